Background: an optimization exercise with open tools, aiming at a short achievable clock period and few clock cycles. Do not read the settings as production practice. Where RTL was checked, it was by simulation tests only, not by an equivalence proof against the original. Runs are listed by start time; runs that overlapped did not see each other's results, and the first one shown may already differ from the original design. The series may have gaps, and a smaller design here may also do less where the tests do not look. Only the layout flow was run in runs 2 to 4; the RTL was not checked for function there. Power figures rest on the tool's default switching activity, not on a simulated workload.

===== flow/design.v =====
module CPU (
    input  wire        clk,
    input  wire        rst,
    output wire [31:0] imem_addr,
    input  wire [31:0] imem_rdata,
    output wire [31:0] dmem_addr,
    output wire        dmem_we,
    output wire [ 3:0] dmem_wmask,
    output wire [31:0] dmem_wdata,
    input  wire [31:0] dmem_rdata,
    output wire        diffen,
    output wire [31:0] diffPC,
    output wire [31:0] diffInstr,
    output wire [31:0] nextPC
);
localparam [31:0] RESET_PC = 32'h80000000;
reg  [31:0] pc_f;
reg         valid_d;
reg  [31:0] pc_d, ins_d;
reg         pred_d;
reg         valid_x;
reg  [31:0] pc_x, ins_x;
reg  [31:0] a_x, b_x;           
reg         fa_x, fb_x;         
reg  [9:0]  aluop_x;            
reg         sel_alu_x, sel_ld_x, sel_dv_x;
reg  [31:0] dval_x;             
reg         br_x, jmp_x, predx_x, p8_x;
reg  [2:0]  f3_x;
reg  [31:0] tgt_x, pc4_x, alt_x;
reg         we_x;               
reg  [4:0]  rd_x;
reg         st_x;               
reg  [3:0]  wmask_x;
reg  [31:0] addr_x;
reg         csrw_x, csrs_x, ecall_x, ebreak_x;
reg  [3:0]  csrsel_x;           
reg         valid_w;
reg  [31:0] pc_w, ins_w, npc_w, res_w;
reg         halted;
reg  [31:0] rf [1:31];
reg  [31:0] mstatus, mtvec, mepc, mcause;
wire [31:0] ins_f = imem_rdata;
wire        f_jal = ins_f[6:0] == 7'b1101111;
wire        f_bb  = (ins_f[6:0] == 7'b1100011) & ins_f[31];
wire        pred_f = f_jal | f_bb;
wire [31:0] immJ_f = {{12{ins_f[31]}}, ins_f[19:12], ins_f[20], ins_f[30:21], 1'b0};
wire [31:0] immB_f = {{20{ins_f[31]}}, ins_f[7], ins_f[30:25], ins_f[11:8], 1'b0};
wire [31:0] tgtJ_f = pc_f + immJ_f;
wire [31:0] tgtB_f = pc_f + immB_f;
wire [31:0] tgt_f  = ins_f[3] ? tgtJ_f : tgtB_f;
assign imem_addr = pc_f;
wire [6:0] op  = ins_d[6:0];
wire [2:0] f3  = ins_d[14:12];
wire [4:0] rs1 = ins_d[19:15];
wire [4:0] rs2 = ins_d[24:20];
wire [4:0] rd  = ins_d[11:7];
wire d_lui   = op == 7'b0110111;
wire d_auipc = op == 7'b0010111;
wire d_jal   = op == 7'b1101111;
wire d_jalr  = op == 7'b1100111;
wire d_br    = op == 7'b1100011;
wire d_ld    = op == 7'b0000011;
wire d_st    = op == 7'b0100011;
wire d_opi   = op == 7'b0010011;
wire d_op    = op == 7'b0110011;
wire d_sys   = op == 7'b1110011;
wire d_csrrw = d_sys & (f3 == 3'b001);
wire d_csrrs = d_sys & (f3 == 3'b010);
wire d_csr   = d_csrrw | d_csrrs;
wire d_ecall = ins_d == 32'h00000073;
wire d_mret  = ins_d == 32'h30200073;
wire d_ebrk  = ins_d == 32'h00100073;
wire [31:0] immI = {{20{ins_d[31]}}, ins_d[31:20]};
wire [31:0] immS = {{20{ins_d[31]}}, ins_d[31:25], ins_d[11:7]};
wire [31:0] immB = {{20{ins_d[31]}}, ins_d[7], ins_d[30:25], ins_d[11:8], 1'b0};
wire [31:0] immU = {ins_d[31:12], 12'b0};
wire [31:0] immJ = {{12{ins_d[31]}}, ins_d[19:12], ins_d[20], ins_d[30:21], 1'b0};
wire [31:0] rv1 = (rs1 == 5'd0) ? 32'd0 : rf[rs1];
wire [31:0] rv2 = (rs2 == 5'd0) ? 32'd0 : rf[rs2];
wire [31:0] agu   = rv1 + (d_st ? immS : immI);
wire [31:0] pcimm = pc_d + (d_jal ? immJ : d_br ? immB : immU);
wire [31:0] pc4_d = pc_d + 32'd4;
wire [11:0] csra = ins_d[31:20];
wire [31:0] csr_old = (csra == 12'h341 | d_mret) ? mepc :
                      (csra == 12'h342)          ? mcause :
                      (csra == 12'h300)          ? mstatus :
                      (csra == 12'h305 | d_ecall) ? mtvec : 32'd0;
wire d_we = (d_lui | d_auipc | d_jal | d_jalr | d_ld | d_opi | d_op | d_csr) & (rd != 5'd0);
wire d_agi = (d_ld | d_st | d_jalr) & valid_x & we_x & (rd_x == rs1);
wire x_taken;
wire x_mispred;
wire x_p8kill;
wire kill_fd = valid_x & (x_mispred | ebreak_x);    
wire dkill   = kill_fd | x_p8kill;                   
wire stall   = valid_d & d_agi & ~dkill;
wire d_jump  = d_jalr | d_ecall | d_mret;           
wire redir_d = valid_d & d_jump & ~stall & ~dkill;
wire [31:0] tgt_d = d_jalr ? agu : (d_ecall | d_mret) ? csr_old : pcimm;
wire        predx_d = pred_d | d_jump;
wire [31:0] alt_d = predx_d ? pc4_d : tgt_d;
wire        vx_next = valid_d & ~stall & ~dkill;
wire rr  = d_op;
wire ri  = d_opi;
wire alu_add  = (ri & f3 == 3'b000) | (rr & f3 == 3'b000 & ~ins_d[30]);
wire alu_sub  = rr & f3 == 3'b000 & ins_d[30];
wire alu_sll  = (ri | rr) & f3 == 3'b001;
wire alu_slt  = (ri | rr) & f3 == 3'b010;
wire alu_sltu = (ri | rr) & f3 == 3'b011;
wire alu_xor  = (ri | rr) & f3 == 3'b100;
wire alu_srl  = (ri | rr) & f3 == 3'b101 & ~ins_d[30];
wire alu_sra  = (ri | rr) & f3 == 3'b101 & ins_d[30];
wire alu_or   = (ri | rr) & f3 == 3'b110;
wire alu_and  = (ri | rr) & f3 == 3'b111;
wire [31:0] dval_d = d_lui ? immU : d_auipc ? pcimm : d_csr ? csr_old : pc4_d;
wire fa_d = valid_x & we_x & (rd_x == rs1);
wire fb_d = valid_x & we_x & (rd_x == rs2) & ~d_opi;
wire [31:0] A = fa_x ? res_w : a_x;
wire [31:0] B = fb_x ? res_w : b_x;
wire [31:0] x_add = A + B;
wire [31:0] x_sub = A - B;
wire        x_eq  = A == B;
wire        x_lt  = $signed(A) < $signed(B);
wire        x_ltu = A < B;
wire [31:0] x_sll = A << B[4:0];
wire [31:0] x_srl = A >> B[4:0];
wire [31:0] x_sra = $signed(A) >>> B[4:0];
wire [31:0] alu =
      ({32{aluop_x[0]}} & x_add)
    | ({32{aluop_x[1]}} & x_sub)
    | ({32{aluop_x[2]}} & x_sll)
    | ({32{aluop_x[3]}} & {31'd0, x_lt})
    | ({32{aluop_x[4]}} & {31'd0, x_ltu})
    | ({32{aluop_x[5]}} & (A ^ B))
    | ({32{aluop_x[6]}} & x_srl)
    | ({32{aluop_x[7]}} & x_sra)
    | ({32{aluop_x[8]}} & (A | B))
    | ({32{aluop_x[9]}} & (A & B));
reg x_cond;
always @(*) begin
    case (f3_x)
        3'b000:  x_cond = x_eq;
        3'b001:  x_cond = ~x_eq;
        3'b100:  x_cond = x_lt;
        3'b101:  x_cond = ~x_lt;
        3'b110:  x_cond = x_ltu;
        3'b111:  x_cond = ~x_ltu;
        default: x_cond = 1'b0;
    endcase
end
assign x_taken   = br_x ? x_cond : jmp_x;
assign x_mispred = (x_taken ^ predx_x) & ~x_p8kill;
assign x_p8kill  = valid_x & br_x & x_cond & ~predx_x & p8_x & valid_d & ~pred_d;
reg [31:0] ld;
always @(*) begin
    case (f3_x)
        3'b000:  ld = {{24{dmem_rdata[7]}}, dmem_rdata[7:0]};
        3'b001:  ld = {{16{dmem_rdata[15]}}, dmem_rdata[15:0]};
        3'b100:  ld = {24'd0, dmem_rdata[7:0]};
        3'b101:  ld = {16'd0, dmem_rdata[15:0]};
        default: ld = dmem_rdata;
    endcase
end
wire [31:0] res_x = ({32{sel_alu_x}} & alu) | ({32{sel_ld_x}} & ld) | ({32{sel_dv_x}} & dval_x);
assign dmem_addr  = addr_x;
assign dmem_we    = st_x & ~rst;
assign dmem_wmask = wmask_x;
assign dmem_wdata = B;
wire [31:0] csr_new = csrs_x ? (dval_x | A) : A;
assign diffen    = valid_w;
assign diffPC    = pc_w;
assign diffInstr = ins_w;
assign nextPC    = npc_w;
always @(posedge clk) begin
    if (rst)
        pc_f <= RESET_PC;
    else if (kill_fd)
        pc_f <= alt_x;
    else if (redir_d)
        pc_f <= tgt_d;
    else if (!stall)
        pc_f <= pred_f ? tgt_f : pc_f + 32'd4;
end
always @(posedge clk) begin
    if (rst)
        valid_d <= 1'b0;
    else if (!stall)
        valid_d <= ~kill_fd & ~redir_d & ~halted;
    if (!stall) begin
        pc_d   <= pc_f;
        ins_d  <= ins_f;
        pred_d <= pred_f;
    end
end
always @(posedge clk) begin
    if (rst) begin
        valid_x <= 1'b0;
        we_x    <= 1'b0;
        st_x    <= 1'b0;
        csrw_x  <= 1'b0;
        ecall_x <= 1'b0;
        ebreak_x <= 1'b0;
        br_x    <= 1'b0;
        jmp_x   <= 1'b0;
        predx_x <= 1'b0;
    end else begin
        valid_x <= vx_next;
        we_x    <= vx_next & d_we;
        st_x    <= vx_next & d_st;
        csrw_x  <= vx_next & d_csr;
        ecall_x <= vx_next & d_ecall;
        ebreak_x <= vx_next & d_ebrk;
        br_x    <= vx_next & d_br;
        jmp_x   <= vx_next & (d_jal | d_jump);
        predx_x <= vx_next & predx_d;
    end
    pc_x    <= pc_d;
    ins_x   <= ins_d;
    a_x     <= rv1;
    b_x     <= d_opi ? immI : rv2;
    fa_x    <= fa_d;
    fb_x    <= fb_d;
    aluop_x <= {alu_and, alu_or, alu_sra, alu_srl, alu_xor, alu_sltu, alu_slt, alu_sll, alu_sub, alu_add};
    sel_alu_x <= d_op | d_opi;
    sel_ld_x  <= d_ld;
    sel_dv_x  <= ~(d_op | d_opi | d_ld);
    dval_x  <= dval_d;
    p8_x    <= immB == 32'd8;
    f3_x    <= f3;
    tgt_x   <= tgt_d;
    pc4_x   <= pc4_d;
    alt_x   <= alt_d;
    rd_x    <= rd;
    wmask_x <= (f3[1:0] == 2'b00) ? 4'b0001 : (f3[1:0] == 2'b01) ? 4'b0011 : 4'b1111;
    addr_x  <= agu;
    csrs_x  <= d_csrrs;
    csrsel_x <= {csra == 12'h342, csra == 12'h341, csra == 12'h305, csra == 12'h300};
end
always @(posedge clk) begin
    if (valid_x & we_x)
        rf[rd_x] <= res_x;
end
always @(posedge clk) begin
    if (rst) begin
        mstatus <= 32'h1800;
        mtvec   <= 32'd0;
        mepc    <= 32'd0;
        mcause  <= 32'd0;
    end else if (csrw_x) begin
        if (csrsel_x[0]) mstatus <= csr_new;
        if (csrsel_x[1]) mtvec   <= csr_new;
        if (csrsel_x[2]) mepc    <= csr_new;
        if (csrsel_x[3]) mcause  <= csr_new;
    end else if (ecall_x) begin
        mepc   <= pc_x;
        mcause <= 32'd11;
    end
end
always @(posedge clk) begin
    if (rst)
        halted <= 1'b0;
    else if (ebreak_x)
        halted <= 1'b1;
end
always @(posedge clk) begin
    if (rst)
        valid_w <= 1'b0;
    else
        valid_w <= valid_x;
    pc_w  <= pc_x;
    ins_w <= ins_x;
    npc_w <= x_taken ? tgt_x : pc4_x;
    res_w <= res_x;
end
endmodule

===== flow/run.sh =====
#!/bin/bash
# synth_recipe.tcl (not shown) runs the flow's synth.tcl, then flattens the netlist and writes it again
# the make line also repeats each setting of config.mk as NAME=value (left out here)
make -C /OpenROAD-flow-scripts/flow DESIGN_CONFIG=/design/flow/config.mk WORK_HOME=/design/flow/orfs CLKGATE_MAP_FILE= SYNTH_SCRIPT=/design/flow/synth_recipe.tcl finish

===== flow/config.mk =====
export PLATFORM = sky130hd
export DESIGN_NAME = CPU
export DESIGN_NICKNAME = CPU
export VERILOG_FILES = /design/flow/design.v
export SDC_FILE = /design/flow/constraint.sdc
export NUM_CORES = 4
export LEC_CHECK = 0
export CAP_MARGIN = 20
export CORE_MARGIN = 2
export CORE_UTILIZATION = 40
export PLACE_DENSITY = 0.6
export SETUP_SLACK_MARGIN = 5
export SLEW_MARGIN = 20

===== flow/constraint.sdc =====
create_clock -name core_clock -period 11.0 [get_ports {clk}]
set_input_delay 2.2000 -clock core_clock [delete_from_list [all_inputs] [get_ports {clk}]]
set_output_delay 2.2000 -clock core_clock [all_outputs]
set_load 0.01 [all_outputs]

==> impl_metrics.yaml, run 1 <==
cells_and_area:
  layout.area.seq_sq_um: 44200
  stdcell_area_sq_um: 95200
  nFillCells: 18100
  multiInputGateArea_sq_um: 36700
  most-common-layout-cells: "1,057 x sky130_fd_sc_hd__edfxtp_1, 606 x sky130_fd_sc_hd__dfxtp_1, 605 x sky130_fd_sc_hd__nor2_1"
  most_frequent_standard_cell_in_the_layout_excluding_fill_and_tap_cells: "sky130_fd_sc_hd__edfxtp_1"
  flow.area_growth_from_synthesis_pct: 15.3
  largest_register_ff_count: 992
  regMostFlops: "rf"
  number_of_nets_in_the_final_layout: 6855
  post_route_cells_drive_above_1_share_pct: 19.0
yosys:
  synthesis.yosys.warnings: 1
  syn_avg_cell_area_sq_um: 12.9
  synth-edff-count: 1057
  mappedNetlistNets: 6666
  async_s_r_ff_share_synth_pct: 0
  ys_types: 107
  synth_seq_area_share_pct: 53.5
  synth_seq_cells: 1676
  syn-cell-area_sq_um: 82500
  proportion_of_netlist_area_held_by_the_largest_area_contributor_pct: 38.5
  post_synth_inst_count: 6405
  synth_top_area_cell: "sky130_fd_sc_hd__edfxtp_1"
  synth_area_leaders: "sky130_fd_sc_hd__edfxtp_1 38%, sky130_fd_sc_hd__mux4_2 16%, sky130_fd_sc_hd__dfxtp_1 15%"
  ys.flop_type: "sky130_fd_sc_hd__edfxtp_1"
setup_path:
  timing.critical_path.from_type: "flip-flop"
  worstSetupStartpoint: "ins_d[4]"
  criticalPathCategory: "reg -> reg"
  ff2ff_setup_slack_ps: 5010
  type_of_destination_of_the_critical_path: "flip-flop"
  cpPeakStageDelay_ps: 590
  required_ps: 11770
  critical_path.reg2reg.startpoint: "ins_d[4]"
  path_max_fanout: 18
  cp.arrival_ps: 6760
  path_cells: "nand2b_1, nor2_1, nand3_1, nor2_1, nor2_2, buf_4, nor2b_1, buf_4, a21o_1, ha_1, a21oi_1, nand4b_1, o21ai_0, xor2_1, a22oi_1, o21a_1, a21oi_1, a2111oi_0, a31o_1"
  cpMaxStageDelayCell: "sky130_fd_sc_hd__edfxtp_1"
sta:
  grt_setup_unrepaired: "true"
  setup_viol: 0
  maxSlewViolCount: 0
  final.period_utilization_pct: 54.4
  final_period_minus_worst_setup_slack_ps: 5990
  hold_violations: 0
  maxSlewHeadroom_pct: 8.11
  timing_worst_slew_pin_value_ps: 1380
  timing.clock.skew_ps: 98.8
  fmaxAchievable_mhz: 167
  setup-tns-final_ps: 0
floorplan:
  core_footprint_sq_um: 205000
  floorplan.initialDensity_pct: 40.3
  die-area_sq_um: 210000
  die_ht_um: 458
  io_pins: 264
  core.rowCount: 166
  die_x_um: 458
power:
  power_per_cell_area_nw_per_um2: 161
  leakage_nw: 33.5
  ir_worst_vdd_mv: 0.166
  fin_total_pwr_mw: 15.3
global_route:
  global_route_wire_length_before_repair_um: 465000
  grt_antenna_before_repair: 26
  grt.total_usage_pct: 31.6
  first_global_vias: 58400
  grt.overflow.total: 0
  grt_max_degree: 150
clock_network:
  insertion_delay_ps: 870
  clock_sinks: 1676
  cts_buffer_count: 176
  clock_tree.buffer_depth: 3
  cts_hold_bufs: 0
  root_buffer_cell: "sky130_fd_sc_hd__clkbuf_16"
  htree_num_levels: 4
  tritoncts: "yes"
  clock_transition_at_the_register_clock_pins_on_the_worst_setup_and_hold_paths_after_cts_ps: 60
run_status:
  outcome: "complete, no violations"
routing:
  detailedRoute.firstIterationViolations: 8726
  post_detailed_routing_wire_length_um: 339000
  drt_drc_violations_left: 0
  dr_total_vias: 60700
  wl_per_cell_um: 35.9
  drtPass1Iterations: 9
  post_drt_via_cell_ratio: 6.44
  detail-route-antenna-nets: 0
worst_hold_path:
  hp-class: "reg -> reg"
  hold_path.startpoint: "ins_x[22]"
placement:
  detailedPlacementHpwl_um: 230000
  gp_congestion: 1.03
  placement_cell_area_sq_um: 88600
  placement.io_buffers: 262
flow_run:
  drv.max_cap_violation_count: 0
[worst max-delay path, delay by kind of cell, from the launching register on]
family	cells	cell delay [ps]
compound gates	8	2450
simple gates	7	1800
flops	1	590
buf+inv	2	470
fa+ha+maj	1	310
xor+xnor	1	260
[through the flow]
stage | hold slack [ps] | cells | util, % | setup slack, ps
global placement | 313 | 9076 | 43.3 | 4120
CTS | 325 | 9410 | 46.3 | 4960
finish | 324 | 9433 | 46.5 | 5010
detailed placement | 312 | 9081 | 43.3 | 4060
floorplan | 310 | 6405 | - | 5000
global route | 330 | 9423 | 46.5 | 4850
[metal layers]
layer  wire, um  up-vias  track usage [%]  share of wire, %
met1     134000    31100             43.1                40
li1           -    25200                -                 -
met5        174        -            0.482             0.051
met2     149000     3763             46.9                44
met3      34100      712             6.76                10
met4      21700       11             17.6               6.4
[cells by family after synthesis]
kind of cell / share of synthesized area [%]
compound gates: 11.5
xor+xnor: 1.76
fa+ha+maj: 3.00
buf+inv: 2.98
flops: 53.5
mux: 19.7
other cells: 0.00454
simple gates: 7.58
[Yosys cell counts (all sizes together), types with 14 or more instances]
cell        n
a211oi    172
a21boi     21
a21o       84
a21oi     436
a221o      20
a221oi     44
a222oi     26
a22o       25
a22oi      28
a31oi      30
and2       17
and3       37
buf       116
clkbuf    330
dfxtp     619
edfxtp   1057
ha        190
inv       180
mux2       72
mux2i     253
mux4      575
nand2     350
nand2b     36
nand3      81
nand4      21
nor2      643
nor2b      30
nor3       75
nor4       19
o2111ai    14
o211ai     38
o21a       20
o21ai     283
o21bai     28
o221ai     22
o22ai      20
o31ai      33
or3        30
xnor2     109
xor2       57
[power breakdown]
part / switching (mW) / leakage [nW] / internal, mW
clock network: 2.64 / 2.82 / 3.40
registers: 0.161 / 15.0 / 6.78
logic: 1.52 / 15.7 / 0.834
[area by class of cell]
type	count	area share, %
sequential	1676	46.4
antenna	15	0.0394
multi-input combinational	4102	38.5
timing repair buffer	456	4.64
clock inverter	81	0.948
inverter	182	0.718
tap	2688	3.53
clock buffer	233	5.17
[final timing paths]
check | endpoint | cells after the start
worst max register to register | pc_f[22] | 19
worst min register to register | ins_w[22] | 0
worst max-delay path | pc_f[22] | 19
worst min-delay path | ins_w[22] | 0
[repair_timing]
item | 4_1_cts | 5_1_grt
endpoints found under the setup margin | 426 | 337
gates resized for setup | 43 | 36
buffers inserted | 11 | 6
pin swaps | 3 | 1
cloned | 4 | 1
Testbench counts, summed over its fixed seeds: cycles 47,886.
==> inputs of run 2 (changes only) <==
--- a/flow/design.v
+++ b/flow/design.v
@@ -18,10 +18,10 @@
 reg         valid_d;
 reg  [31:0] pc_d, ins_d;
 reg         pred_d;
+reg  [31:0] rv1_d, rv2_d;       
 reg         valid_x;
 reg  [31:0] pc_x, ins_x;
 reg  [31:0] a_x, b_x;           
-reg         fa_x, fb_x;         
 reg  [9:0]  aluop_x;            
 reg         sel_alu_x, sel_ld_x, sel_dv_x;
 reg  [31:0] dval_x;             
@@ -37,6 +37,8 @@
 reg  [3:0]  csrsel_x;           
 reg         valid_w;
 reg  [31:0] pc_w, ins_w, npc_w, res_w;
+reg         we_w;
+reg  [4:0]  rd_w;
 reg         halted;
 reg  [31:0] rf [1:31];
 reg  [31:0] mstatus, mtvec, mepc, mcause;
@@ -50,6 +52,10 @@
 wire [31:0] tgtB_f = pc_f + immB_f;
 wire [31:0] tgt_f  = ins_f[3] ? tgtJ_f : tgtB_f;
 assign imem_addr = pc_f;
+wire [4:0]  rs1_f = ins_f[19:15];
+wire [4:0]  rs2_f = ins_f[24:20];
+wire [31:0] rf1_f = (rs1_f == 5'd0) ? 32'd0 : (we_w & (rd_w == rs1_f)) ? res_w : rf[rs1_f];
+wire [31:0] rf2_f = (rs2_f == 5'd0) ? 32'd0 : (we_w & (rd_w == rs2_f)) ? res_w : rf[rs2_f];
 wire [6:0] op  = ins_d[6:0];
 wire [2:0] f3  = ins_d[14:12];
 wire [4:0] rs1 = ins_d[19:15];
@@ -76,8 +82,8 @@
 wire [31:0] immB = {{20{ins_d[31]}}, ins_d[7], ins_d[30:25], ins_d[11:8], 1'b0};
 wire [31:0] immU = {ins_d[31:12], 12'b0};
 wire [31:0] immJ = {{12{ins_d[31]}}, ins_d[19:12], ins_d[20], ins_d[30:21], 1'b0};
-wire [31:0] rv1 = (rs1 == 5'd0) ? 32'd0 : rf[rs1];
-wire [31:0] rv2 = (rs2 == 5'd0) ? 32'd0 : rf[rs2];
+wire [31:0] rv1 = (we_w & (rd_w == rs1)) ? res_w : rv1_d;
+wire [31:0] rv2 = (we_w & (rd_w == rs2)) ? res_w : rv2_d;
 wire [31:0] agu   = rv1 + (d_st ? immS : immI);
 wire [31:0] pcimm = pc_d + (d_jal ? immJ : d_br ? immB : immU);
 wire [31:0] pc4_d = pc_d + 32'd4;
@@ -87,7 +93,7 @@
                       (csra == 12'h300)          ? mstatus :
                       (csra == 12'h305 | d_ecall) ? mtvec : 32'd0;
 wire d_we = (d_lui | d_auipc | d_jal | d_jalr | d_ld | d_opi | d_op | d_csr) & (rd != 5'd0);
-wire d_agi = (d_ld | d_st | d_jalr) & valid_x & we_x & (rd_x == rs1);
+wire d_agi = (d_ld | d_st | d_jalr) & we_x & (rd_x == rs1);
 wire x_taken;
 wire x_mispred;
 wire x_p8kill;
@@ -113,10 +119,10 @@
 wire alu_or   = (ri | rr) & f3 == 3'b110;
 wire alu_and  = (ri | rr) & f3 == 3'b111;
 wire [31:0] dval_d = d_lui ? immU : d_auipc ? pcimm : d_csr ? csr_old : pc4_d;
-wire fa_d = valid_x & we_x & (rd_x == rs1);
-wire fb_d = valid_x & we_x & (rd_x == rs2) & ~d_opi;
-wire [31:0] A = fa_x ? res_w : a_x;
-wire [31:0] B = fb_x ? res_w : b_x;
+wire fa_d = we_x & (rd_x == rs1);
+wire fb_d = we_x & (rd_x == rs2);
+wire [31:0] A = a_x;
+wire [31:0] B = b_x;
 wire [31:0] x_add = A + B;
 wire [31:0] x_sub = A - B;
 wire        x_eq  = A == B;
@@ -190,6 +196,11 @@
         pc_d   <= pc_f;
         ins_d  <= ins_f;
         pred_d <= pred_f;
+        rv1_d  <= rf1_f;
+        rv2_d  <= rf2_f;
+    end else begin
+        rv1_d  <= rv1;
+        rv2_d  <= rv2;
     end
 end
 always @(posedge clk) begin
@@ -216,10 +227,8 @@
     end
     pc_x    <= pc_d;
     ins_x   <= ins_d;
-    a_x     <= rv1;
-    b_x     <= d_opi ? immI : rv2;
-    fa_x    <= fa_d;
-    fb_x    <= fb_d;
+    a_x     <= fa_d ? res_x : rv1;
+    b_x     <= d_opi ? immI : fb_d ? res_x : rv2;
     aluop_x <= {alu_and, alu_or, alu_sra, alu_srl, alu_xor, alu_sltu, alu_slt, alu_sll, alu_sub, alu_add};
     sel_alu_x <= d_op | d_opi;
     sel_ld_x  <= d_ld;
@@ -237,8 +246,8 @@
     csrsel_x <= {csra == 12'h342, csra == 12'h341, csra == 12'h305, csra == 12'h300};
 end
 always @(posedge clk) begin
-    if (valid_x & we_x)
-        rf[rd_x] <= res_x;
+    if (we_w)
+        rf[rd_w] <= res_w;
 end
 always @(posedge clk) begin
     if (rst) begin
@@ -263,10 +272,14 @@
         halted <= 1'b1;
 end
 always @(posedge clk) begin
-    if (rst)
+    if (rst) begin
         valid_w <= 1'b0;
-    else
+        we_w    <= 1'b0;
+    end else begin
         valid_w <= valid_x;
+        we_w    <= we_x;
+    end
+    rd_w  <= rd_x;
     pc_w  <= pc_x;
     ins_w <= ins_x;
     npc_w <= x_taken ? tgt_x : pc4_x;
==> run 2 against run 1 <==
First-iteration DRC count rose by 6.2%. Clock skew fell by 22 ps. Critical endpoint is now pc_f[28]. Clock power rose by 4.6%. Final area rose by 4.4%. Via count rose by 8.6%. Highest routed layer unchanged. Largest power group unchanged. Combinational power fell by 3%.
==> impl_metrics.yaml, run 2 <==
run_status:
  outcome: "complete, no violations"
global_route:
  grt_max_degree: 127
  grt_antenna_before_repair: 30
  first_global_vias: 62900
  grt.total_usage_pct: 29.9
  grt.overflow.total: 0
  global_route_wire_length_before_repair_um: 476000
setup_path:
  cp.arrival_ps: 6650
  timing.critical_path.from_type: "flip-flop"
  critical_path.reg2reg.startpoint: "ins_d[19]"
  criticalPathCategory: "reg -> reg"
  r2r.worst_path.cells: 18
  path_max_fanout: 15
  r2r_end: "pc_f[28]"
  cp-endpoint: "pc_f[28]"
  ff2ff_setup_slack_ps: 5120
  worstSetupStartpoint: "ins_d[19]"
  required_ps: 11770
  type_of_destination_of_the_critical_path: "flip-flop"
power:
  ir_worst_vdd_mv: 0.153
  power_per_cell_area_nw_per_um2: 159
  fin_total_pwr_mw: 15.8
  leakage_nw: 34.9
floorplan:
  core.rowCount: 170
  die-area_sq_um: 220000
  die_x_um: 469
  floorplan.initialDensity_pct: 40.3
  core_footprint_sq_um: 215000
  io_pins: 264
  die_ht_um: 469
routing:
  drtPass1Iterations: 9
  post_drt_via_cell_ratio: 6.44
  drt_drc_violations_left: 0
  detail-route-antenna-nets: 0
  dr_total_vias: 65900
  detailedRoute.firstIterationViolations: 9269
  post_detailed_routing_wire_length_um: 341000
  wl_per_cell_um: 33.3
worst_hold_path:
  hp-class: "reg -> reg"
cells_and_area:
  largest_register_ff_count: 992
  number_of_nets_in_the_final_layout: 7503
  nFillCells: 19100
  most-common-layout-cells: "1,057 x sky130_fd_sc_hd__edfxtp_1, 656 x sky130_fd_sc_hd__nor2_1, 652 x sky130_fd_sc_hd__dfxtp_1"
  most_frequent_standard_cell_in_the_layout_excluding_fill_and_tap_cells: "sky130_fd_sc_hd__edfxtp_1"
  regMostFlops: "rf"
  post_route_cells_drive_above_1_share_pct: 17.2
  flow.area_growth_from_synthesis_pct: 14.6
yosys:
  syn_avg_cell_area_sq_um: 12.3
  post_synth_inst_count: 7068
  ys_types: 99
  async_s_r_ff_share_synth_pct: 0
  syn-cell-area_sq_um: 86600
  mappedNetlistNets: 7329
  synth_top_area_cell: "sky130_fd_sc_hd__edfxtp_1"
  ys.flop_type: "sky130_fd_sc_hd__edfxtp_1"
  synth.cells.most_frequent: "1,057 x sky130_fd_sc_hd__edfxtp_1, 694 x sky130_fd_sc_hd__nor2_1, 672 x sky130_fd_sc_hd__dfxtp_1"
  synth_seq_cells: 1729
  synth_seq_area_share_pct: 52.2
  proportion_of_netlist_area_held_by_the_largest_area_contributor_pct: 36.6
  synth_area_leaders: "sky130_fd_sc_hd__edfxtp_1 37%, sky130_fd_sc_hd__dfxtp_1 16%, sky130_fd_sc_hd__mux4_2 14%"
  synth-edff-count: 1057
  most_common_cell_in_the_synthesized_netlist: "sky130_fd_sc_hd__edfxtp_1"
  synthesis.yosys.warnings: 1
clock_network:
  clock_tree.buffer_depth: 3
  htree_num_levels: 4
  root_buffer_cell: "sky130_fd_sc_hd__clkbuf_16"
  tritoncts: "yes"
  clock_transition_at_the_register_clock_pins_on_the_worst_setup_and_hold_paths_after_cts_ps: 70
  cts_hold_bufs: 0
  cts_buffer_count: 182
  insertion_delay_ps: 870
  clock_sinks: 1729
placement:
  gp_congestion: 0.994
  placement.io_buffers: 262
  detailedPlacementHpwl_um: 228000
sta:
  setup-tns-final_ps: 0
  timing.clock.skew_ps: 76.9
  grt_setup_unrepaired: "false"
  setup_viol: 0
  timing_worst_slew_pin_value_ps: 1330
  final.period_utilization_pct: 53.5
  maxSlewViolCount: 0
  hold_violations: 0
  fmaxAchievable_mhz: 170
  maxSlewHeadroom_pct: 10.5
  final_period_minus_worst_setup_slack_ps: 5880
flow_run:
  drv.max_cap_violation_count: 0
[run 2: cell count changes after synthesis, moves of 23 or more]
cell                       delta
sky130_fd_sc_hd__o21ai_0     +77
sky130_fd_sc_hd__o221ai_1    +23
sky130_fd_sc_hd__o22ai_1     +47
sky130_fd_sc_hd__nor2_1      +53
sky130_fd_sc_hd__dfxtp_1     +53
sky130_fd_sc_hd__a211oi_1    +39
sky130_fd_sc_hd__inv_1       +45
sky130_fd_sc_hd__mux2i_1    +104
sky130_fd_sc_hd__a221oi_1    +23
sky130_fd_sc_hd__a21oi_1     +84
sky130_fd_sc_hd__clkbuf_1    +48
sky130_fd_sc_hd__mux4_2      -32
sky130_fd_sc_hd__o21ai_1     +49
[run 2: stage by stage]
stage	cells	hold slack [ps]	worst slack, ps	area, sq um	util [%]
5_1_grt	10200	267	4990	99300	46.2
3_3_place_gp	9880	313	3960	92900	43.2
4_1_cts	10200	261	4970	99100	46.1
3_5_place_dp	9882	312	4000	92900	43.2
6_report	10200	271	5120	99300	46.2
2_1_floorplan	7068	310	5000	86600	-
[run 2: what timing repair did]
item | CTS | global route
gates resized for setup | 13 | 27
cloned | 0 | 1
endpoints found under the setup margin | 159 | 151
buffers inserted | 0 | 12
pin swaps | 0 | 2
[run 2: worst min path at each step]
stage / start / end / slack (ps) / cells past startpoint
after global routing: ins_x[20] / ins_w[20] / 270 / 0
after floorplan: ins_x[0] / ins_w[0] / 310 / 0
final: ins_x[20] / ins_w[20] / 270 / 0
after global placement: ins_x[6] / ins_w[6] / 310 / 0
after detailed placement: ins_x[31] / ins_w[31] / 310 / 0
after CTS: ins_x[20] / ins_w[20] / 260 / 0
[run 2: final cells by class]
type	count	area, sq um	area share [%]
timing repair inverter	1	5.00	0.00504
inverter	231	875	0.881
timing repair buffer	494	4440	4.48
multi-input combinational	4603	39100	39.3
clock inverter	96	1140	1.14
sequential	1729	45200	45.5
clock buffer	244	4990	5.03
tap	2838	3550	3.58
antenna	8	20.0	0.0202
[run 2: cells by family after synthesis]
family | after synthesis | synth area share, %
compound gates | 1762 | 13.1
flops | 1729 | 52.2
simple gates | 1501 | 7.67
mux | 969 | 19.1
buf+inv | 736 | 3.28
fa+ha+maj | 195 | 2.86
xor+xnor | 175 | 1.77
other cells | 1 | 0.00433
[run 2: worst max-delay path: stages, from the launching register on]
cell	delay, ps
sky130_fd_sc_hd__edfxtp_1	420
sky130_fd_sc_hd__xor2_1	190
sky130_fd_sc_hd__nor4_1	300
sky130_fd_sc_hd__and3_2	250
sky130_fd_sc_hd__buf_6	270
sky130_fd_sc_hd__mux2i_1	660
sky130_fd_sc_hd__inv_1	250
sky130_fd_sc_hd__ha_1	460
sky130_fd_sc_hd__nand2_1	100
sky130_fd_sc_hd__a211oi_1	220
sky130_fd_sc_hd__a21oi_2	140
sky130_fd_sc_hd__o21a_1	250
sky130_fd_sc_hd__o31ai_1	750
sky130_fd_sc_hd__o311a_1	360
sky130_fd_sc_hd__nor4_1	90
sky130_fd_sc_hd__o21a_1	230
sky130_fd_sc_hd__a211oi_2	470
sky130_fd_sc_hd__a21oi_1	130
sky130_fd_sc_hd__a32oi_1	230
[run 2: power breakdown]
| part | leakage, nW | internal (mW) | switching (mW) |
|---|---|---|---|
| logic | 16.9 | 0.825 | 1.46 |
| clock network | 2.97 | 3.58 | 2.74 |
| registers | 14.9 | 6.99 | 0.155 |
| total | 34.9 | 11.4 | 4.36 |
[run 2: per-layer routing]
metal,vias to the layer above,share of wire (%),track usage (%)
li1,27700,-,-
met1,33300,39,40.4
met2,4155,45,46.8
met3,777,10,5.79
met4,8,5.3,13.6
met5,-,0.015,0
==> inputs of run 3 (changes only) <==
--- a/flow/design.v
+++ b/flow/design.v
@@ -18,7 +18,8 @@
 reg         valid_d;
 reg  [31:0] pc_d, ins_d;
 reg         pred_d;
-reg  [31:0] rv1_d, rv2_d;       
+reg  [31:0] oh1_d, oh2_d;       
+reg         byp1_d, byp2_d;     
 reg         valid_x;
 reg  [31:0] pc_x, ins_x;
 reg  [31:0] a_x, b_x;           
@@ -54,8 +55,8 @@
 assign imem_addr = pc_f;
 wire [4:0]  rs1_f = ins_f[19:15];
 wire [4:0]  rs2_f = ins_f[24:20];
-wire [31:0] rf1_f = (rs1_f == 5'd0) ? 32'd0 : (we_w & (rd_w == rs1_f)) ? res_w : rf[rs1_f];
-wire [31:0] rf2_f = (rs2_f == 5'd0) ? 32'd0 : (we_w & (rd_w == rs2_f)) ? res_w : rf[rs2_f];
+wire [31:0] oh1_f = (32'd1 << rs1_f) & ~32'd1;
+wire [31:0] oh2_f = (32'd1 << rs2_f) & ~32'd1;
 wire [6:0] op  = ins_d[6:0];
 wire [2:0] f3  = ins_d[14:12];
 wire [4:0] rs1 = ins_d[19:15];
@@ -82,8 +83,18 @@
 wire [31:0] immB = {{20{ins_d[31]}}, ins_d[7], ins_d[30:25], ins_d[11:8], 1'b0};
 wire [31:0] immU = {ins_d[31:12], 12'b0};
 wire [31:0] immJ = {{12{ins_d[31]}}, ins_d[19:12], ins_d[20], ins_d[30:21], 1'b0};
-wire [31:0] rv1 = (we_w & (rd_w == rs1)) ? res_w : rv1_d;
-wire [31:0] rv2 = (we_w & (rd_w == rs2)) ? res_w : rv2_d;
+reg  [31:0] rfr1, rfr2;
+integer k;
+always @(*) begin
+    rfr1 = 32'd0;
+    rfr2 = 32'd0;
+    for (k = 1; k < 32; k = k + 1) begin
+        rfr1 = rfr1 | ({32{oh1_d[k]}} & rf[k]);
+        rfr2 = rfr2 | ({32{oh2_d[k]}} & rf[k]);
+    end
+end
+wire [31:0] rv1 = byp1_d ? res_w : rfr1;
+wire [31:0] rv2 = byp2_d ? res_w : rfr2;
 wire [31:0] agu   = rv1 + (d_st ? immS : immI);
 wire [31:0] pcimm = pc_d + (d_jal ? immJ : d_br ? immB : immU);
 wire [31:0] pc4_d = pc_d + 32'd4;
@@ -99,7 +110,7 @@
 wire x_p8kill;
 wire kill_fd = valid_x & (x_mispred | ebreak_x);    
 wire dkill   = kill_fd | x_p8kill;                   
-wire stall   = valid_d & d_agi & ~dkill;
+wire stall   = valid_d & d_agi;
 wire d_jump  = d_jalr | d_ecall | d_mret;           
 wire redir_d = valid_d & d_jump & ~stall & ~dkill;
 wire [31:0] tgt_d = d_jalr ? agu : (d_ecall | d_mret) ? csr_old : pcimm;
@@ -188,7 +199,7 @@
         pc_f <= pred_f ? tgt_f : pc_f + 32'd4;
 end
 always @(posedge clk) begin
-    if (rst)
+    if (rst | kill_fd)
         valid_d <= 1'b0;
     else if (!stall)
         valid_d <= ~kill_fd & ~redir_d & ~halted;
@@ -196,11 +207,13 @@
         pc_d   <= pc_f;
         ins_d  <= ins_f;
         pred_d <= pred_f;
-        rv1_d  <= rf1_f;
-        rv2_d  <= rf2_f;
+        oh1_d  <= oh1_f;
+        oh2_d  <= oh2_f;
+        byp1_d <= we_x & (rd_x == rs1_f);
+        byp2_d <= we_x & (rd_x == rs2_f);
     end else begin
-        rv1_d  <= rv1;
-        rv2_d  <= rv2;
+        byp1_d <= we_x & (rd_x == rs1);
+        byp2_d <= we_x & (rd_x == rs2);
     end
 end
 always @(posedge clk) begin
==> flow/flow/run.sh (new file) <==
#!/bin/bash
set -euo pipefail
bash standard.sh finish SETUP_SLACK_MARGIN=6 > standard.log 2>&1
==> flow/standard.sh (new file) <==
#!/bin/bash
# synth_recipe.tcl (not shown) runs the flow's synth.tcl, then flattens the netlist and writes it again
# the make line also repeats each setting of config.mk as NAME=value (left out here)
make -C /OpenROAD-flow-scripts/flow DESIGN_CONFIG=/design/flow/config.mk WORK_HOME=/design/flow/orfs CLKGATE_MAP_FILE= SYNTH_SCRIPT=/design/flow/synth_recipe.tcl "${@:-finish}"
--- a/flow/config.mk
+++ b/flow/config.mk
@@ -9,5 +9,4 @@
 export CORE_MARGIN = 2
 export CORE_UTILIZATION = 40
 export PLACE_DENSITY = 0.6
-export SETUP_SLACK_MARGIN = 5
 export SLEW_MARGIN = 20
removed: flow/run.sh
==> run 3 against run 2 <==
Maximum frequency increased by 15%. Cell count decreased by 1.3%. Clock skew grew 23 ps. Register-to-register slack improved by 760 ps. Clock-buffer cell count shrank 12. Synthesized cell count down 0.27%. Worst hold slack better by 55 ps. Sequential power rose by 1%. Critical path depth unchanged. Sequential share of layout area increased by 3.1 points. Total power grew 1.8%. Final area decreased by 5.1%.
==> impl_metrics.yaml, run 3 <==
run_status:
  outcome: "complete, no violations"
power:
  ir_worst_vdd_mv: 0.174
  sw_frac_of_total_pct: 28.6
  share_comb_of_total_power_pct: 15.6
  clock_power_share_pct: 39.3
  switchingPower_mw: 4.58
  seqPwrFrac_pct: 45.1
  leakage_nw: 33.3
  power.internal_mw: 11.5
  power_per_cell_area_nw_per_um2: 170
clock_network:
  tritoncts: "yes"
  root_buffer_cell: "sky130_fd_sc_hd__clkbuf_16"
  insertion_delay_ps: 890
  htree_num_levels: 4
  cts_hold_bufs: 0
  clock_tree.buffer_depth: 3
  clock_transition_at_the_register_clock_pins_on_the_worst_setup_and_hold_paths_after_cts_ps: 60
  cts_buffer_count: 178
  clock_sinks: 1729
setup_path:
  cpPeakStageDelay_ps: 610
  timing.critical_path.from_type: "flip-flop"
  cp.arrival_ps: 5830
  critical_path.n_buffers_inverters: 5
  ff2ff_setup_slack_ps: 5880
  type_of_destination_of_the_critical_path: "flip-flop"
  cpMaxStageDelayCell: "sky130_fd_sc_hd__o221ai_1"
  cp_top_family: "compound AO/OA/AOI/OAI gates"
  path_cells: "buf_6, inv_1, buf_12, o32a_1, ha_1, inv_1, fa_1, nor2b_2, o31ai_4, a211o_1, and2_2, o21ai_0, a21oi_1, xnor2_2, o221ai_1, inv_1, a21oi_1, o21ai_1"
  criticalPathCategory: "reg -> reg"
  most_common_cell_type_on_the_critical_path: "sky130_fd_sc_hd__inv_1"
  path_max_fanout: 26
  required_ps: 11710
global_route:
  grt.total_usage_pct: 38.2
  first_global_vias: 67200
  global_route_wire_length_before_repair_um: 547000
  grt_max_degree: 90
  grt_antenna_before_repair: 20
  grt.overflow.total: 0
cells_and_area:
  largest_register_ff_count: 992
  most-common-layout-cells: "1,119 x sky130_fd_sc_hd__edfxtp_1, 659 x sky130_fd_sc_hd__nor2_1, 603 x sky130_fd_sc_hd__dfxtp_1"
  regMostFlops: "rf"
  most_frequent_standard_cell_in_the_layout_excluding_fill_and_tap_cells: "sky130_fd_sc_hd__edfxtp_1"
  final_cell_count_no_fill: 10100
  post-route-util_pct: 47.2
  flow.area_growth_from_synthesis_pct: 17.1
  stdcell_area_sq_um: 94300
  post_route_cells_drive_above_1_share_pct: 12.8
  number_of_nets_in_the_final_layout: 7547
placement:
  detailedPlacementHpwl_um: 249000
  placed_cells: 9728
  placement_cell_area_sq_um: 86800
  gp_congestion: 1.02
  placement.io_buffers: 262
yosys:
  synth_simple_gate_area_share_pct: 10.1
  combinational_family_with_the_most_area_after_synthesis: "compound AO/OA/AOI/OAI gates"
  async_s_r_ff_share_synth_pct: 0
  ys.flop_type: "sky130_fd_sc_hd__edfxtp_1"
  synth.cells.most_frequent: "1,119 x sky130_fd_sc_hd__edfxtp_1, 696 x sky130_fd_sc_hd__nor2_1, 610 x sky130_fd_sc_hd__dfxtp_1"
  synth-compound-area-share_pct: 21.5
  synth_seq_area_share_pct: 56.9
  synth_top_area_cell: "sky130_fd_sc_hd__edfxtp_1"
  syn-cell-area_sq_um: 80500
  post_synth_inst_count: 7049
  most_common_cell_in_the_synthesized_netlist: "sky130_fd_sc_hd__edfxtp_1"
  ys_types: 102
  synthXorXnorAreaFrac_pct: 1.83
  synthMuxAreaShare_pct: 3.28
  synthAdderAreaFrac_pct: 3.08
  syn_avg_cell_area_sq_um: 11.4
  proportion_of_netlist_area_held_by_the_largest_area_contributor_pct: 41.7
  synth-edff-count: 1119
  synth_seq_cells: 1729
  mappedNetlistNets: 7310
  synthesis.yosys.warnings: 1
  synth_area_leaders: "sky130_fd_sc_hd__edfxtp_1 42%, sky130_fd_sc_hd__dfxtp_1 15%, sky130_fd_sc_hd__a22oi_1 4.1%"
sta:
  maxSlewViolCount: 0
  fin_worst_hold_slack_ps: 326
  timing_worst_slew_pin_value_ps: 1260
  final_period_minus_worst_setup_slack_ps: 5120
  setup-tns-final_ps: 0
  fmaxAchievable_mhz: 195
  timing.clock.skew_ps: 100
  maxSlewHeadroom_pct: 14.9
  hold_violations: 0
  grt_setup_unrepaired: "true"
  final.period_utilization_pct: 46.5
  setup_viol: 0
floorplan:
  die_x_um: 453
  core_footprint_sq_um: 200000
  core.rowCount: 164
  die_ht_um: 453
  die-area_sq_um: 205000
  floorplan.initialDensity_pct: 40.3
  io_pins: 264
routing:
  detailedRoute.firstIterationViolations: 14800
  detail-route-antenna-nets: 0
  post_detailed_routing_wire_length_um: 408000
  drtPass1Iterations: 9
  wl_per_cell_um: 40.3
  dr_total_vias: 72700
  post_drt_via_cell_ratio: 7.19
  drt_drc_violations_left: 0
worst_hold_path:
  hp-class: "reg -> reg"
flow_run:
  drv.max_cap_violation_count: 0
## run 3: cell count changes after synthesis, moves of 73 or more
cell,before,now
sky130_fd_sc_hd__a211oi_1,210,121
sky130_fd_sc_hd__a21oi_1,519,446
sky130_fd_sc_hd__a221oi_1,66,370
sky130_fd_sc_hd__a22o_1,23,309
sky130_fd_sc_hd__a22oi_1,14,440
sky130_fd_sc_hd__mux2i_1,357,50
sky130_fd_sc_hd__mux4_2,543,57
sky130_fd_sc_hd__nand4_1,32,160
sky130_fd_sc_hd__o21ai_0,352,206
## run 3: repair_timing
| action | in CTS | in global routing |
|---|---|---|
| setup endpoints to repair | 146 | 84 |
| pin swaps | 7 | 20 |
| resized for setup | 89 | 165 |
| setup buffers | 19 | 14 |
| cloned | 1 | 0 |
## run 3: worst reg2reg max path, stage by stage, from the launching register on
cell,delay [ps]
sky130_fd_sc_hd__dfxtp_4,470
sky130_fd_sc_hd__buf_6,310
sky130_fd_sc_hd__inv_1,260
sky130_fd_sc_hd__buf_12,300
sky130_fd_sc_hd__o32a_1,370
sky130_fd_sc_hd__ha_1,240
sky130_fd_sc_hd__inv_1,70
sky130_fd_sc_hd__fa_1,480
sky130_fd_sc_hd__nor2b_2,210
sky130_fd_sc_hd__o31ai_4,90
sky130_fd_sc_hd__a211o_1,280
sky130_fd_sc_hd__and2_2,260
sky130_fd_sc_hd__o21ai_0,200
sky130_fd_sc_hd__a21oi_1,130
sky130_fd_sc_hd__xnor2_2,250
sky130_fd_sc_hd__o221ai_1,610
sky130_fd_sc_hd__inv_1,200
sky130_fd_sc_hd__a21oi_1,180
sky130_fd_sc_hd__o21ai_1,90
## run 3: path summary, 6_finish.rpt
path / start / end / cells past startpoint
setup / recovery: byp1_d / pc_f[16] / 18
hold / removal: ins_x[17] / ins_w[17] / 0
setup reg to reg: byp1_d / pc_f[16] / 18
hold reg to reg: ins_x[17] / ins_w[17] / 0
## run 3: metal layers
| metal | routed length [um] | GRT usage [%] |
|---|---|---|
| met1 | 142000 | 46.7 |
| met2 | 167000 | 55.0 |
| met3 | 63100 | 15.8 |
| met4 | 35300 | 25.1 |
| met5 | 602 | 0.676 |
## run 3: kinds of logic (layout without fill, tap and decap cells)
kind of cell | count (synthesis) | in the layout
flops | 1729 | 1729
mux | 183 | 183
xor+xnor | 168 | 168
buf+inv | 674 | 1063
simple gates | 1730 | 1731
fa+ha+maj | 195 | 195
compound gates | 2369 | 2369
other cells | 1 | 13
## run 3: final cells by class
cell class / count / area (sq um)
clock inverter: 101 / 1170
multi-input combinational: 4647 / 33300
tap: 2656 / 3320
fill: 18100 / 106000
antenna: 12 / 30.0
timing repair buffer: 551 / 5050
inverter: 179 / 684
clock buffer: 232 / 4910
sequential: 1729 / 45800
## run 3: stage by stage
step / setup WS [ps] / power (mW)
after global routing: 5790 / 16.4
after detailed placement: 4400 / 9.66
after floorplan: 5880 / 8.54
after CTS: 5830 / 15.9
final: 5880 / 16.0
after global placement: 4360 / 9.66
## run 3: power by group through the flow
| stage | clock, mW | combinational, mW | sequential (mW) |
|---|---|---|---|
| 3_5_place_dp | 0 | 2.30 | 7.36 |
| 5_1_grt | 6.56 | 2.58 | 7.23 |
| 2_1_floorplan | 0 | 1.23 | 7.31 |
| 3_3_place_gp | 0 | 2.30 | 7.36 |
| 4_1_cts | 6.30 | 2.34 | 7.22 |
| 6_report | 6.30 | 2.51 | 7.23 |
==> inputs of run 4 (changes only) <==
--- a/flow/design.v
+++ b/flow/design.v
@@ -18,6 +18,9 @@
 reg         valid_d;
 reg  [31:0] pc_d, ins_d;
 reg         pred_d;
+reg  [31:0] tgtf_d;             
+reg  [31:0] auipc_d;            
+reg  [31:0] pc4_d;
 reg  [31:0] oh1_d, oh2_d;       
 reg         byp1_d, byp2_d;     
 reg         valid_x;
@@ -52,6 +55,8 @@
 wire [31:0] tgtJ_f = pc_f + immJ_f;
 wire [31:0] tgtB_f = pc_f + immB_f;
 wire [31:0] tgt_f  = ins_f[3] ? tgtJ_f : tgtB_f;
+wire [31:0] tgtU_f = pc_f + {ins_f[31:12], 12'b0};
+wire [31:0] pc4_f  = pc_f + 32'd4;
 assign imem_addr = pc_f;
 wire [4:0]  rs1_f = ins_f[19:15];
 wire [4:0]  rs2_f = ins_f[24:20];
@@ -96,8 +101,6 @@
 wire [31:0] rv1 = byp1_d ? res_w : rfr1;
 wire [31:0] rv2 = byp2_d ? res_w : rfr2;
 wire [31:0] agu   = rv1 + (d_st ? immS : immI);
-wire [31:0] pcimm = pc_d + (d_jal ? immJ : d_br ? immB : immU);
-wire [31:0] pc4_d = pc_d + 32'd4;
 wire [11:0] csra = ins_d[31:20];
 wire [31:0] csr_old = (csra == 12'h341 | d_mret) ? mepc :
                       (csra == 12'h342)          ? mcause :
@@ -111,10 +114,8 @@
 wire kill_fd = valid_x & (x_mispred | ebreak_x);    
 wire dkill   = kill_fd | x_p8kill;                   
 wire stall   = valid_d & d_agi;
-wire d_jump  = d_jalr | d_ecall | d_mret;           
-wire redir_d = valid_d & d_jump & ~stall & ~dkill;
-wire [31:0] tgt_d = d_jalr ? agu : (d_ecall | d_mret) ? csr_old : pcimm;
-wire        predx_d = pred_d | d_jump;
+wire [31:0] tgt_d = d_jalr ? agu : (d_ecall | d_mret) ? csr_old : tgtf_d;
+wire        predx_d = pred_d;
 wire [31:0] alt_d = predx_d ? pc4_d : tgt_d;
 wire        vx_next = valid_d & ~stall & ~dkill;
 wire rr  = d_op;
@@ -129,7 +130,7 @@
 wire alu_sra  = (ri | rr) & f3 == 3'b101 & ins_d[30];
 wire alu_or   = (ri | rr) & f3 == 3'b110;
 wire alu_and  = (ri | rr) & f3 == 3'b111;
-wire [31:0] dval_d = d_lui ? immU : d_auipc ? pcimm : d_csr ? csr_old : pc4_d;
+wire [31:0] dval_d = d_lui ? immU : d_auipc ? auipc_d : d_csr ? csr_old : pc4_d;
 wire fa_d = we_x & (rd_x == rs1);
 wire fb_d = we_x & (rd_x == rs2);
 wire [31:0] A = a_x;
@@ -193,20 +194,21 @@
         pc_f <= RESET_PC;
     else if (kill_fd)
         pc_f <= alt_x;
-    else if (redir_d)
-        pc_f <= tgt_d;
     else if (!stall)
-        pc_f <= pred_f ? tgt_f : pc_f + 32'd4;
+        pc_f <= pred_f ? tgt_f : pc4_f;
 end
 always @(posedge clk) begin
     if (rst | kill_fd)
         valid_d <= 1'b0;
     else if (!stall)
-        valid_d <= ~kill_fd & ~redir_d & ~halted;
+        valid_d <= ~halted;
     if (!stall) begin
         pc_d   <= pc_f;
         ins_d  <= ins_f;
         pred_d <= pred_f;
+        tgtf_d <= tgt_f;
+        auipc_d <= tgtU_f;
+        pc4_d  <= pc4_f;
         oh1_d  <= oh1_f;
         oh2_d  <= oh2_f;
         byp1_d <= we_x & (rd_x == rs1_f);
@@ -235,7 +237,7 @@
         ecall_x <= vx_next & d_ecall;
         ebreak_x <= vx_next & d_ebrk;
         br_x    <= vx_next & d_br;
-        jmp_x   <= vx_next & (d_jal | d_jump);
+        jmp_x   <= vx_next & (d_jal | d_jalr | d_ecall | d_mret);
         predx_x <= vx_next & predx_d;
     end
     pc_x    <= pc_d;
==> run 4 against run 3 <==
Still clean on timing, DRC and antenna. First-iteration DRC count is 4.5% higher. Via count is 1.7% lower. Wire length is 1.2% lower. Synthesized cell count is 1.4% lower. Sequential share of layout area is 2.1 points higher. Clock power is 5.2% higher. Utilization is 0.22 points lower. Critical endpoint is now alt_x[25]. Largest cell class unchanged.
==> impl_metrics.yaml, run 4 <==
sta:
  timing.clock.skew_ps: 61.1
  maxSlewHeadroom_pct: 7.55
  maxSlewViolCount: 0
  setup-tns-final_ps: 0
  final_period_minus_worst_setup_slack_ps: 5200
  timing_worst_slew_pin_value_ps: 1380
  setup_viol: 0
  fin_worst_hold_slack_ps: 327
  fmaxAchievable_mhz: 192
  final.period_utilization_pct: 47.3
  hold_violations: 0
  grt_setup_unrepaired: "true"
yosys:
  synth.cells.most_frequent: "1,200 x sky130_fd_sc_hd__edfxtp_1, 610 x sky130_fd_sc_hd__dfxtp_1, 587 x sky130_fd_sc_hd__nor2_1"
  synthesis.yosys.warnings: 1
  synth_area_leaders: "sky130_fd_sc_hd__edfxtp_1 44%, sky130_fd_sc_hd__dfxtp_1 15%, sky130_fd_sc_hd__a221oi_1 3.8%"
  syn-cell-area_sq_um: 81700
  post_synth_inst_count: 6948
  syn_avg_cell_area_sq_um: 11.8
  synth-edff-count: 1200
  async_s_r_ff_share_synth_pct: 0
  proportion_of_netlist_area_held_by_the_largest_area_contributor_pct: 44.1
  ys.flop_type: "sky130_fd_sc_hd__edfxtp_1"
  most_common_cell_in_the_synthesized_netlist: "sky130_fd_sc_hd__edfxtp_1"
  synth_top_area_cell: "sky130_fd_sc_hd__edfxtp_1"
  ys_types: 93
  mappedNetlistNets: 7197
  synth_seq_area_share_pct: 59.0
  synth_seq_cells: 1810
power:
  share_comb_of_total_power_pct: 15.2
  power.internal_mw: 12.0
  seqPwrFrac_pct: 45.4
  sw_frac_of_total_pct: 28.4
  switchingPower_mw: 4.77
  leakage_nw: 33.8
  power_per_cell_area_nw_per_um2: 177
  ir_worst_vdd_mv: 0.174
  clock_power_share_pct: 39.4
global_route:
  grt_antenna_before_repair: 35
  grt.overflow.total: 0
  grt.total_usage_pct: 37.3
  first_global_vias: 65800
  grt_max_degree: 105
  global_route_wire_length_before_repair_um: 543000
clock_network:
  cts_buffer_count: 180
  tritoncts: "yes"
  insertion_delay_ps: 880
  htree_num_levels: 4
  clock_transition_at_the_register_clock_pins_on_the_worst_setup_and_hold_paths_after_cts_ps: 60
  root_buffer_cell: "sky130_fd_sc_hd__clkbuf_16"
  clock_sinks: 1810
  clock_tree.buffer_depth: 3
  cts_hold_bufs: 0
floorplan:
  die-area_sq_um: 208000
  die_x_um: 456
  die_ht_um: 456
  core_footprint_sq_um: 203000
  core.rowCount: 165
  floorplan.initialDensity_pct: 40.4
  io_pins: 264
setup_path:
  path_cells: "buf_4, a22o_1, a221oi_1, nand4_1, nor3_1, a21oi_1, ha_1, a21o_1, a21o_1, a21o_1, a21o_1, a21oi_1, o31ai_4, or2_1, a31oi_4, o21ai_2, or4b_1, nand3_1"
  cp-endpoint: "alt_x[25]"
  critical_path.n_buffers_inverters: 1
  cpMaxStageDelayCell: "sky130_fd_sc_hd__buf_4"
  critical_path.reg2reg.startpoint: "oh1_d[12]"
  ff2ff_setup_slack_ps: 5800
  cp.arrival_ps: 5970
  path_max_fanout: 23
  criticalPathCategory: "reg -> reg"
  timing.critical_path.from_type: "flip-flop"
  most_common_cell_type_on_the_critical_path: "sky130_fd_sc_hd__a21o_1"
  r2r.worst_path.cells: 18
  worstSetupStartpoint: "oh1_d[12]"
  r2r_end: "alt_x[25]"
  cp_top_family: "compound AO/OA/AOI/OAI gates"
  cpPeakStageDelay_ps: 630
  worst-path-stages: 18
  type_of_destination_of_the_critical_path: "flip-flop"
  required_ps: 11770
cells_and_area:
  most-common-layout-cells: "1,200 x sky130_fd_sc_hd__edfxtp_1, 600 x sky130_fd_sc_hd__dfxtp_1, 549 x sky130_fd_sc_hd__nor2_1"
  largest_register_ff_count: 992
  regMostFlops: "rf"
  number_of_nets_in_the_final_layout: 7413
  post_route_cells_drive_above_1_share_pct: 12.4
  flow.area_growth_from_synthesis_pct: 16.4
  most_frequent_standard_cell_in_the_layout_excluding_fill_and_tap_cells: "sky130_fd_sc_hd__edfxtp_1"
flow_run:
  drv.max_cap_violation_count: 0
routing:
  detail-route-antenna-nets: 0
  post_drt_via_cell_ratio: 7.14
  post_detailed_routing_wire_length_um: 403000
  drt_drc_violations_left: 0
  detailedRoute.firstIterationViolations: 15500
  drtPass1Iterations: 7
  dr_total_vias: 71400
  wl_per_cell_um: 40.3
worst_hold_path:
  hp-class: "reg -> reg"
placement:
  gp_congestion: 0.983
  placement.io_buffers: 262
  detailedPlacementHpwl_um: 247000
run_status:
  outcome: "complete, no violations"
-- run 4: cell count changes in the layout (fill, tap and decap cells not counted), moves of 46 or more --
cell / delta
sky130_fd_sc_hd__a21oi_1: -50
sky130_fd_sc_hd__nor2_1: -110
sky130_fd_sc_hd__edfxtp_1: +81
sky130_fd_sc_hd__nor3_1: +46
sky130_fd_sc_hd__mux2i_1: +46
sky130_fd_sc_hd__a22oi_1: -52
sky130_fd_sc_hd__o21ai_0: +78
-- run 4: cell type report --
| cell class | instances | area, sq um |
|---|---|---|
| fill | 18100 | 107000 |
| sequential | 1810 | 48300 |
| multi-input combinational | 4447 | 31500 |
| clock buffer | 223 | 4880 |
| timing repair buffer | 522 | 4820 |
| tap | 2672 | 3340 |
| clock inverter | 118 | 1440 |
| inverter | 203 | 773 |
| antenna | 10 | 25.0 |
-- run 4: metal layers --
layer / track usage (%) / part of all wire (%)
met5: 0.0918 / 0.086
met4: 21.2 / 7.2
met3: 14.2 / 16
met2: 50.4 / 39
met1: 50.6 / 37
-- run 4: worst min-delay path by stage --
stage,from,slack (ps),depth (start not counted),to
after CTS,ins_x[0],330,0,ins_w[0]
after global placement,ins_x[3],310,0,ins_w[3]
after floorplan,ins_x[0],310,0,ins_w[0]
after detailed placement,ins_x[24],310,0,ins_w[24]
after global routing,ins_x[0],330,0,ins_w[0]
final,ins_x[25],330,0,ins_w[25]
-- run 4: power groups by stage --
stage	clock, mW	combinational, mW	sequential [mW]
floorplan	0	1.29	7.69
detailed placement	0	2.38	7.77
finish	6.63	2.56	7.63
global placement	0	2.37	7.77
CTS	6.61	2.43	7.62
global route	6.87	2.65	7.63
-- run 4: cell families after synthesis --
family | after synthesis | synth area share (%)
other cells | 1 | 0.00459
mux | 263 | 4.22
buf+inv | 691 | 3.29
xor+xnor | 134 | 1.44
simple gates | 1626 | 9.32
fa+ha+maj | 183 | 2.85
flops | 1810 | 59.0
compound gates | 2240 | 19.9
-- run 4: per-stage QoR --
step                instances  utilization (%)  worst slack [ps]  area, sq um  power [mW]
global route             9996             46.9              5920        95100        17.1
finish                  10000             47.0              5800        95100        16.8
detailed placement       9635             43.4              4570        87900        10.2
CTS                      9990             46.7              5980        94600        16.7
floorplan                6948                -              6000        81800        8.98
global placement         9635             43.4              4610        87900        10.1
-- run 4: repair_timing --
item,CTS,global route
endpoints found under the setup margin,161,112
pin swaps,4,7
cloned,0,0
gates resized for setup,66,112
setup buffers,14,4
-- run 4: worst register-to-register path, cell delays in order, from the launching register on --
cell                       delay, ps
sky130_fd_sc_hd__edfxtp_1        510
sky130_fd_sc_hd__buf_4           630
sky130_fd_sc_hd__a22o_1          270
sky130_fd_sc_hd__a221oi_1         50
sky130_fd_sc_hd__nand4_1         220
sky130_fd_sc_hd__nor3_1           80
sky130_fd_sc_hd__a21oi_1         480
sky130_fd_sc_hd__ha_1            420
sky130_fd_sc_hd__a21o_1          210
sky130_fd_sc_hd__a21o_1          170
sky130_fd_sc_hd__a21o_1          200
sky130_fd_sc_hd__a21o_1          170
sky130_fd_sc_hd__a21oi_1         230
sky130_fd_sc_hd__o31ai_4         170
sky130_fd_sc_hd__or2_1           290
sky130_fd_sc_hd__a31oi_4         220
sky130_fd_sc_hd__o21ai_2         160
sky130_fd_sc_hd__or4b_1          530
sky130_fd_sc_hd__nand3_1         120
==> inputs of run 5 (changes only) <==
--- a/flow/design.v
+++ b/flow/design.v
@@ -32,6 +32,9 @@
 reg         br_x, jmp_x, predx_x, p8_x;
 reg  [2:0]  f3_x;
 reg  [31:0] tgt_x, pc4_x, alt_x;
+reg         jalr_x;             
+reg  [31:0] sha_x;              
+reg  [4:0]  shamt_x;            
 reg         we_x;               
 reg  [4:0]  rd_x;
 reg         st_x;               
@@ -114,7 +117,7 @@
 wire kill_fd = valid_x & (x_mispred | ebreak_x);    
 wire dkill   = kill_fd | x_p8kill;                   
 wire stall   = valid_d & d_agi;
-wire [31:0] tgt_d = d_jalr ? agu : (d_ecall | d_mret) ? csr_old : tgtf_d;
+wire [31:0] tgt_d = (d_ecall | d_mret) ? csr_old : tgtf_d;    
 wire        predx_d = pred_d;
 wire [31:0] alt_d = predx_d ? pc4_d : tgt_d;
 wire        vx_next = valid_d & ~stall & ~dkill;
@@ -130,6 +133,7 @@
 wire alu_sra  = (ri | rr) & f3 == 3'b101 & ins_d[30];
 wire alu_or   = (ri | rr) & f3 == 3'b110;
 wire alu_and  = (ri | rr) & f3 == 3'b111;
+wire d_shift  = alu_sll | alu_srl | alu_sra;
 wire [31:0] dval_d = d_lui ? immU : d_auipc ? auipc_d : d_csr ? csr_old : pc4_d;
 wire fa_d = we_x & (rd_x == rs1);
 wire fb_d = we_x & (rd_x == rs2);
@@ -140,9 +144,9 @@
 wire        x_eq  = A == B;
 wire        x_lt  = $signed(A) < $signed(B);
 wire        x_ltu = A < B;
-wire [31:0] x_sll = A << B[4:0];
-wire [31:0] x_srl = A >> B[4:0];
-wire [31:0] x_sra = $signed(A) >>> B[4:0];
+wire [31:0] x_sll = sha_x << shamt_x;
+wire [31:0] x_srl = sha_x >> shamt_x;
+wire [31:0] x_sra = $signed(sha_x) >>> shamt_x;
 wire [31:0] alu =
       ({32{aluop_x[0]}} & x_add)
     | ({32{aluop_x[1]}} & x_sub)
@@ -193,7 +197,7 @@
     if (rst)
         pc_f <= RESET_PC;
     else if (kill_fd)
-        pc_f <= alt_x;
+        pc_f <= jalr_x ? addr_x : alt_x;
     else if (!stall)
         pc_f <= pred_f ? tgt_f : pc4_f;
 end
@@ -252,6 +256,9 @@
     p8_x    <= immB == 32'd8;
     f3_x    <= f3;
     tgt_x   <= tgt_d;
+    jalr_x  <= d_jalr;
+    sha_x   <= d_shift ? (fa_d ? res_x : rv1) : 32'd0;
+    shamt_x <= d_shift ? (d_opi ? immI[4:0] : fb_d ? res_x[4:0] : rv2[4:0]) : 5'd0;
     pc4_x   <= pc4_d;
     alt_x   <= alt_d;
     rd_x    <= rd;
@@ -297,7 +304,7 @@
     rd_w  <= rd_x;
     pc_w  <= pc_x;
     ins_w <= ins_x;
-    npc_w <= x_taken ? tgt_x : pc4_x;
+    npc_w <= x_taken ? (jalr_x ? addr_x : tgt_x) : pc4_x;
     res_w <= res_x;
 end
 endmodule
==> flow/flow/run.sh (replaced) <==
#!/bin/bash
set -euo pipefail
bash standard.sh finish SETUP_SLACK_MARGIN=6.3 > standard.log 2>&1
==> run 5 against run 4 <==
Clock power is 4.2% higher. Flip-flop and latch count rose by 38. Sequential power is 4.2% higher. Critical endpoint is now addr_x[29].
==> impl_metrics.yaml, run 5 <==
run_status:
  outcome: "complete, no violations"
sta:
  layout_setup_ws_ps: 6200
  timing_worst_slew_pin_value_ps: 1340
  setup_viol: 0
  setup-tns-final_ps: 0
  hold_violations: 0
  timing.clock.skew_ps: 78.2
  grt_setup_unrepaired: "true"
  final.period_utilization_pct: 43.7
  final_period_minus_worst_setup_slack_ps: 4800
  maxSlewViolCount: 0
  maxSlewHeadroom_pct: 9.90
  fmaxAchievable_mhz: 208
  fin_worst_hold_slack_ps: 320
yosys:
  mappedNetlistNets: 7482
  syn-cell-area_sq_um: 84200
  syn_avg_cell_area_sq_um: 11.6
  proportion_of_netlist_area_held_by_the_largest_area_contributor_pct: 42.8
  post_synth_inst_count: 7234
  async_s_r_ff_share_synth_pct: 0
  ys.flop_type: "sky130_fd_sc_hd__edfxtp_1"
  ys_types: 102
  synth_area_leaders: "sky130_fd_sc_hd__edfxtp_1 43%, sky130_fd_sc_hd__dfxtp_1 15%, sky130_fd_sc_hd__a22oi_1 3.7%"
  synth_seq_cells: 1848
  most_common_cell_in_the_synthesized_netlist: "sky130_fd_sc_hd__edfxtp_1"
  synth-edff-count: 1200
  synth.cells.most_frequent: "1,200 x sky130_fd_sc_hd__edfxtp_1, 648 x sky130_fd_sc_hd__dfxtp_1, 521 x sky130_fd_sc_hd__nor2_1"
  synthesis.yosys.warnings: 1
  synth_top_area_cell: "sky130_fd_sc_hd__edfxtp_1"
  synth_seq_area_share_pct: 58.2
worst_hold_path:
  hp-class: "reg -> reg"
cells_and_area:
  largest_register_ff_count: 992
  regMostFlops: "rf"
  number_of_nets_in_the_final_layout: 7686
  final_cell_count_no_fill: 10400
  most-common-layout-cells: "1,200 x sky130_fd_sc_hd__edfxtp_1, 612 x sky130_fd_sc_hd__dfxtp_1, 487 x sky130_fd_sc_hd__nor2_1"
  nFillCells: 18900
  stdcell_area_sq_um: 98100
  flow.area_growth_from_synthesis_pct: 16.6
  multiInputGateArea_sq_um: 33300
  post_route_cells_drive_above_1_share_pct: 12.7
  most_frequent_standard_cell_in_the_layout_excluding_fill_and_tap_cells: "sky130_fd_sc_hd__edfxtp_1"
  layout.area.seq_sq_um: 49100
clock_network:
  insertion_delay_ps: 880
  tritoncts: "yes"
  clock_sinks: 1848
  clock_transition_at_the_register_clock_pins_on_the_worst_setup_and_hold_paths_after_cts_ps: 60
  root_buffer_cell: "sky130_fd_sc_hd__clkbuf_16"
  cts_hold_bufs: 0
  clock_tree.buffer_depth: 3
  cts_buffer_count: 190
  htree_num_levels: 4
routing:
  wl_per_cell_um: 38.9
  detail-route-antenna-nets: 0
  drt_drc_violations_left: 0
  dr_total_vias: 73200
  drtPass1Iterations: 10
  post_detailed_routing_wire_length_um: 406000
  detailedRoute.firstIterationViolations: 15200
  post_drt_via_cell_ratio: 7.03
placement:
  placement_stage_worst_setup_slack_ps: 4730
  placement.io_buffers: 262
  placed_cells: 10000
  detailedPlacementHpwl_um: 257000
  placement_cell_area_sq_um: 90600
  gp_congestion: 1.02
global_route:
  grt_max_degree: 108
  global_route_wire_length_before_repair_um: 550000
  grt_antenna_before_repair: 31
  grt.total_usage_pct: 36.3
  first_global_vias: 67600
  grt.overflow.total: 0
setup_path:
  required_ps: 11770
  type_of_destination_of_the_critical_path: "flip-flop"
  cp.arrival_ps: 5570
  criticalPathCategory: "reg -> reg"
  timing.critical_path.from_type: "flip-flop"
  path_max_fanout: 18
floorplan:
  die-area_sq_um: 214000
  floorplan.initialDensity_pct: 40.2
  die_ht_um: 463
  core_footprint_sq_um: 209000
  die_x_um: 463
  core.rowCount: 168
  io_pins: 264
power:
  ir_worst_vdd_mv: 0.180
  leakage_nw: 34.0
  power_per_cell_area_nw_per_um2: 171
flow_run:
  drv.max_cap_violation_count: 0
run 5: area by class of cell:
type                    instances  share of cell area [%]
inverters                     214                   0.826
clock inverters               107                    1.35
diodes                         14                  0.0357
multi-input cells            4661                    33.9
repair buffers                523                    4.91
clock buffers                 247                    5.42
flip-flops and latches       1848                    50.0
well taps                    2805                    3.58
run 5: stage by stage:
| stage | util [%] | power [mW] |
|---|---|---|
| after CTS | 46.6 | 16.6 |
| after global placement | 43.3 | 9.85 |
| after floorplan | - | 8.83 |
| after detailed placement | 43.3 | 9.86 |
| after global routing | 46.9 | 17.1 |
| final | 46.9 | 16.8 |
run 5: critical path: stages (launching register included):
cell and delay, ps:
sky130_fd_sc_hd__edfxtp_1 330, sky130_fd_sc_hd__buf_4 460, sky130_fd_sc_hd__buf_4 500, sky130_fd_sc_hd__a22o_1 210, sky130_fd_sc_hd__a221oi_1 60, sky130_fd_sc_hd__nand4_1 190
sky130_fd_sc_hd__nor3_1 80, sky130_fd_sc_hd__a21oi_1 570, sky130_fd_sc_hd__ha_2 450, sky130_fd_sc_hd__and3_1 230, sky130_fd_sc_hd__a311o_1 400, sky130_fd_sc_hd__a31oi_4 230
sky130_fd_sc_hd__o311a_1 300, sky130_fd_sc_hd__o31ai_4 120, sky130_fd_sc_hd__or4_1 420, sky130_fd_sc_hd__nand4_1 100
run 5: logic make-up (layout without fill, tap and decap cells):
group | after synthesis | after routing | synth area share (%)
compound gates | 2424 | 2424 | 20.7
flops | 1848 | 1848 | 58.2
simple gates | 1678 | 1678 | 9.58
buf+inv | 725 | 1091 | 3.44
mux | 250 | 250 | 3.99
fa+ha+maj | 182 | 182 | 2.75
xor+xnor | 126 | 126 | 1.31
other cells | 1 | 15 | 0.00445
run 5: routing by layer:
layer / global-route usage, % / up-vias / routed length, um
li1: - / 28700 / -
met1: 46.1 / 35500 / 144000
met2: 52.0 / 7126 / 166000
met3: 14.5 / 1884 / 64300
met4: 21.1 / 34 / 30500
met5: 0.758 / - / 632
run 5: power breakdown:
group / internal, mW / switching (mW) / leakage, nW
Combinational: 0.702 / 1.23 / 14.1
Clock: 3.98 / 2.93 / 3.25
Sequential: 7.53 / 0.417 / 16.7
Total: 12.2 / 4.58 / 34.0
run 5: timing repair:
item / CTS / global route
pin swaps: 2 / 11
endpoints found under the setup margin: 191 / 93
resized for setup: 84 / 104
setup buffers: 9 / 9
cloned: 1 / 0
run 5: final timing paths:
| kind | slack [ps] | depth (start not counted) | end | startpoint |
|---|---|---|---|---|
| max | 6200 | 15 | addr_x[29] | oh1_d[17] |
| min | 320 | 0 | ins_w[5] | ins_x[5] |
| max reg2reg | 6200 | 15 | addr_x[29] | oh1_d[17] |
| min reg2reg | 320 | 0 | ins_w[5] | ins_x[5] |
Testbench counts for the RTL of run 5, summed over its fixed seeds: cycles 48,006.
==> inputs of run 6 (changes only) <==
==> flow/flow/run.sh (replaced) <==
#!/bin/bash
set -euo pipefail
bash standard.sh finish SETUP_SLACK_MARGIN=6.6 > standard.log 2>&1
--- a/flow/config.mk
+++ b/flow/config.mk
@@ -7,6 +7,6 @@
 export LEC_CHECK = 0
 export CAP_MARGIN = 20
 export CORE_MARGIN = 2
-export CORE_UTILIZATION = 40
-export PLACE_DENSITY = 0.6
+export CORE_UTILIZATION = 50
+export PLACE_DENSITY = 0.65
 export SLEW_MARGIN = 20
==> run 6 against run 5 <==
Largest cell class unchanged. Still clean on timing, DRC and antenna. Synthesized area unchanged. Sequential share of layout area increased by 0.34 points. Maximum frequency increased by 1.8%.
==> impl_metrics.yaml, run 6 <==
clock_network:
  cts_buffer_count: 187
  cts_hold_bufs: 0
  clock_sinks: 1848
  tritoncts: "yes"
  htree_num_levels: 4
  clock_tree.buffer_depth: 3
  clock_transition_at_the_register_clock_pins_on_the_worst_setup_and_hold_paths_after_cts_ps: 60
  insertion_delay_ps: 880
  root_buffer_cell: "sky130_fd_sc_hd__clkbuf_16"
routing:
  routed.top_layer: "met5"
  detail-route-antenna-nets: 0
  wl_met2_um: 163000
  drt_drc_violations_left: 0
  met3WireLength_um: 62400
  dr_total_vias: 73600
  drtPass1Iterations: 10
  post_drt_via_cell_ratio: 7.49
  route.layer.met1.wl_um: 137000
  wl_per_cell_um: 40.6
  detailedRoute.firstIterationViolations: 16200
  post_detailed_routing_wire_length_um: 399000
global_route:
  grt.total_usage_pct: 44.6
  global_route_wire_length_before_repair_um: 538000
  grt_antenna_before_repair: 28
  grt_max_degree: 112
  first_global_vias: 67100
  grt.overflow.total: 0
sta:
  setup-tns-final_ps: 0
  final_period_minus_worst_setup_slack_ps: 4720
  setup_viol: 0
  timing.clock.skew_ps: 65.6
  maxSlewHeadroom_pct: 9.83
  layout_setup_ws_ps: 6280
  maxSlewViolCount: 0
  final.period_utilization_pct: 42.9
  grt_setup_unrepaired: "true"
  hold_violations: 0
  timing_worst_slew_pin_value_ps: 1340
  fmaxAchievable_mhz: 212
yosys:
  async_s_r_ff_share_synth_pct: 0
  synth_seq_cells: 1848
  ys_types: 102
  synth_seq_area_share_pct: 58.2
  synth-compound-area-share_pct: 20.7
  mappedNetlistNets: 7482
  synth_area_leaders: "sky130_fd_sc_hd__edfxtp_1 43%, sky130_fd_sc_hd__dfxtp_1 15%, sky130_fd_sc_hd__a22oi_1 3.7%"
  synth_top_area_cell: "sky130_fd_sc_hd__edfxtp_1"
  synthAdderAreaFrac_pct: 2.75
  syn-cell-area_sq_um: 84200
  synthesis.yosys.warnings: 1
  synth.cells.most_frequent: "1,200 x sky130_fd_sc_hd__edfxtp_1, 648 x sky130_fd_sc_hd__dfxtp_1, 521 x sky130_fd_sc_hd__nor2_1"
  most_common_cell_in_the_synthesized_netlist: "sky130_fd_sc_hd__edfxtp_1"
  synthMuxAreaShare_pct: 3.99
  post_synth_inst_count: 7234
  synthXorXnorAreaFrac_pct: 1.31
  synth-edff-count: 1200
  syn_avg_cell_area_sq_um: 11.6
  synth_simple_gate_area_share_pct: 9.58
  ys.flop_type: "sky130_fd_sc_hd__edfxtp_1"
  proportion_of_netlist_area_held_by_the_largest_area_contributor_pct: 42.8
  combinational_family_with_the_most_area_after_synthesis: "compound AO/OA/AOI/OAI gates"
floorplan:
  io_pins: 264
  die_x_um: 414
  core_footprint_sq_um: 167000
  floorplan.initialDensity_pct: 50.3
  die-area_sq_um: 172000
  die_ht_um: 414
  core.rowCount: 150
setup_path:
  path_max_fanout: 2
  required_ps: 8800
  criticalPathCategory: "in -> out"
  cp_top_family: "buffers and inverters"
  cpMaxStageDelayCell: "sky130_fd_sc_hd__buf_16"
  cp.arrival_ps: 2520
  timing.critical_path.from_type: "primary input"
  path_cells: "buf_16, nor2b_4, buf_6"
  type_of_destination_of_the_critical_path: "primary output"
  critical_path.n_buffers_inverters: 2
  cpPeakStageDelay_ps: 110
cells_and_area:
  number_of_nets_in_the_final_layout: 7693
  most-common-layout-cells: "1,200 x sky130_fd_sc_hd__edfxtp_1, 592 x sky130_fd_sc_hd__dfxtp_1, 486 x sky130_fd_sc_hd__nor2_1"
  largest_register_ff_count: 992
  flow.area_growth_from_synthesis_pct: 15.8
  most_frequent_standard_cell_in_the_layout_excluding_fill_and_tap_cells: "sky130_fd_sc_hd__edfxtp_1"
  post_route_cells_drive_above_1_share_pct: 13.7
  regMostFlops: "rf"
power:
  power.internal_mw: 11.9
  switchingPower_mw: 4.48
  ir_worst_vdd_mv: 0.182
  seqPwrFrac_pct: 48.3
  share_comb_of_total_power_pct: 12.2
  sw_frac_of_total_pct: 27.4
  clock_power_share_pct: 39.5
  leakage_nw: 33.9
  power_per_cell_area_nw_per_um2: 168
placement:
  gp_congestion: 1.03
  placement_stage_worst_setup_slack_ps: 4450
  placement.io_buffers: 262
  detailedPlacementHpwl_um: 248000
run_status:
  outcome: "complete, no violations"
worst_hold_path:
  hp-class: "reg -> reg"
flow_run:
  drv.max_cap_violation_count: 0
[run 6: cell counts after synthesis]
Identical to the previous run, type by type.
[run 6: worst paths after layout]
check	cells after the start	slack, ps	end	start
setup / recovery	3	6280	dmem_we	rst
hold / removal	0	320	ins_w[18]	ins_x[18]
setup reg to reg	10	6430	b_x[7]	aluop_x[7]
hold reg to reg	0	320	ins_w[18]	ins_x[18]
[run 6: metal layers]
metal  global-route usage [%]  vias to the layer above
met5                    0.695                        -
met4                     30.8                       28
met3                     16.0                     2004
met2                     63.1                     7428
met1                     56.9                    35400
li1                         -                    28700
[run 6: repair_timing]
item,4_1_cts,5_1_grt
setup endpoints to repair,307,88
pin swaps,22,35
setup buffers,24,25
gates resized for setup,201,158
hold endpoints to repair,0,0
cloned,2,5
[run 6: final cells by class]
class | instances | area (sq um)
diodes | 20 | 50.0
clock buffers | 242 | 5150
clock inverters | 103 | 982
fillers | 13600 | 69700
inverters | 214 | 811
multi-input cells | 4663 | 33700
flip-flops and latches | 1848 | 49100
well taps | 2204 | 2760
repair buffers | 531 | 5020
[run 6: cell families after synthesis]
kind of cell | count (synthesis)
compound gates | 2424
flops | 1848
simple gates | 1678
buf+inv | 725
mux | 250
fa+ha+maj | 182
xor+xnor | 126
other cells | 1
[run 6: stage by stage]
stage / total power [mW] / std cells / area, sq um / hold WS, ps / utilization, %
final: 16.3 / 9825 / 97500 / 322 / 58.3
after global routing: 16.7 / 9805 / 97500 / 329 / 58.3
after CTS: 16.2 / 9774 / 96600 / 326 / 57.8
after detailed placement: 9.84 / 9403 / 89700 / 312 / 53.6
after global placement: 9.82 / 9401 / 89600 / 310 / 53.6
after floorplan: 8.83 / 7234 / 84500 / 310 / -
[run 6: power by group through the flow]
stage / clock (mW) / combinational, mW / sequential [mW]
5_1_grt: 6.71 / 2.07 / 7.87
3_5_place_dp: 0 / 1.82 / 8.02
6_report: 6.45 / 2.00 / 7.89
2_1_floorplan: 0 / 1.01 / 7.83
3_3_place_gp: 0 / 1.81 / 8.01
4_1_cts: 6.44 / 1.87 / 7.87
==> inputs of run 7 (changes only) <==
--- a/flow/config.mk
+++ b/flow/config.mk
@@ -7,6 +7,6 @@
 export LEC_CHECK = 0
 export CAP_MARGIN = 20
 export CORE_MARGIN = 2
-export CORE_UTILIZATION = 50
-export PLACE_DENSITY = 0.65
+export CORE_UTILIZATION = 40
+export PLACE_DENSITY = 0.6
 export SLEW_MARGIN = 20
==> run 7 against run 6 <==
Clock-buffer cell count rose by 11. Synthesized cell count did not move. Critical path depth did not move. Worst hold slack improved by 2.3 ps. Non-clock buffer count rose by 2. Critical endpoint unchanged. Worst setup slack improved by 19 ps. Register-to-register slack improved by 80 ps. Flip-flop and latch count did not move. Synthesized area did not move. Combinational power fell by 2%. Maximum frequency rose by 0.41%.
==> impl_metrics.yaml, run 7 <==
run_status:
  outcome: "complete, no violations"
cells_and_area:
  largest_register_ff_count: 992
  most-common-layout-cells: "1,200 x sky130_fd_sc_hd__edfxtp_1, 581 x sky130_fd_sc_hd__dfxtp_1, 487 x sky130_fd_sc_hd__nor2_1"
  most_frequent_standard_cell_in_the_layout_excluding_fill_and_tap_cells: "sky130_fd_sc_hd__edfxtp_1"
  post_route_cells_drive_above_1_share_pct: 14.0
  regMostFlops: "rf"
  layout.area.seq_sq_um: 49100
  nFillCells: 18800
  multiInputGateArea_sq_um: 33600
  flow.area_growth_from_synthesis_pct: 17.3
  number_of_nets_in_the_final_layout: 7699
  final_cell_count_no_fill: 10400
placement:
  placed_cells: 10000
  placement.io_buffers: 262
  placement_stage_worst_setup_slack_ps: 4590
  detailedPlacementHpwl_um: 257000
  gp_congestion: 1.01
clock_network:
  clock_transition_at_the_register_clock_pins_on_the_worst_setup_and_hold_paths_after_cts_ps: 60
  tritoncts: "yes"
  clock_tree.buffer_depth: 3
  clock_sinks: 1848
  cts_buffer_count: 193
  root_buffer_cell: "sky130_fd_sc_hd__clkbuf_16"
  htree_num_levels: 4
  insertion_delay_ps: 890
yosys:
  synth.cells.most_frequent: "1,200 x sky130_fd_sc_hd__edfxtp_1, 648 x sky130_fd_sc_hd__dfxtp_1, 521 x sky130_fd_sc_hd__nor2_1"
  ys.flop_type: "sky130_fd_sc_hd__edfxtp_1"
  synth-compound-area-share_pct: 20.7
  synth_area_leaders: "sky130_fd_sc_hd__edfxtp_1 43%, sky130_fd_sc_hd__dfxtp_1 15%, sky130_fd_sc_hd__a22oi_1 3.7%"
  post_synth_inst_count: 7234
  syn-cell-area_sq_um: 84200
  synthesis.yosys.warnings: 1
  synth_top_area_cell: "sky130_fd_sc_hd__edfxtp_1"
  most_common_cell_in_the_synthesized_netlist: "sky130_fd_sc_hd__edfxtp_1"
  ys_types: 102
  synth_seq_cells: 1848
  mappedNetlistNets: 7482
  synthXorXnorAreaFrac_pct: 1.31
  synth_simple_gate_area_share_pct: 9.58
  async_s_r_ff_share_synth_pct: 0
  proportion_of_netlist_area_held_by_the_largest_area_contributor_pct: 42.8
  syn_avg_cell_area_sq_um: 11.6
  synthAdderAreaFrac_pct: 2.75
  synthMuxAreaShare_pct: 3.99
  synth_seq_area_share_pct: 58.2
  synth-edff-count: 1200
  combinational_family_with_the_most_area_after_synthesis: "compound AO/OA/AOI/OAI gates"
sta:
  timing_worst_slew_pin_value_ps: 1380
  grt_setup_unrepaired: "true"
  hold_violations: 0
  fmaxAchievable_mhz: 213
  layout_setup_ws_ps: 6300
  final_period_minus_worst_setup_slack_ps: 4700
  final.period_utilization_pct: 42.7
  setup-tns-final_ps: 0
  maxSlewViolCount: 0
  timing.clock.skew_ps: 87.3
  setup_viol: 0
  maxSlewHeadroom_pct: 7.36
setup_path:
  timing.critical_path.from_type: "primary input"
  type_of_destination_of_the_critical_path: "primary output"
  path_max_fanout: 3
  required_ps: 8800
  cp.arrival_ps: 2500
  criticalPathCategory: "in -> out"
power:
  fin_total_pwr_mw: 16.8
  power_per_cell_area_nw_per_um2: 170
  leakage_nw: 34.2
  ir_worst_vdd_mv: 0.188
floorplan:
  die_ht_um: 463
  core.rowCount: 168
  die-area_sq_um: 214000
  io_pins: 264
  floorplan.initialDensity_pct: 40.2
  core_footprint_sq_um: 209000
  die_x_um: 463
routing:
  detailedRoute.firstIterationViolations: 14900
  dr_total_vias: 72500
  post_drt_via_cell_ratio: 6.95
  detail-route-antenna-nets: 0
  drtPass1Iterations: 8
  post_detailed_routing_wire_length_um: 407000
  drt_drc_violations_left: 0
  wl_per_cell_um: 39.0
global_route:
  global_route_wire_length_before_repair_um: 549000
  grt_antenna_before_repair: 18
  grt_max_degree: 110
  grt.total_usage_pct: 36.3
  first_global_vias: 67000
  grt.overflow.total: 0
flow_run:
  drv.max_cap_violation_count: 0
worst_hold_path:
  hp-class: "reg -> reg"
run 7: cell counts after synthesis:
Identical to the previous run, type by type.
run 7: layout make-up:
type	count	area share, %
Sequential cell	1848	49.7
Multi-Input combinational cell	4661	34.0
Clock buffer	253	5.49
Timing Repair Buffer	533	5.11
Tap cell	2805	3.55
Clock inverter	105	1.23
Inverter	214	0.821
Antenna cell	13	0.0329
run 7: timing repair:
item | in CTS | in global routing
resized for setup | 234 | 155
endpoints found under the setup margin | 305 | 126
hold buffers | 0 | 0
buffers inserted | 20 | 16
pin swaps | 11 | 35
cloned | 2 | 0
run 7: final timing paths:
| path | from | endpoint | slack, ps | cells past startpoint |
|---|---|---|---|---|
| worst max-delay path | rst | dmem_we | 6300 | 3 |
| worst min-delay path | ins_x[28] | ins_w[28] | 320 | 0 |
| worst min register to register | ins_x[28] | ins_w[28] | 320 | 0 |
| worst max register to register | ins_d[5] | dval_x[21] | 6510 | 10 |
run 7: metal layers:
layer | up-vias | share of wire, % | wire length, um | global-route usage [%]
met5 | - | 0.062 | 254 | 0.646
li1 | 28800 | - | - | -
met3 | 1827 | 15 | 61800 | 13.9
met4 | 14 | 7.5 | 30600 | 21.4
met2 | 6748 | 41 | 168000 | 52.5
met1 | 35200 | 36 | 146000 | 46.0
run 7: stage by stage:
| stage | hold slack [ps] | util (%) | cell area [sq um] |
|---|---|---|---|
| 6_report | 324 | 47.2 | 98800 |
| 3_5_place_dp | 312 | 43.2 | 90500 |
| 4_1_cts | 323 | 46.8 | 98000 |
| 2_1_floorplan | 310 | - | 84500 |
| 5_1_grt | 324 | 47.2 | 98700 |
| 3_3_place_gp | 313 | 43.2 | 90500 |
run 7: power breakdown:
part           internal (mW)  switching, mW
combinational          0.719           1.25
clock                   3.95           2.92
sequential              7.53          0.417
total                   12.2           4.58
run 7: cells by family after synthesis:
kind of cell               count (synthesis)
AOI/OAI and AO/OA                       2424
other                                      1
muxes                                    250
DFF                                     1848
xor gates and xnor gates                 126
adders and majority gates                182
and+or+nand+nor                         1678
buffers and inverters                    725
run 7: critical path, cell delays in order:
cell                      delay [ps]
sky130_fd_sc_hd__buf_16          100
sky130_fd_sc_hd__nor2b_4          90
sky130_fd_sc_hd__buf_6           100
==> inputs of run 8 (changes only) <==
--- a/flow/design.v
+++ b/flow/design.v
@@ -21,6 +21,8 @@
 reg  [31:0] tgtf_d;             
 reg  [31:0] auipc_d;            
 reg  [31:0] pc4_d;
+reg         ecall_d, mret_d, ebrk_d;
+reg  [3:0]  cs_d;               
 reg  [31:0] oh1_d, oh2_d;       
 reg         byp1_d, byp2_d;     
 reg         valid_x;
@@ -47,19 +49,33 @@
 reg         we_w;
 reg  [4:0]  rd_w;
 reg         halted;
+reg         lp_ok;
+reg  [31:0] lp_pc;
+reg  [7:0]  lp_cnt, lp_trip;
+reg         jp_ok;
+reg  [31:0] jp_pc, jp_tgt;
 reg  [31:0] rf [1:31];
 reg  [31:0] mstatus, mtvec, mepc, mcause;
 wire [31:0] ins_f = imem_rdata;
 wire        f_jal = ins_f[6:0] == 7'b1101111;
 wire        f_bb  = (ins_f[6:0] == 7'b1100011) & ins_f[31];
-wire        pred_f = f_jal | f_bb;
+wire        lp_exit_f = lp_ok & (pc_f == lp_pc) & (lp_cnt == lp_trip);
+wire        f_jalr = ins_f[6:0] == 7'b1100111;
+wire        jp_hit_f = jp_ok & (pc_f == jp_pc);
+wire        pred_f = f_jal | (f_bb & ~lp_exit_f) | (f_jalr & jp_hit_f);
 wire [31:0] immJ_f = {{12{ins_f[31]}}, ins_f[19:12], ins_f[20], ins_f[30:21], 1'b0};
 wire [31:0] immB_f = {{20{ins_f[31]}}, ins_f[7], ins_f[30:25], ins_f[11:8], 1'b0};
 wire [31:0] tgtJ_f = pc_f + immJ_f;
 wire [31:0] tgtB_f = pc_f + immB_f;
-wire [31:0] tgt_f  = ins_f[3] ? tgtJ_f : tgtB_f;
+wire [31:0] tgt_f  = ins_f[3] ? tgtJ_f : ins_f[2] ? jp_tgt : tgtB_f;
 wire [31:0] tgtU_f = pc_f + {ins_f[31:12], 12'b0};
 wire [31:0] pc4_f  = pc_f + 32'd4;
+wire [11:0] csra_f  = ins_f[31:20];
+wire        ecall_f = ins_f == 32'h00000073;
+wire        mret_f  = ins_f == 32'h30200073;
+wire        ebrk_f  = ins_f == 32'h00100073;
+wire [3:0]  cs_f    = {csra_f == 12'h342, csra_f == 12'h341 | mret_f,
+                       csra_f == 12'h305 | ecall_f, csra_f == 12'h300};
 assign imem_addr = pc_f;
 wire [4:0]  rs1_f = ins_f[19:15];
 wire [4:0]  rs2_f = ins_f[24:20];
@@ -83,9 +99,9 @@
 wire d_csrrw = d_sys & (f3 == 3'b001);
 wire d_csrrs = d_sys & (f3 == 3'b010);
 wire d_csr   = d_csrrw | d_csrrs;
-wire d_ecall = ins_d == 32'h00000073;
-wire d_mret  = ins_d == 32'h30200073;
-wire d_ebrk  = ins_d == 32'h00100073;
+wire d_ecall = ecall_d;
+wire d_mret  = mret_d;
+wire d_ebrk  = ebrk_d;
 wire [31:0] immI = {{20{ins_d[31]}}, ins_d[31:20]};
 wire [31:0] immS = {{20{ins_d[31]}}, ins_d[31:25], ins_d[11:7]};
 wire [31:0] immB = {{20{ins_d[31]}}, ins_d[7], ins_d[30:25], ins_d[11:8], 1'b0};
@@ -104,11 +120,8 @@
 wire [31:0] rv1 = byp1_d ? res_w : rfr1;
 wire [31:0] rv2 = byp2_d ? res_w : rfr2;
 wire [31:0] agu   = rv1 + (d_st ? immS : immI);
-wire [11:0] csra = ins_d[31:20];
-wire [31:0] csr_old = (csra == 12'h341 | d_mret) ? mepc :
-                      (csra == 12'h342)          ? mcause :
-                      (csra == 12'h300)          ? mstatus :
-                      (csra == 12'h305 | d_ecall) ? mtvec : 32'd0;
+wire [31:0] csr_old = ({32{cs_d[2]}} & mepc) | ({32{cs_d[3]}} & mcause) |
+                      ({32{cs_d[0]}} & mstatus) | ({32{cs_d[1]}} & mtvec);
 wire d_we = (d_lui | d_auipc | d_jal | d_jalr | d_ld | d_opi | d_op | d_csr) & (rd != 5'd0);
 wire d_agi = (d_ld | d_st | d_jalr) & we_x & (rd_x == rs1);
 wire x_taken;
@@ -171,7 +184,7 @@
     endcase
 end
 assign x_taken   = br_x ? x_cond : jmp_x;
-assign x_mispred = (x_taken ^ predx_x) & ~x_p8kill;
+assign x_mispred = ((x_taken ^ predx_x) | (jalr_x & (addr_x != tgt_x))) & ~x_p8kill;
 assign x_p8kill  = valid_x & br_x & x_cond & ~predx_x & p8_x & valid_d & ~pred_d;
 reg [31:0] ld;
 always @(*) begin
@@ -213,6 +226,10 @@
         tgtf_d <= tgt_f;
         auipc_d <= tgtU_f;
         pc4_d  <= pc4_f;
+        ecall_d <= ecall_f;
+        mret_d <= mret_f;
+        ebrk_d <= ebrk_f;
+        cs_d   <= cs_f;
         oh1_d  <= oh1_f;
         oh2_d  <= oh2_f;
         byp1_d <= we_x & (rd_x == rs1_f);
@@ -265,7 +282,7 @@
     wmask_x <= (f3[1:0] == 2'b00) ? 4'b0001 : (f3[1:0] == 2'b01) ? 4'b0011 : 4'b1111;
     addr_x  <= agu;
     csrs_x  <= d_csrrs;
-    csrsel_x <= {csra == 12'h342, csra == 12'h341, csra == 12'h305, csra == 12'h300};
+    csrsel_x <= {cs_d[3], cs_d[2] & ~d_mret, cs_d[1] & ~d_ecall, cs_d[0]};
 end
 always @(posedge clk) begin
     if (we_w)
@@ -288,6 +305,40 @@
     end
 end
 always @(posedge clk) begin
+    if (rst) begin
+        jp_ok  <= 1'b0;
+        jp_pc  <= 32'd0;
+        jp_tgt <= 32'd0;
+    end else if (jalr_x & valid_x) begin
+        jp_ok  <= 1'b1;
+        jp_pc  <= pc_x;
+        jp_tgt <= addr_x;
+    end
+end
+wire x_back = br_x & ins_x[31];
+wire x_lp   = pc_x == lp_pc;
+always @(posedge clk) begin
+    if (rst) begin
+        lp_ok  <= 1'b0;
+        lp_pc  <= 32'd0;
+        lp_cnt <= 8'd0;
+        lp_trip <= 8'd0;
+    end else if (x_back) begin
+        if (x_cond) begin
+            if (x_lp)
+                lp_cnt <= lp_cnt + 8'd1;
+        end else if (x_lp) begin
+            lp_trip <= lp_cnt;
+            lp_cnt  <= 8'd0;
+            lp_ok   <= 1'b1;
+        end else begin
+            lp_pc   <= pc_x;
+            lp_cnt  <= 8'd0;
+            lp_ok   <= 1'b0;
+        end
+    end
+end
+always @(posedge clk) begin
     if (rst)
         halted <= 1'b0;
     else if (ebreak_x)
==> run 8 against run 7 <==
Combinational power up 9.7%. First-iteration DRC count up 12%. Register-to-register slack lost 140 ps. Utilization increased by 0.25 points. Final area rose by 8.0%. Largest power group unchanged. Global-route usage increased by 1.8 points. Maximum frequency shrank 0.74%. Non-clock buffer count rose by 37. Via count rose by 11%. Worst hold slack worse by 12 ps. Critical path depth stayed put. Synthesized cell count up 11%.
==> impl_metrics.yaml, run 8 <==
run_status:
  outcome: "complete, no violations"
cells_and_area:
  most_frequent_standard_cell_in_the_layout_excluding_fill_and_tap_cells: "sky130_fd_sc_hd__edfxtp_1"
  number_of_nets_in_the_final_layout: 8494
  flow.area_growth_from_synthesis_pct: 17.8
  post_route_cells_drive_above_1_share_pct: 14.0
  final_cell_count_no_fill: 11400
  regMostFlops: "rf"
  nFillCells: 20200
  largest_register_ff_count: 992
  most-common-layout-cells: "1,208 x sky130_fd_sc_hd__edfxtp_1, 691 x sky130_fd_sc_hd__dfxtp_1, 612 x sky130_fd_sc_hd__nor2_1"
yosys:
  proportion_of_netlist_area_held_by_the_largest_area_contributor_pct: 40.1
  mappedNetlistNets: 8292
  syn-cell-area_sq_um: 90500
  synth_top_area_cell: "sky130_fd_sc_hd__edfxtp_1"
  ys.flop_type: "sky130_fd_sc_hd__edfxtp_1"
  synth_seq_cells: 1970
  syn_avg_cell_area_sq_um: 11.3
  synthesis.yosys.warnings: 1
  most_common_cell_in_the_synthesized_netlist: "sky130_fd_sc_hd__edfxtp_1"
  synth-edff-count: 1208
  async_s_r_ff_share_synth_pct: 0
  synth_seq_area_share_pct: 56.9
  synth_area_leaders: "sky130_fd_sc_hd__edfxtp_1 40%, sky130_fd_sc_hd__dfxtp_1 17%, sky130_fd_sc_hd__a22oi_1 3.6%"
  synth.cells.most_frequent: "1,208 x sky130_fd_sc_hd__edfxtp_1, 762 x sky130_fd_sc_hd__dfxtp_1, 652 x sky130_fd_sc_hd__nor2_1"
  post_synth_inst_count: 8037
  ys_types: 94
sta:
  maxSlewHeadroom_pct: 11.2
  timing_worst_slew_pin_value_ps: 1330
  timing.clock.skew_ps: 139
  setup-tns-final_ps: 0
  layout_setup_ws_ps: 6260
  final.period_utilization_pct: 43.1
  hold_violations: 0
  grt_setup_unrepaired: "true"
  maxSlewViolCount: 0
  fmaxAchievable_mhz: 211
  setup_viol: 0
  final_period_minus_worst_setup_slack_ps: 4740
global_route:
  grt_antenna_before_repair: 48
  first_global_vias: 73900
  global_route_wire_length_before_repair_um: 612000
  grt.overflow.total: 0
  grt_max_degree: 164
  grt.total_usage_pct: 38.2
power:
  seqPwrFrac_pct: 47.4
  power.internal_mw: 12.9
  switchingPower_mw: 5.01
  power_per_cell_area_nw_per_um2: 168
  sw_frac_of_total_pct: 28.0
  leakage_nw: 37.4
  share_comb_of_total_power_pct: 12.0
  clock_power_share_pct: 40.6
  ir_worst_vdd_mv: 0.164
routing:
  drtPass1Iterations: 11
  post_detailed_routing_wire_length_um: 457000
  detail-route-antenna-nets: 0
  wl_per_cell_um: 39.9
  dr_total_vias: 80600
  detailedRoute.firstIterationViolations: 16800
  drt_drc_violations_left: 0
  post_drt_via_cell_ratio: 7.05
clock_network:
  root_buffer_cell: "sky130_fd_sc_hd__clkbuf_16"
  insertion_delay_ps: 930
  tritoncts: "yes"
  htree_num_levels: 4
  clock_sinks: 1970
  cts_hold_bufs: 0
  clock_transition_at_the_register_clock_pins_on_the_worst_setup_and_hold_paths_after_cts_ps: 60
  clock_tree.buffer_depth: 3
  cts_buffer_count: 202
floorplan:
  die-area_sq_um: 230000
  die_x_um: 480
  io_pins: 264
  core.rowCount: 174
  die_ht_um: 480
  core_footprint_sq_um: 225000
  floorplan.initialDensity_pct: 40.3
setup_path:
  cp.arrival_ps: 2540
  criticalPathCategory: "in -> out"
  required_ps: 8800
  path_cells: "clkbuf_16, nor2b_4, buf_6"
  type_of_destination_of_the_critical_path: "primary output"
  path_max_fanout: 3
  timing.critical_path.from_type: "primary input"
  cpPeakStageDelay_ps: 130
  cpMaxStageDelayCell: "sky130_fd_sc_hd__clkbuf_16"
placement:
  gp_congestion: 1.01
  placed_cells: 11000
  placement.io_buffers: 262
  placement_stage_worst_setup_slack_ps: 4930
  detailedPlacementHpwl_um: 285000
worst_hold_path:
  hp-class: "reg -> reg"
flow_run:
  drv.max_cap_violation_count: 0
run 8: area by class of cell:
| cell class | instances | area, sq um | share of cell area, % |
|---|---|---|---|
| clock inverters | 102 | 1280 | 1.20 |
| diodes | 30 | 75.1 | 0.0704 |
| multi-input cells | 5287 | 37800 | 35.4 |
| repair buffers | 570 | 5530 | 5.19 |
| clock buffers | 281 | 5770 | 5.41 |
| flip-flops and latches | 1970 | 51700 | 48.4 |
| well taps | 2992 | 3740 | 3.51 |
| inverters | 208 | 788 | 0.739 |
run 8: worst paths after layout:
kind / start / end / slack (ps) / cells after the start
max: rst / dmem_we / 6260 / 3
min: pc4_d[14] / pc4_x[14] / 310 / 0
max reg2reg: oh1_d[22] / addr_x[31] / 6370 / 16
min reg2reg: pc4_d[14] / pc4_x[14] / 310 / 0
run 8: kinds of logic (layout without fill, tap and decap cells):
family                   after synthesis  count (layout)  share of synthesized area, %
multiplexers                         275             275                          4.02
other                                  1              31                       0.00414
adder cells (fa/ha/maj)              189             189                          2.66
AND/OR/NAND/NOR                     1985            1985                          10.3
flip-flops                          1970            1970                          56.9
buffers and inverters                780            1161                          3.36
XOR/XNOR                             267             267                          2.58
AO/OA/AOI/OAI                       2570            2570                          20.2
run 8: what timing repair did:
item                       in CTS  in global routing
setup endpoints to repair     253                284
resized for setup             287                252
pin swaps                      15                 55
buffers inserted               14                 36
cloned                          3                  1
run 8: worst max-delay path, delay by kind of cell:
kind	cells	cell delay [ps]
AND/OR/NAND/NOR	1	100
buffers and inverters	2	230
run 8: metrics by stage:
stage / util, % / hold slack (ps) / area (sq um) / total power, mW
CTS: 46.8 / 317 / 105000 / 17.7
detailed placement: 43.2 / 312 / 97200 / 10.5
global placement: 43.2 / 312 / 97200 / 10.5
finish: 47.4 / 312 / 107000 / 17.9
global route: 47.4 / 330 / 107000 / 18.2
floorplan: - / 310 / 90900 / 9.40
run 8: layer usage:
| layer | routed length (um) | vias to the layer above | track usage (%) |
|---|---|---|---|
| met5 | 534 | - | 0.311 |
| met4 | 35100 | 55 | 22.7 |
| met3 | 75500 | 1880 | 17.1 |
| met2 | 181000 | 7721 | 52.2 |
| met1 | 165000 | 39400 | 49.2 |
| li1 | - | 31500 | - |
run 8: power by group through the flow:
stage	Clock (mW)	Combinational, mW	Sequential, mW
2_1_floorplan	0	1.06	8.34
3_3_place_gp	0	1.92	8.59
3_5_place_dp	0	1.92	8.59
4_1_cts	7.23	1.98	8.44
5_1_grt	7.53	2.23	8.45
6_report	7.26	2.15	8.47
Testbench counts for the RTL of run 8, summed over its fixed seeds: cycles 47,226.
==> inputs of run 9 (changes only) <==
==> flow/flow/run.sh (replaced) <==
#!/bin/bash
set -euo pipefail
bash standard.sh finish SETUP_SLACK_MARGIN=6.8 > standard.log 2>&1
==> run 9 against run 8 <==
Worst setup slack gained 6.1 ps. Die area unchanged. Clock skew is 58 ps lower. Final area increased by 2.0%. Wire length is 1.2% higher. Critical path depth unchanged. Combinational power rose by 6%. Clock-buffer cell count did not move. Synthesized cell count is the same. Largest cell class unchanged.
==> impl_metrics.yaml, run 9 <==
cells_and_area:
  regMostFlops: "rf"
  most_frequent_standard_cell_in_the_layout_excluding_fill_and_tap_cells: "sky130_fd_sc_hd__edfxtp_1"
  most-common-layout-cells: "1,208 x sky130_fd_sc_hd__edfxtp_1, 649 x sky130_fd_sc_hd__dfxtp_1, 608 x sky130_fd_sc_hd__nor2_1"
  number_of_nets_in_the_final_layout: 8614
  post_route_cells_drive_above_1_share_pct: 16.7
  flow.area_growth_from_synthesis_pct: 20.2
  final_cell_count_no_fill: 11600
  largest_register_ff_count: 992
setup_path:
  required_ps: 8800
  critical_path.reg2reg.startpoint: "oh1_d[23]"
  r2r_end: "addr_x[31]"
  cpMaxStageDelayCell: "sky130_fd_sc_hd__clkbuf_16"
  path_max_fanout: 4
  criticalPathCategory: "in -> out"
  path_cells: "clkbuf_16, nor2b_4, buf_6"
  ff2ff_setup_slack_ps: 6630
  type_of_destination_of_the_critical_path: "primary output"
  cp.arrival_ps: 2530
  cpPeakStageDelay_ps: 130
  timing.critical_path.from_type: "primary input"
  r2r.worst_path.cells: 14
yosys:
  synth_top_area_cell: "sky130_fd_sc_hd__edfxtp_1"
  synth_seq_cells: 1970
  synth_seq_area_share_pct: 56.9
  synth.cells.most_frequent: "1,208 x sky130_fd_sc_hd__edfxtp_1, 762 x sky130_fd_sc_hd__dfxtp_1, 652 x sky130_fd_sc_hd__nor2_1"
  post_synth_inst_count: 8037
  async_s_r_ff_share_synth_pct: 0
  ys_types: 94
  ys.flop_type: "sky130_fd_sc_hd__edfxtp_1"
  syn-cell-area_sq_um: 90500
  syn_avg_cell_area_sq_um: 11.3
  synth_area_leaders: "sky130_fd_sc_hd__edfxtp_1 40%, sky130_fd_sc_hd__dfxtp_1 17%, sky130_fd_sc_hd__a22oi_1 3.6%"
  synthesis.yosys.warnings: 1
  mappedNetlistNets: 8292
  most_common_cell_in_the_synthesized_netlist: "sky130_fd_sc_hd__edfxtp_1"
  synth-edff-count: 1208
  proportion_of_netlist_area_held_by_the_largest_area_contributor_pct: 40.1
routing:
  route.layer.met1.wl_um: 169000
  post_detailed_routing_wire_length_um: 462000
  met3WireLength_um: 74400
  wl_met2_um: 182000
  post_drt_via_cell_ratio: 7.10
  detailedRoute.firstIterationViolations: 17000
  detail-route-antenna-nets: 0
  wl_per_cell_um: 40.0
  routed.top_layer: "met5"
  drt_drc_violations_left: 0
  drtPass1Iterations: 11
  dr_total_vias: 82000
clock_network:
  cts_hold_bufs: 0
  clock_transition_at_the_register_clock_pins_on_the_worst_setup_and_hold_paths_after_cts_ps: 60
  tritoncts: "yes"
  cts_buffer_count: 199
  htree_num_levels: 4
  insertion_delay_ps: 910
  root_buffer_cell: "sky130_fd_sc_hd__clkbuf_16"
  clock_sinks: 1970
  clock_tree.buffer_depth: 3
power:
  leakage_nw: 38.3
  ir_worst_vdd_mv: 0.128
  power_per_cell_area_nw_per_um2: 164
sta:
  maxSlewHeadroom_pct: 12.5
  fmaxAchievable_mhz: 211
  maxSlewViolCount: 0
  setup-tns-final_ps: 0
  timing_worst_slew_pin_value_ps: 1310
  timing.clock.skew_ps: 81.1
  final_period_minus_worst_setup_slack_ps: 4730
  grt_setup_unrepaired: "true"
  hold_violations: 0
  setup_viol: 0
  final.period_utilization_pct: 43.0
run_status:
  outcome: "complete, no violations"
worst_hold_path:
  hold_path.startpoint: "ins_x[15]"
  worstHoldEndpoint: "ins_w[15]"
  hp-class: "reg -> reg"
  hold-path-cell-count: 0
placement:
  placed_cells: 11000
  placement.io_buffers: 262
  detailedPlacementHpwl_um: 287000
  gp_congestion: 0.995
global_route:
  global_route_wire_length_before_repair_um: 613000
  grt_antenna_before_repair: 47
  grt.total_usage_pct: 38.2
  grt_max_degree: 108
  grt.overflow.total: 0
  first_global_vias: 74000
floorplan:
  core.rowCount: 174
  io_pins: 264
  die_ht_um: 480
  core_footprint_sq_um: 225000
  die_x_um: 480
  die-area_sq_um: 230000
  floorplan.initialDensity_pct: 40.3
flow_run:
  drv.max_cap_violation_count: 0
[run 9: cell counts after synthesis]
Identical to the previous run, type by type.
[run 9: where the power goes]
part	switching, mW	total, mW	internal, mW
Clock	3.09	7.14	4.05
Combinational	1.43	2.27	0.842
Sequential	0.463	8.48	8.01
[run 9: how the worst max path moves through the flow]
stage                     slack [ps]           start  cells past startpoint           to
after floorplan                 6200             rst                      3      dmem_we
after global placement          5060  imem_rdata[24]                     12     pc_f[27]
after detailed placement        5010  imem_rdata[16]                     12  auipc_d[31]
after CTS                       6270             rst                      3      dmem_we
after global routing            6260             rst                      3      dmem_we
final                           6270             rst                      3      dmem_we
[run 9: logic make-up after synthesis]
| group | count (synthesis) | share of synthesized area [%] |
|---|---|---|
| buffers and inverters | 780 | 3.36 |
| flip-flops | 1970 | 56.9 |
| XOR/XNOR | 267 | 2.58 |
| AND/OR/NAND/NOR | 1985 | 10.3 |
| other | 1 | 0.00414 |
| AO/OA/AOI/OAI | 2570 | 20.2 |
| multiplexers | 275 | 4.02 |
| adder cells (fa/ha/maj) | 189 | 2.66 |
[run 9: metal layers]
layer / vias to the layer above / global-route usage [%]
met5: - / 1.82
met4: 44 / 21.5
met3: 2050 / 16.0
met2: 8145 / 52.3
met1: 40000 / 50.2
li1: 31800 / -
[run 9: metrics by stage]
stage	utilization [%]	worst slack, ps	hold WS [ps]	instance area [sq um]	total power, mW
2_1_floorplan	-	6200	310	91100	9.41
3_3_place_gp	43.4	5060	311	97600	10.5
3_5_place_dp	43.4	5010	312	97600	10.5
4_1_cts	47.5	6270	326	107000	17.6
5_1_grt	48.4	6260	327	109000	18.2
6_report	48.4	6270	309	109000	17.9
[run 9: timing repair]
item                                    in CTS  in global routing
cloned                                       8                  9
pin swaps                                   60                 89
endpoints found under the setup margin     343                180
resized for setup                          563                266
setup buffers                               78                 57
endpoints found under the hold margin        0                  0
[run 9: worst max-delay path, delay by kind of cell]
| family | cells | cell delay, ps |
|---|---|---|
| buf+inv | 2 | 230 |
| simple gates | 1 | 100 |
[run 9: layout make-up]
cell class              count  area (sq um)
clock inverters            93          1040
clock buffers             281          5800
well taps                2992          3740
multi-input cells        5287         38400
inverters                 208           800
flip-flops and latches   1970         51800
fillers                 19900        116000
diodes                     37          92.6
repair buffers            693          7130

==> re-timing with driven ports <==
In the flow no input, the clock included, has a driving cell. The finished layouts below were timed again as built, in two steps.
Step 1, drivers: a clkbuf_16 drives clk and a buf_2 each remaining input, both assumed.
Step 2, shift: input delay + t, output delay - t, t = (earliest + latest rising clock arrival at the registers) / 2. This alone moves slack from input paths to output paths.
a / b / c = ideal ports / drivers / drivers and shift; a / b = the first two.
| run | t, ns | setup WS [ns] | worst setup path at the end | worst slew at a driven data input, ns | cell pins on the clock port's net |
|---|---|---|---|---|---|
| run 1 | 0.904 | 5.013 / 5.013 / 4.421 | input to register | 0.07 | 1 |
| run 2 | 0.912 | 5.120 / 5.120 / 4.415 | input to register | 0.07 | 1 |
| run 3 | 0.925 | 5.881 / 5.881 / 5.103 | input to register | 0.06 | 1 |
| run 4 | 0.935 | 5.800 / 5.800 / 5.330 | input to register | 0.06 | 1 |
| run 5 | 0.938 | 6.195 / 6.147 / 5.454 | input to register | 0.23 | 1 |
| run 6 | 0.932 | 6.280 / 6.128 / 5.686 | input to register | 0.24 | 1 |
| run 7 | 0.934 | 6.300 / 6.175 / 5.729 | input to register | 0.19 | 1 |
| run 8 | 0.952 | 6.264 / 6.117 / 5.698 | input to register | 0.21 | 1 |
| run 9 | 0.970 | 6.270 / 6.106 / 5.795 | input to register | 0.23 | 1 |
After both steps setup and hold are still met in every run listed. The setup slack of run 3, which loses most, moves by 0.000 ns with the drivers and by -0.778 ns with both steps.
